Context: an optimization exercise on an open-source flow, tuned for small area, a short achievable clock period and few clock cycles. The choices shown serve that exercise and are no tape-out recipe. RTL that was checked went through simulation tests only; none was proved equivalent to the original. Runs are listed by start time; runs that overlapped did not see each other's results, and the first one shown may already differ from the original design. Some runs may be left out. An edit can pass the tests and still lose a function that they never use. The RTL of runs 2 to 4 was laid out without a check of its function. Power and IR drop assume default switching activity.

[flow/design.v]
`timescale 1ns / 1ps
module ControlUnit (
    input  logic        clk,
    input  logic        reset,
    input  logic [31:0] instrCode,
    output logic        PCEn,
    output logic        regFileWe,
    output logic [ 3:0] aluControl,
    output logic        aluSrcMuxSel,
    output logic        busWe,
    output logic [ 2:0] RFWDSrcMuxSel,
    output logic        branch,
    output logic        jal,
    output logic        jalr,
    output logic        transfer,
    input  logic        ready
);
    wire  [ 6:0] opcode = instrCode[6:0];
    wire  [ 3:0] operator = {instrCode[30], instrCode[14:12]};
    logic [10:0] signals;
    assign {PCEn, regFileWe, aluSrcMuxSel, busWe, RFWDSrcMuxSel, branch, jal, jalr, transfer} = signals;
    typedef enum {
        FETCH,
        DECODE,
        R_EXE,
        I_EXE,
        B_EXE,
        LU_EXE,
        AU_EXE,
        J_EXE,
        JL_EXE,
        S_EXE,
        S_MEM,
        L_EXE,
        L_MEM,
        L_WB
    } state_e;
    state_e state, next_state;
    always_ff @(posedge clk, posedge reset) begin
        if (reset) begin
            state <= FETCH;
        end else begin
            state <= next_state;
        end
    end
    always_comb begin
        next_state = state;
        case (state)
            FETCH:  next_state = DECODE;
            DECODE: begin
                case (opcode)
                    7'b0110011:  next_state = R_EXE;
                    7'b0010011:  next_state = I_EXE;
                    7'b1100011:  next_state = B_EXE;
                    7'b0110111: next_state = LU_EXE;
                    7'b0010111: next_state = AU_EXE;
                    7'b1101111:  next_state = J_EXE;
                    7'b1100111: next_state = JL_EXE;
                    7'b0100011:  next_state = S_EXE;
                    7'b0000011:  next_state = L_EXE;
                endcase
            end
            R_EXE:  next_state = FETCH;
            I_EXE:  next_state = FETCH;
            B_EXE:  next_state = FETCH;
            LU_EXE: next_state = FETCH;
            AU_EXE: next_state = FETCH;
            J_EXE:  next_state = FETCH;
            JL_EXE: next_state = FETCH;
            S_EXE:  next_state = S_MEM;
            S_MEM:  if (ready) next_state = FETCH;
            L_EXE:  next_state = L_MEM;
            L_MEM:  if (ready) next_state = L_WB;
            L_WB:   next_state = FETCH;
        endcase
    end
    always_comb begin
        signals = 11'b0;
        aluControl = 4'b0000;
        case (state)
            FETCH:  signals = 11'b1_0_0_0_000_0_0_0_0;
            DECODE: signals = 11'b0_0_0_0_000_0_0_0_0;
            R_EXE: begin
                signals = 11'b0_1_0_0_000_0_0_0_0;
                aluControl = operator;
            end
            I_EXE: begin
                signals = 11'b0_1_1_0_000_0_0_0_0;
                if (operator == 4'b1101) aluControl = operator;
                else aluControl = {1'b0, operator[2:0]};
            end
            B_EXE: begin
                signals = 11'b0_0_0_0_000_1_0_0_0;
                aluControl = operator;
            end
            LU_EXE: signals = 11'b0_1_0_0_010_0_0_0_0;
            AU_EXE: signals = 11'b0_1_0_0_011_0_0_0_0;
            J_EXE:  signals = 11'b0_1_0_0_100_0_1_0_0;
            JL_EXE: signals = 11'b0_1_0_0_100_0_1_1_0;
            S_EXE:  signals = 11'b0_0_1_0_000_0_0_0_0;
            S_MEM:  signals = 11'b0_0_1_1_000_0_0_0_1;
            L_EXE:  signals = 11'b0_0_1_0_001_0_0_0_0;
            L_MEM:  signals = 11'b0_0_1_0_001_0_0_0_1;
            L_WB:   signals = 11'b0_1_1_0_001_0_0_0_0;
        endcase
    end
endmodule
`timescale 1ns / 1ps
module DataPath (
    input  logic        clk,
    input  logic        reset,
    input  logic [31:0] instrCode,
    output logic [31:0] instrMemAddr,
    input  logic        PCEn,
    input  logic        regFileWe,
    input  logic [ 3:0] aluControl,
    input  logic        aluSrcMuxSel,
    input  logic [ 2:0] RFWDSrcMuxSel,
    input  logic        branch,
    input  logic        jal,
    input  logic        jalr,
    output logic [31:0] busAddr,
    output logic [31:0] busWData,
    input  logic [31:0] busRData
);
    logic [31:0] aluResult, ExeReg_aluResult;
    logic [31:0] RFData1, RFData2, DecReg_RFData1, DecReg_RFData2, ExeReg_RFData2;
    logic [31:0] PCSrcData, PCOutData, PC_Imm_AdderSrcMuxOut;
    logic [31:0] aluSrcMuxOut, immExt, DecReg_immExt, RFWDSrcMuxOut;
    logic [31:0] PC_4_AdderResult, PC_Imm_AdderResult, PCSrcMuxOut, ExeReg_PCSrcMuxOut;
    logic [31:0] MemAccReg_busRData;
    logic PCSrcMuxSel;
    logic btaken;
    assign instrMemAddr = PCOutData;
    assign busAddr = ExeReg_aluResult;
    assign busWData = ExeReg_RFData2;
    RegisterFile U_RegFile (
        .clk(clk),
        .we (regFileWe),
        .RA1(instrCode[19:15]),
        .RA2(instrCode[24:20]),
        .WA (instrCode[11:7]),
        .WD (RFWDSrcMuxOut),
        .RD1(RFData1),
        .RD2(RFData2)
    );
    register U_DecReg_RFRD1 (
        .clk  (clk),
        .reset(reset),
        .d    (RFData1),
        .q    (DecReg_RFData1)
    );
    register U_DecReg_RFRD2 (
        .clk  (clk),
        .reset(reset),
        .d    (RFData2),
        .q    (DecReg_RFData2)
    );
    register U_ExeReg_RFRD2 (
        .clk  (clk),
        .reset(reset),
        .d    (DecReg_RFData2),
        .q    (ExeReg_RFData2)
    );
    mux_2x1 U_AluSrcMux (
        .sel(aluSrcMuxSel),
        .x0 (DecReg_RFData2),
        .x1 (DecReg_immExt),
        .y  (aluSrcMuxOut)
    );
    register U_MemAccReg_ReadData (
        .clk  (clk),
        .reset(reset),
        .d    (busRData),
        .q    (MemAccReg_busRData)
    );
    mux_5x1 U_RFWDSrcMux (
        .sel(RFWDSrcMuxSel),
        .x0 (aluResult),
        .x1 (MemAccReg_busRData),
        .x2 (DecReg_immExt),
        .x3 (PC_Imm_AdderResult),
        .x4 (PC_4_AdderResult),
        .y  (RFWDSrcMuxOut)
    );
    alu U_ALU (
        .aluControl(aluControl),
        .a         (DecReg_RFData1),
        .b         (aluSrcMuxOut),
        .result    (aluResult),
        .btaken    (btaken)
    );
    register U_ExeReg_ALU (
        .clk  (clk),
        .reset(reset),
        .d    (aluResult),
        .q    (ExeReg_aluResult)
    );
    immExtend U_ImmExtend (
        .instrCode(instrCode),
        .immExt   (immExt)
    );
    register U_DecReg_ImmExtend (
        .clk  (clk),
        .reset(reset),
        .d    (immExt),
        .q    (DecReg_immExt)
    );
    mux_2x1 U_PC_Imm_AdderSrcMux (
        .sel(jalr),
        .x0 (PCOutData),
        .x1 (DecReg_RFData1),
        .y  (PC_Imm_AdderSrcMuxOut)
    );
    adder U_PC_Imm_Adder (
        .a(DecReg_immExt),
        .b(PC_Imm_AdderSrcMuxOut),
        .y(PC_Imm_AdderResult)
    );
    adder U_PC_4_Adder (
        .a(32'd4),
        .b(PCOutData),
        .y(PC_4_AdderResult)
    );
    assign PCSrcMuxSel = jal | (btaken & branch);
    mux_2x1 U_PCSrcMux (
        .sel(PCSrcMuxSel),
        .x0 (PC_4_AdderResult),
        .x1 (PC_Imm_AdderResult),
        .y  (PCSrcMuxOut)
    );
    register U_ExeReg_PCSrcMux (
        .clk  (clk),
        .reset(reset),
        .d    (PCSrcMuxOut),
        .q    (ExeReg_PCSrcMuxOut)
    );
    registerEn U_PC (
        .clk  (clk),
        .reset(reset),
        .en   (PCEn),
        .d    (ExeReg_PCSrcMuxOut),
        .q    (PCOutData)
    );
endmodule
module alu (
    input  logic [ 3:0] aluControl,
    input  logic [31:0] a,
    input  logic [31:0] b,
    output logic [31:0] result,
    output logic        btaken
);
    always_comb begin
        result = 32'bx;
        case (aluControl)
            4'b0000:  result = a + b;
            4'b1000:  result = a - b;
            4'b0001:  result = a << b[4:0];
            4'b0101:  result = a >> b[4:0];
            4'b1101:  result = $signed(a) >>> b[4:0];
            4'b0010:  result = ($signed(a) < $signed(b)) ? 1 : 0;
            4'b0011: result = (a < b) ? 1 : 0;
            4'b0100:  result = a ^ b;
            4'b0110:   result = a | b;
            4'b0111:  result = a & b;
        endcase
    end
    always_comb begin : branch
        btaken = 1'b0;
        case (aluControl[2:0])
            3'b000:  btaken = (a == b);
            3'b001:  btaken = (a != b);
            3'b100:  btaken = ($signed(a) < $signed(b));
            3'b101:  btaken = ($signed(a) >= $signed(b));
            3'b110: btaken = (a < b);
            3'b111: btaken = (a >= b);
        endcase
    end
endmodule
module RegisterFile (
    input  logic        clk,
    input  logic        we,
    input  logic [ 4:0] RA1,
    input  logic [ 4:0] RA2,
    input  logic [ 4:0] WA,
    input  logic [31:0] WD,
    output logic [31:0] RD1,
    output logic [31:0] RD2
);
    logic [31:0] mem[0:2**5-1];
    always_ff @(posedge clk) begin
        if (we) mem[WA] <= WD;
    end
    assign RD1 = (RA1 != 0) ? mem[RA1] : 32'b0;
    assign RD2 = (RA2 != 0) ? mem[RA2] : 32'b0;
endmodule
module registerEn (
    input  logic        clk,
    input  logic        reset,
    input  logic        en,
    input  logic [31:0] d,
    output logic [31:0] q
);
    always_ff @(posedge clk, posedge reset) begin
        if (reset) begin
            q <= 0;
        end else begin
            if (en) q <= d;
        end
    end
endmodule
module register (
    input  logic        clk,
    input  logic        reset,
    input  logic [31:0] d,
    output logic [31:0] q
);
    always_ff @(posedge clk, posedge reset) begin
        if (reset) begin
            q <= 0;
        end else begin
            q <= d;
        end
    end
endmodule
module adder (
    input  logic [31:0] a,
    input  logic [31:0] b,
    output logic [31:0] y
);
    assign y = a + b;
endmodule
module mux_2x1 (
    input  logic        sel,
    input  logic [31:0] x0,
    input  logic [31:0] x1,
    output logic [31:0] y
);
    always_comb begin
        y = 32'bx;
        case (sel)
            1'b0: y = x0;
            1'b1: y = x1;
        endcase
    end
endmodule
module mux_5x1 (
    input  logic [ 2:0] sel,
    input  logic [31:0] x0,
    input  logic [31:0] x1,
    input  logic [31:0] x2,
    input  logic [31:0] x3,
    input  logic [31:0] x4,
    output logic [31:0] y
);
    always_comb begin
        y = 32'bx;
        case (sel)
            3'b000: y = x0;
            3'b001: y = x1;
            3'b010: y = x2;
            3'b011: y = x3;
            3'b100: y = x4;
        endcase
    end
endmodule
module immExtend (
    input  logic [31:0] instrCode,
    output logic [31:0] immExt
);
    wire [6:0] opcode = instrCode[6:0];
    wire [2:0] func3 = instrCode[14:12];
    always_comb begin
        immExt = 32'bx;
        case (opcode)
            7'b0110011: immExt = 32'bx;   
            7'b0000011: immExt = {{20{instrCode[31]}}, instrCode[31:20]};
            7'b0100011:
            immExt = {
                {20{instrCode[31]}}, instrCode[31:25], instrCode[11:7]
            };   
            7'b0010011: begin
                case (func3)
                    3'b001:  immExt = {27'b0, instrCode[24:20]};   
                    3'b101:  immExt = {27'b0, instrCode[24:20]};   
                    3'b011:  immExt = {{20{instrCode[31]}}, instrCode[31:20]};   
                    default: immExt = {{20{instrCode[31]}}, instrCode[31:20]};
                endcase
            end
            7'b1100011:
            immExt = {
                {20{instrCode[31]}},
                instrCode[7],
                instrCode[30:25],
                instrCode[11:8],
                1'b0
            };
            7'b0110111: immExt = {instrCode[31:12], 12'b0};
            7'b0010111: immExt = {instrCode[31:12], 12'b0};
            7'b1101111:
            immExt = {
                {12{instrCode[31]}},
                instrCode[19:12],
                instrCode[20],
                instrCode[30:21],
                1'b0
            };
            7'b1100111: immExt = {{20{instrCode[31]}}, instrCode[31:20]};
        endcase
    end
endmodule
`timescale 1ns / 1ps
module CPU_RV32I (
    input  logic        clk,
    input  logic        reset,
    input  logic [31:0] instrCode,
    output logic [31:0] instrMemAddr,
    output logic        busWe,
    output logic [31:0] busAddr,
    output logic [31:0] busWData,
    input  logic [31:0] busRData,
    output logic        transfer,
    input  logic        ready
);
    logic       PCEn;
    logic       regFileWe;
    logic [3:0] aluControl;
    logic       aluSrcMuxSel;
    logic [2:0] RFWDSrcMuxSel;
    logic       branch;
    logic       jal;
    logic       jalr;
    ControlUnit U_ControlUnit (.*);
    DataPath U_DataPath (.*);
endmodule
[flow/run.sh]
#!/bin/bash
# synth_recipe.tcl (not shown) runs the flow's synth.tcl, then flattens the netlist and writes it again
# the make line also repeats each setting of config.mk as NAME=value (left out here)
make -C /OpenROAD-flow-scripts/flow DESIGN_CONFIG=/design/flow/config.mk WORK_HOME=/design/flow/orfs CLKGATE_MAP_FILE= SYNTH_SCRIPT=/design/flow/synth_recipe.tcl finish
[flow/config.mk]
export PLATFORM = sky130hd
export DESIGN_NAME = CPU_RV32I
export DESIGN_NICKNAME = CPU_RV32I
export VERILOG_FILES = /design/flow/design.v
export SDC_FILE = /design/flow/constraint.sdc
export NUM_CORES = 4
export LEC_CHECK = 0
export CAP_MARGIN = 20
export CORE_MARGIN = 2
export CORE_UTILIZATION = 45
export PLACE_DENSITY = 0.6
export SLEW_MARGIN = 20
[flow/constraint.sdc]
create_clock -name core_clock -period 10.0 [get_ports {clk}]
set_input_delay 2.0000 -clock core_clock [delete_from_list [all_inputs] [get_ports {clk}]]
set_output_delay 2.0000 -clock core_clock [all_outputs]
set_load 0.01 [all_outputs]
==> impl_metrics.yaml, run 1 <==
status:
  status: "no timing/DRC/antenna violations"
clock_tree:
  cts-buffers-inserted: 140
  cts.sinks: 1284
  post_cts_buffers: 0
  clk_pin_slew_ns: 0.06
  ctsHoldBuffers: 0
  ctsRootBufferMaster: "clkbuf_16"
  ctsHtreeMaxLevel: 4
  clock_path_buffers: 3
  cts-resized-gates: 0
  clk_latency_ns: 0.80
  cts_tree: "built"
sta:
  min_period_over_period: 0.792
  setup_viol: 0
  slew_headroom: 0.243
  worstMarginPinSlew_ns: 1.12
  clock_skew_ns: 0.0438
  fin_crit_ns: 7.92
  rsz0062_at_grt: "no"
  fin_setup_tns_ns: 0
  slew_violations: 0
  holdWs_ns: 0.416
  worst_slack_ns: 2.08
  finalHoldViolCount: 0
  fmax_ghz: 0.126
logic_synthesis:
  synth_cell_type_count: 98
  synth-simple-area-share: 0.0567
  synth_ff_type: "edfxtp_1"
  synthArstFlopShare: 0.202
  synthMuxAreaShare: 0.245
  synthCells: 4557
  synth_top_area_frac: 0.451
  synth_area_leaders: "edfxtp_1 (45%), mux4_2 (21%), dfrtp_1 (9.6%)"
  synth_nets: 4748
  synth_top_family_by_area: "multiplexers"
  synth.avg_cell_area_um2: 14.9
  ys_warn_count: 8
  synth_seq_cells: 1284
  synth_compound_area_frac: 0.0926
  ys_seq_area_frac: 0.547
  yosys.area_share.adder: 0.0230
  syn_area_um2: 68100
  synth_top_area_cell: "edfxtp_1"
  synth_xor_area_frac: 0.00900
  synth_edf_count: 1024
power_and_ir_drop:
  p_total_mw: 21.1
  peakVddDrop_uv: 167
  p_per_area_nw_per_um2: 273
  power_leakage_nw: 26.4
route:
  drt_iter0_drc: 5949
  viasPerCell: 6.87
  firstDrtPassIters: 6
  wl_per_cell_um: 38.6
  antenna_left: 0
  wirelength_mm: 263
  vias: 46800
  drc: 0
floorplanning:
  die-area_um2: 154000
  start_util: 0.454
  boundaryPins: 165
  die_w_um: 393
  row_count: 142
  die_h_um: 393
  core_area_um2: 150000
worst_hold_path:
  whs_path_depth: 0
  worst_hold_path_type: "flop to flop"
worst_setup_path:
  critPathArrivalTime_ns: 8.28
  setup.worst_path.end_class: "flop"
  critPathRequiredTime_ns: 10.36
  worstRegToRegCells: 16
  cp_max_fo: 32
  startpoint_type: "flop"
  criticalPathCategory: "flop to flop"
place:
  gp_congestion: 1.06
  io_buffers: 164
  dpl.hpwl_mm: 172
  dp_slack_ns: 2.39
global_route:
  overflow: 0
  grt_pass1_vias: 45700
  grt_max_degree: 128
  antenna_found_initial: 30
  grtUsageTotal: 0.341
  grt_pass1_wl_mm: 364
flow_run:
  drv_cap: 0
layout:
  nets: 4855
  syn2layout_area_growth_pct: 13.5
  final_layout_size_suffix_gt1_frac: 0.253
  post-route-util: 0.515
==> layout make-up <==
class                      count  area, um^2
antenna                       12        30.0
clock buffer                 183        3790
clock inverter                78         925
fill                       12400       72900
inverter                     126         480
multi-input combinational   2814       29500
sequential                  1284       37300
tap                         2016        2520
timing repair buffer         298        2800
==> synthesized netlist by cell type (28+ instances only) <==
| cell type | number |
|---|---|
| nor3_1 | 60 |
| xor2_1 | 31 |
| o21ai_0 | 187 |
| inv_1 | 119 |
| a221oi_1 | 35 |
| nor2_1 | 318 |
| dfrtp_1 | 260 |
| mux4_2 | 640 |
| nand3_1 | 92 |
| a21o_1 | 60 |
| xnor2_1 | 39 |
| ha_1 | 122 |
| edfxtp_1 | 1024 |
| o21a_1 | 38 |
| o211ai_1 | 62 |
| a21oi_1 | 224 |
| buf_2 | 38 |
| mux2i_1 | 120 |
| clkbuf_1 | 216 |
| a211oi_1 | 33 |
| a31oi_1 | 28 |
| mux2_2 | 95 |
| buf_1 | 75 |
| nand2_1 | 175 |
==> per-stage QoR <==
| step | instance area [um^2] | instances |
|---|---|---|
| after floorplan | 68100 | 4557 |
| after global placement | 72400 | 6534 |
| after detailed placement | 72500 | 6536 |
| after CTS | 77200 | 6797 |
| after global routing | 77200 | 6799 |
| final | 77300 | 6811 |
==> registers in the layout, summed over array words and instances, names as in the netlist <==
register,cells
U_DataPath.U_ExeReg_PCSrcMux.q,32
U_DataPath.U_ExeReg_RFRD2.q,32
U_DataPath.U_ExeReg_ALU.q,32
U_DataPath.U_PC.q,32
U_DataPath.U_MemAccReg_ReadData.q,32
U_DataPath.U_DecReg_RFRD1.q,32
U_DataPath.U_RegFile.mem,1024
U_DataPath.U_DecReg_ImmExtend.q,32
U_DataPath.U_DecReg_RFRD2.q,32
U_ControlUnit.state,4
==> final timing paths <==
kind                                                 start                               end  slack (ns)
max in group asynchronous                            reset     U_DataPath.U_ExeReg_ALU.q[14]        6.92
setup / recovery                    U_ControlUnit.state[1]  U_DataPath.U_RegFile.mem[24][26]        2.08
min in group asynchronous                            reset    U_DataPath.U_ExeReg_RFRD2.q[0]        1.71
hold reg to reg            U_DataPath.U_DecReg_RFRD2.q[22]   U_DataPath.U_ExeReg_RFRD2.q[22]        0.42
hold / removal             U_DataPath.U_DecReg_RFRD2.q[22]   U_DataPath.U_ExeReg_RFRD2.q[22]        0.42
setup reg to reg                    U_ControlUnit.state[1]  U_DataPath.U_RegFile.mem[24][26]        2.08
==> per-layer routing <==
layer	global-route usage	share of wire	up-vias
met2	0.523	0.46	2769
li1	-	-	18800
met5	0	0.00065	-
met1	0.472	0.40	24700
met4	0.144	0.048	22
met3	0.0766	0.097	556
==> logic make-up after synthesis <==
| kind of cell | Yosys count |
|---|---|
| flip-flops | 1284 |
| AO/OA/AOI/OAI | 933 |
| multiplexers | 857 |
| AND/OR/NAND/NOR | 830 |
| buffers and inverters | 459 |
| adder cells (fa/ha/maj) | 124 |
| XOR/XNOR | 70 |
==> cells in the final DEF (no fill, tap or decap), types with 31 or more instances in the layout <==
cell type / count
mux2_2: 95
clkbuf_1: 33
mux2i_1: 120
dfrtp_1: 260
inv_1: 118
clkdlybuf4s50_1: 154
edfxtp_1: 1024
o21ai_0: 186
nor2_4: 36
mux4_2: 640
a21oi_1: 223
nand2_1: 175
xnor2_1: 39
a21o_1: 60
clkbuf_16: 142
buf_4: 126
a221oi_1: 35
nor3_1: 58
ha_1: 122
xor2_1: 31
nand3_1: 92
nor2_1: 282
a211oi_1: 33
o211ai_1: 62
==> worst max-delay path, stage by stage (launching register included) <==
cell,delay [ns]
dfrtp_1,0.87
nor2_2,0.28
a2111oi_4,0.40
or2_2,0.42
inv_2,0.37
fa_1,0.50
a21o_1,0.19
a21oi_1,0.36
o21ai_0,0.30
a2111oi_0,0.74
buf_4,0.26
o211ai_1,0.20
a221oi_1,0.67
o21ai_0,0.18
o32ai_1,0.47
o2111ai_1,0.61
o21a_1,0.68
==> power breakdown <==
group	internal (mW)	leakage, nW	switching [mW]
Combinational	2.29	11.8	5.44
Sequential	7.60	12.4	0.459
Clock	3.07	2.29	2.26
Testbench counts, summed over its fixed seeds: cycles 80,180.
==> run 2, diff against run 1 <==
==> flow/design.v (replaced) <==
`timescale 1ns / 1ps
module ControlUnit (
    input  logic        clk,
    input  logic [31:0] instrCode,
    input  logic [31:0] pc,
    input  logic        ex_fwdEn,
    input  logic [ 4:0] ex_rd,
    input  logic [31:0] ex_result,
    input  logic        rf_we,
    output logic [31:0] a,
    output logic [31:0] b,
    output logic [31:0] c,
    output logic        cin,
    output logic [ 2:0] op,
    output logic        sra,
    output logic        predTaken,
    output logic        wr,
    output logic        isL,
    output logic        isS,
    output logic        isB,
    output logic        isJALR,
    output logic        link,
    output logic [31:0] nextPc
);
    wire [6:0] opcode = instrCode[6:0];
    wire [2:0] f3     = instrCode[14:12];
    wire [4:0] rs1    = instrCode[19:15];
    wire [4:0] rs2    = instrCode[24:20];
    wire [4:0] rd     = instrCode[11:7];
    wire isR   = (opcode == 7'b0110011);
    wire isI   = (opcode == 7'b0010011);
    wire isLUI = (opcode == 7'b0110111);
    wire isAUI = (opcode == 7'b0010111);
    wire isJAL = (opcode == 7'b1101111);
    assign isL    = (opcode == 7'b0000011);
    assign isS    = (opcode == 7'b0100011);
    assign isB    = (opcode == 7'b1100011);
    assign isJALR = (opcode == 7'b1100111);
    assign link   = isJAL | isJALR;
    assign wr     = (isR | isI | isL | isLUI | isAUI | isJAL | isJALR) & (rd != 5'd0);
    wire [31:0] immI = {{20{instrCode[31]}}, instrCode[31:20]};
    wire [31:0] immS = {{20{instrCode[31]}}, instrCode[31:25], instrCode[11:7]};
    wire [31:0] immB = {{20{instrCode[31]}}, instrCode[7], instrCode[30:25], instrCode[11:8], 1'b0};
    wire [31:0] immU = {instrCode[31:12], 12'b0};
    wire [31:0] immJ = {{12{instrCode[31]}}, instrCode[19:12], instrCode[20], instrCode[30:21], 1'b0};
    wire [31:0] pcImm = pc + (isJAL ? immJ : (isB ? immB : immU));
    wire [31:0] pc4   = pc + 32'd4;
    assign predTaken = isJAL | (isB & instrCode[31]);
    assign nextPc    = predTaken ? pcImm : pc4;
    logic [31:0] rd1, rd2, v1, v2;
    RegisterFile U_RegFile (
        .clk(clk),
        .we (rf_we),
        .RA1(rs1),
        .RA2(rs2),
        .WA (ex_rd),
        .WD (ex_result),
        .RD1(rd1),
        .RD2(rd2)
    );
    assign v1 = (ex_fwdEn && ex_rd == rs1) ? ex_result : rd1;
    assign v2 = (ex_fwdEn && ex_rd == rs2) ? ex_result : rd2;
    wire isSltx = (f3 == 3'b010) | (f3 == 3'b011);
    assign cin = isB | (isR & ((f3 == 3'b000) & instrCode[30] | isSltx)) | (isI & isSltx);
    logic [31:0] bsel;
    always_comb begin
        if (isR | isB) bsel = v2;
        else if (isLUI) bsel = immU;
        else if (isAUI) bsel = pcImm;
        else if (isS) bsel = immS;
        else bsel = immI;
    end
    assign b   = bsel ^ {32{cin}};
    assign a   = (isLUI | isAUI) ? 32'd0 : v1;
    assign c   = isS ? v2 : ((predTaken | isJALR) ? pc4 : pcImm);
    assign op  = (isR | isI) ? f3 : 3'd0;
    assign sra = instrCode[30];
endmodule
`timescale 1ns / 1ps
module DataPath (
    input  logic        valid,
    input  logic [31:0] a,
    input  logic [31:0] b,
    input  logic [31:0] c,
    input  logic        cin,
    input  logic [ 2:0] op,
    input  logic        sra,
    input  logic [ 2:0] f3,
    input  logic        isL,
    input  logic        isB,
    input  logic        isJALR,
    input  logic        link,
    input  logic        predTaken,
    input  logic [31:0] busRData,
    output logic [31:0] sum,
    output logic [31:0] result,
    output logic        redirect,
    output logic [31:0] target
);
    logic        cout;
    assign {cout, sum} = {1'b0, a} + {1'b0, b} + {32'd0, cin};
    wire lt  = (a[31] == b[31]) ? a[31] : sum[31];
    wire ltu = ~cout;
    wire eq  = &(a ^ b);
    logic [31:0] alu, srl, sra_r;
    assign srl   = a >> b[4:0];
    assign sra_r = $signed(a) >>> b[4:0];
    always_comb begin
        case (op)
            3'd0:  alu = sum;
            3'd1:  alu = a << b[4:0];
            3'd2:  alu = {31'd0, lt};
            3'd3: alu = {31'd0, ltu};
            3'd4:  alu = a ^ b;
            3'd5:   alu = sra ? sra_r : srl;
            3'd6:   alu = a | b;
            default: alu = a & b;
        endcase
    end
    assign result = isL ? busRData : (link ? c : alu);
    logic taken;
    always_comb begin
        case (f3)
            3'b000:    taken = eq;
            3'b001:    taken = ~eq;
            3'b100:    taken = lt;
            3'b101:    taken = ~lt;
            3'b110:   taken = ltu;
            3'b111:   taken = ~ltu;
            default: taken = 1'b0;
        endcase
    end
    assign redirect = valid & (isJALR | (isB & (taken != predTaken)));
    assign target   = isJALR ? sum : c;
endmodule
module RegisterFile (
    input  logic        clk,
    input  logic        we,
    input  logic [ 4:0] RA1,
    input  logic [ 4:0] RA2,
    input  logic [ 4:0] WA,
    input  logic [31:0] WD,
    output logic [31:0] RD1,
    output logic [31:0] RD2
);
    logic [31:0] mem[1:31];
    always_ff @(posedge clk) begin
        if (we && WA != 5'd0) mem[WA] <= WD;
    end
    always_comb begin
        RD1 = 32'd0;
        RD2 = 32'd0;
        for (int i = 1; i < 32; i++) begin
            RD1 = RD1 | (mem[i] & {32{RA1 == 5'(i)}});
            RD2 = RD2 | (mem[i] & {32{RA2 == 5'(i)}});
        end
    end
endmodule
`timescale 1ns / 1ps
module CPU_RV32I (
    input  logic        clk,
    input  logic        reset,
    input  logic [31:0] instrCode,
    output logic [31:0] instrMemAddr,
    output logic        busWe,
    output logic [31:0] busAddr,
    output logic [31:0] busWData,
    input  logic [31:0] busRData,
    output logic        transfer,
    input  logic        ready
);
    logic [31:0] pc;
    logic [31:0] id_a, id_b, id_c;
    logic        id_cin, id_predTaken, id_wr, id_isL, id_isS, id_isB, id_isJALR, id_link, id_sra;
    logic [ 2:0] id_op;
    logic [31:0] id_nextPc;
    logic        ex_valid;
    logic [31:0] ex_a, ex_b, ex_c;
    logic        ex_cin, ex_predTaken, ex_wr, ex_isL, ex_isS, ex_isB, ex_isJALR, ex_link, ex_sra;
    logic [ 2:0] ex_op, ex_f3;
    logic [ 4:0] ex_rd;
    logic [31:0] ex_result, ex_sum, ex_target;
    logic        ex_redirect, stall, rf_we;
    ControlUnit U_ControlUnit (
        .instrCode  (instrCode),
        .pc         (pc),
        .ex_fwdEn   (ex_valid & ex_wr),
        .ex_rd      (ex_rd),
        .ex_result  (ex_result),
        .rf_we      (rf_we),
        .clk        (clk),
        .a          (id_a),
        .b          (id_b),
        .c          (id_c),
        .cin        (id_cin),
        .op         (id_op),
        .sra        (id_sra),
        .predTaken  (id_predTaken),
        .wr         (id_wr),
        .isL        (id_isL),
        .isS        (id_isS),
        .isB        (id_isB),
        .isJALR     (id_isJALR),
        .link       (id_link),
        .nextPc     (id_nextPc)
    );
    always_ff @(posedge clk, posedge reset) begin
        if (reset) begin
            pc       <= 32'd0;
            ex_valid <= 1'b0;
        end else if (ex_redirect) begin
            pc       <= ex_target;
            ex_valid <= 1'b0;
        end else if (!stall) begin
            pc       <= id_nextPc;
            ex_valid <= 1'b1;
        end
    end
    always_ff @(posedge clk) begin
        if (!stall) begin
            ex_a         <= id_a;
            ex_b         <= id_b;
            ex_c         <= id_c;
            ex_cin       <= id_cin;
            ex_op        <= id_op;
            ex_f3        <= instrCode[14:12];
            ex_sra       <= id_sra;
            ex_rd        <= instrCode[11:7];
            ex_predTaken <= id_predTaken;
            ex_wr        <= id_wr;
            ex_isL       <= id_isL;
            ex_isS       <= id_isS;
            ex_isB       <= id_isB;
            ex_isJALR    <= id_isJALR;
            ex_link      <= id_link;
        end
    end
    assign instrMemAddr = pc;
    DataPath U_DataPath (
        .valid     (ex_valid),
        .a         (ex_a),
        .b         (ex_b),
        .c         (ex_c),
        .cin       (ex_cin),
        .op        (ex_op),
        .sra       (ex_sra),
        .f3        (ex_f3),
        .isL       (ex_isL),
        .isB       (ex_isB),
        .isJALR    (ex_isJALR),
        .link      (ex_link),
        .predTaken (ex_predTaken),
        .busRData  (busRData),
        .sum       (ex_sum),
        .result    (ex_result),
        .redirect  (ex_redirect),
        .target    (ex_target)
    );
    assign transfer = ex_valid & (ex_isL | ex_isS);
    assign busWe    = ex_isS;
    assign busAddr  = ex_sum;
    assign busWData = ex_c;
    assign stall    = transfer & ~ready;
    assign rf_we    = ex_valid & ex_wr & ~stall;
endmodule
==> run 2 against run 1 <==
Effect of this change: hold slack improved by 0.22 ns; die area fell by 12%; fmax fell by 3.9%; global-route usage rose by 11 points; highest routed layer unchanged; first-iteration DRC count rose by 97%; design area fell by 12%; synthesized cell count rose by 9.8%.
==> impl_metrics.yaml, run 2 <==
logic_synthesis:
  synth_seq_cells: 1141
  ys_seq_area_frac: 0.572
  yosys-top-cells-count: "edfxtp_1 (1108), a22oi_1 (566), nand2_1 (357)"
  synth_cell_type_count: 84
  synth_top_area_frac: 0.558
  synth_area_leaders: "edfxtp_1 (56%), a22oi_1 (7.1%), a22o_1 (2.7%)"
  synth_ff_type: "edfxtp_1"
  synth.avg_cell_area_um2: 11.9
  synthCells: 5002
  synth_top_area_cell: "edfxtp_1"
  ys_warn_count: 4
  synth_nets: 5169
  syn_area_um2: 59600
  synthArstFlopShare: 0.0289
  synth.most_common_cell: "edfxtp_1"
  synth_edf_count: 1108
floorplanning:
  start_util: 0.454
  boundaryPins: 165
  die_w_um: 368
  die-area_um2: 135000
  row_count: 133
  die_h_um: 368
  core_area_um2: 131000
status:
  status: "no timing/DRC/antenna violations"
sta:
  min_period_over_period: 0.824
  setup_viol: 0
  fin_setup_tns_ns: 0
  fmax_ghz: 0.121
  finalHoldViolCount: 0
  rsz0062_at_grt: "no"
  slew_violations: 0
  fin_crit_ns: 8.24
  slew_headroom: 0.135
  worstMarginPinSlew_ns: 1.28
  clock_skew_ns: 0.0667
global_route:
  overflow: 0
  grt_pass1_vias: 50500
  grt_max_degree: 68
  antenna_found_initial: 20
  grtUsageTotal: 0.450
  grt_pass1_wl_mm: 421
route:
  vias: 54900
  viasPerCell: 7.88
  firstDrtPassIters: 13
  wl_per_cell_um: 45.2
  antenna_left: 0
  drc: 0
  wirelength_mm: 315
  drt_iter0_drc: 11700
layout:
  mostFrequentLayoutCell: "edfxtp_1"
  register_area_um2: 34100
  fillers: 11400
  regMostFlops: "U_ControlUnit.U_RegFile.mem"
  nets: 5277
  final_layout_size_suffix_gt1_frac: 0.122
  syn2layout_area_growth_pct: 14.5
  multiInputGateArea_um2: 24500
  mostFrequentLayoutCells: "edfxtp_1 (1108), a22oi_1 (566), nand2_1 (356), nor2_1 (239), buf_4 (208)"
  largest_register_ffs: 992
power_and_ir_drop:
  combinationalPowerShare: 0.320
  peakVddDrop_uv: 164
  p_int_mw: 10.6
  p_per_area_nw_per_um2: 244
  power_switching_mw: 6.10
  swShare: 0.366
  p_total_mw: 16.7
  p_clk_frac: 0.266
  power_frac_seq: 0.414
  power_leakage_nw: 23.2
flow_run:
  drv_cap: 0
clock_tree:
  cts-buffers-inserted: 116
  post_cts_buffers: 0
  ctsHtreeMaxLevel: 3
  ctsHoldBuffers: 0
  clk_latency_ns: 0.78
  ctsRootBufferMaster: "clkbuf_16"
  clk_pin_slew_ns: 0.07
  cts-resized-gates: 0
  cts.sinks: 1141
  clock_path_buffers: 3
  cts_tree: "built"
worst_setup_path:
  critPathArrivalTime_ns: 6.24
  cp_max_fo: 38
  criticalPathCategory: "flop to output port"
  reg2reg_from: "ex_b[1]"
  startpoint_type: "flop"
  critPathRequiredTime_ns: 8.00
  crit_start: "ex_b[1]"
  setup.worst_path.end_class: "output port"
place:
  gp_congestion: 1.03
  dpl.hpwl_mm: 189
  io_buffers: 164
worst_hold_path:
  worstHoldStart: "pc[6]"
  worst_hold_path_type: "flop to flop"
## run 2: changes by cell type in the layout (fill, tap and decap cells not counted), moves of 82 or more
cell,before,now
a221oi_1,35,181
dfrtp_1,260,33
edfxtp_1,1024,1108
mux4_2,640,72
nand4_1,15,97
a22oi_1,27,566
a22o_1,4,187
nand2_1,175,356
buf_4,126,208
## run 2: critical path: stages (launching register included)
cell             delay (ns)
edfxtp_1               0.32
buf_4                  0.46
inv_1                  0.29
ha_1                   0.40
a21o_1                 0.20
a221o_1                0.37
o31ai_1                0.62
a21o_1                 0.36
nor4b_1                0.51
nor2_1                 0.10
a21oi_1                0.24
nor2b_1                0.07
o21ai_0                0.16
nand2b_1               0.09
fa_1                   0.68
clkdlybuf4s50_1        0.61
## run 2: final timing paths
path | end | slack (ns) | depth (start not counted)
max in group asynchronous | pc[1] | 7.88 | 3
worst max-delay path | busAddr[31] | 1.76 | 15
min in group asynchronous | pc[23] | 1.67 | 3
worst max register to register | ex_b[31] | 2.38 | 23
worst min register to register | pc[6] | 0.64 | 2
worst min-delay path | pc[6] | 0.64 | 2
## run 2: cells by family after synthesis
kind of cell,count (synthesis),share of synthesized area
AOI/OAI and AO/OA,1718,0.213
and+or+nand+nor,1254,0.0989
DFF,1141,0.572
buffers and inverters,495,0.0323
muxes,168,0.0438
xor gates and xnor gates,126,0.0185
adders and majority gates,100,0.0215
## run 2: per-layer routing
metal / GRT usage / share of wire
met4: 0.325 / 0.099
met1: 0.543 / 0.32
met2: 0.644 / 0.40
met3: 0.190 / 0.17
met5: 0.00962 / 0.0015
## run 2: power groups by stage
| stage | clock (mW) | sequential, mW | combinational (mW) |
|---|---|---|---|
| final | 4.43 | 6.90 | 5.32 |
| after global routing | 4.59 | 6.90 | 5.50 |
| after CTS | 4.40 | 6.88 | 5.10 |
| after detailed placement | 0 | 6.98 | 5.09 |
| after global placement | 0 | 6.98 | 5.07 |
| after floorplan | 0 | 6.81 | 2.65 |
## run 2: through the flow
stage / util / setup WS [ns] / hold WS (ns) / cell area (um^2) / std cells
finish: 0.519 / 1.76 / 0.639 / 68300 / 6972
floorplan: - / 1.95 / 0.541 / 59600 / 5002
detailed placement: 0.490 / 1.79 / 0.625 / 64500 / 6747
CTS: 0.519 / 1.89 / 0.639 / 68200 / 6963
global route: 0.519 / 1.44 / 0.694 / 68300 / 6964
global placement: 0.490 / 1.91 / 0.613 / 64400 / 6746
## run 2: cell type report
type                            count  area share
Antenna cell                        9    0.000330
Clock buffer                      136      0.0436
Clock inverter                     80      0.0119
Inverter                          110     0.00605
Multi-Input combinational cell   3366       0.359
Sequential cell                  1141       0.499
Tap cell                         1755      0.0322
Timing Repair Buffer              375      0.0479
==> run 3, diff against run 2 <==
--- a/flow/config.mk
+++ b/flow/config.mk
@@ -6,7 +6,9 @@
 export NUM_CORES = 4
 export LEC_CHECK = 0
+export ABC_CLOCK_PERIOD_IN_PS = 5000
 export CAP_MARGIN = 20
 export CORE_MARGIN = 2
 export CORE_UTILIZATION = 45
 export PLACE_DENSITY = 0.6
+export SETUP_SLACK_MARGIN = 5
 export SLEW_MARGIN = 20
==> run 3 against run 2 <==
Effect of this change: fmax rose by 27%; via count rose by 4.3%; non-clock buffer count rose by 291; clock skew rose by 0.0014 ns; largest cell class unchanged.
==> impl_metrics.yaml, run 3 <==
layout:
  final_cells: 7275
  post-route-util: 0.561
  nets: 5575
  syn2layout_area_growth_pct: 23.6
  design_area_um2: 73700
  mostFrequentLayoutCells: "edfxtp_1 (1108), a22oi_1 (565), buf_4 (391), nand2_1 (340), nor2_1 (223)"
  mostFrequentLayoutCell: "edfxtp_1"
  regMostFlops: "U_ControlUnit.U_RegFile.mem"
  final_layout_size_suffix_gt1_frac: 0.225
  largest_register_ffs: 992
place:
  dp_slack_ns: 2.76
  dp_cells: 6749
  gp_congestion: 1.06
  dpl.hpwl_mm: 187
  place_area_um2: 64700
  io_buffers: 164
floorplanning:
  core_area_um2: 131000
  die-area_um2: 135000
  die_h_um: 368
  boundaryPins: 165
  row_count: 133
  start_util: 0.454
  die_w_um: 368
clock_tree:
  cts-buffers-inserted: 117
  cts.sinks: 1141
  clk_latency_ns: 0.81
  ctsRootBufferMaster: "clkbuf_16"
  cts_tree: "built"
  ctsHtreeMaxLevel: 3
  clock_path_buffers: 3
  ctsHoldBuffers: 0
  clk_pin_slew_ns: 0.06
sta:
  finalHoldViolCount: 0
  holdWs_ns: 0.658
  fin_crit_ns: 6.49
  setup_viol: 0
  rsz0062_at_grt: "yes"
  fmax_ghz: 0.154
  worstMarginPinSlew_ns: 1.24
  fin_setup_tns_ns: 0
  clock_skew_ns: 0.0682
  worst_slack_ns: 3.51
  slew_headroom: 0.176
  slew_violations: 0
  min_period_over_period: 0.649
route:
  firstDrtPassIters: 12
  antenna_left: 0
  vias: 57300
  drc: 0
  wirelength_mm: 329
  wl_per_cell_um: 45.2
  drt_iter0_drc: 12000
  viasPerCell: 7.87
logic_synthesis:
  synthMuxAreaShare: 0.0438
  ys_seq_area_frac: 0.572
  synth_top_area_cell: "edfxtp_1"
  synth_ff_type: "edfxtp_1"
  yosys.area_share.adder: 0.0215
  synth.most_common_cell: "edfxtp_1"
  synth_top_family_by_area: "compound AO/OA/AOI/OAI gates"
  synth_top_area_frac: 0.558
  synth_edf_count: 1108
  ys_warn_count: 4
  synth_xor_area_frac: 0.0185
  synth_area_leaders: "edfxtp_1 (56%), a22oi_1 (7.1%), a22o_1 (2.7%)"
  yosys-top-cells-count: "edfxtp_1 (1108), a22oi_1 (566), nand2_1 (357)"
  syn_area_um2: 59600
  synth-simple-area-share: 0.0989
  synth_cell_type_count: 84
  synth_nets: 5169
  synth_seq_cells: 1141
  synth.avg_cell_area_um2: 11.9
  synthArstFlopShare: 0.0289
  synthCells: 5002
  synth_compound_area_frac: 0.213
power_and_ir_drop:
  p_int_mw: 11.4
  peakVddDrop_uv: 162
  power_leakage_nw: 25.6
  p_total_mw: 18.2
  power_frac_seq: 0.380
  combinationalPowerShare: 0.372
  swShare: 0.371
  p_per_area_nw_per_um2: 247
  power_switching_mw: 6.75
  p_clk_frac: 0.248
flow_run:
  drv_cap: 0
worst_setup_path:
  critPathRequiredTime_ns: 8.00
  startpoint_type: "flop"
  criticalPathCategory: "flop to output port"
  crit_start: "ex_cin"
  cp_max_fo: 2
  setup.worst_path.end_class: "output port"
  critPathArrivalTime_ns: 4.49
  reg2reg_from: "ex_cin"
  worstRegToRegCells: 23
global_route:
  overflow: 0
  grt_pass1_wl_mm: 438
  grt_max_degree: 77
  grtUsageTotal: 0.470
  grt_pass1_vias: 52300
  antenna_found_initial: 17
worst_hold_path:
  whs_path_depth: 2
  worstHoldStart: "pc[6]"
  worst_hold_path_type: "flop to flop"
status:
  status: "no timing/DRC/antenna violations"
run 3: logic make-up (layout without fill, tap and decap cells):
| kind of cell | Yosys count | in the layout |
|---|---|---|
| AO/OA/AOI/OAI | 1718 | 1718 |
| XOR/XNOR | 126 | 126 |
| adder cells (fa/ha/maj) | 100 | 100 |
| buffers and inverters | 495 | 996 |
| flip-flops | 1141 | 1141 |
| multiplexers | 168 | 168 |
| other | 0 | 14 |
| AND/OR/NAND/NOR | 1254 | 1257 |
run 3: critical path, cell delays in order (launching register included):
cell and delay [ns]:
edfxtp_1 0.58, fa_2 0.49, a21o_1 0.18, a221o_1 0.37, o31ai_4 0.34, a21o_4 0.21
nor4b_4 0.22, nor2_1 0.08, a21oi_2 0.14, nor2b_1 0.06, o21ai_1 0.11, nand2b_1 0.09
fa_2 0.66, buf_6 0.14
run 3: cell type report:
| class | count | area, um^2 |
|---|---|---|
| Fill cell | 10900 | 57700 |
| Inverter | 110 | 492 |
| Tap cell | 1755 | 2200 |
| Antenna cell | 14 | 35.0 |
| Clock inverter | 74 | 817 |
| Timing Repair inverter | 3 | 26.3 |
| Multi-Input combinational cell | 3369 | 26700 |
| Sequential cell | 1141 | 34100 |
| Clock buffer | 143 | 3050 |
| Timing Repair Buffer | 666 | 6310 |
run 3: power groups by stage:
| stage | Combinational, mW | Clock, mW | Sequential (mW) |
|---|---|---|---|
| finish | 6.76 | 4.52 | 6.90 |
| global route | 6.88 | 4.68 | 6.89 |
| CTS | 6.06 | 4.48 | 6.87 |
| detailed placement | 5.15 | 0 | 7.00 |
| global placement | 5.12 | 0 | 7.00 |
| floorplan | 2.75 | 0 | 6.81 |
run 3: metal layers:
| layer | wire (um) | up-vias | part of all wire | track usage |
|---|---|---|---|---|
| li1 | - | 21100 | - | - |
| met1 | 105000 | 27500 | 0.32 | 0.561 |
| met2 | 131000 | 6613 | 0.40 | 0.657 |
| met3 | 57500 | 2075 | 0.17 | 0.208 |
| met4 | 35200 | 24 | 0.11 | 0.371 |
| met5 | 351 | - | 0.0011 | 0.0125 |
run 3: timing repair:
| item | CTS | global route |
|---|---|---|
| buffers inserted | 199 | 74 |
| pin swaps | 106 | 104 |
| gates resized for setup | 489 | 163 |
| gates cloned | 22 | 0 |
| endpoints found under the setup margin | 252 | 170 |
run 3: final timing paths:
path / endpoint / slack [ns]
max: busAddr[31] / 3.51
min: pc[6] / 0.66
max in group asynchronous: pc[26] / 7.91
min in group asynchronous: pc[14] / 1.65
max reg2reg: ex_b[0] / 4.45
min reg2reg: pc[6] / 0.66
==> run 4, diff against run 3 <==
--- a/flow/design.v
+++ b/flow/design.v
@@ -5,6 +5,10 @@
     input  logic [31:0] pc,
     input  logic        ex_fwdEn,
+    input  logic        ex_isL,
     input  logic [ 4:0] ex_rd,
     input  logic [31:0] ex_result,
+    input  logic        m_fwdEn,
+    input  logic [ 4:0] m_rd,
+    input  logic [31:0] m_wb,
     input  logic        rf_we,
     output logic [31:0] a,
@@ -21,4 +25,5 @@
     output logic        isJALR,
     output logic        link,
+    output logic        hazard,
     output logic [31:0] nextPc
 );
@@ -54,11 +59,18 @@
         .RA1(rs1),
         .RA2(rs2),
-        .WA (ex_rd),
-        .WD (ex_result),
+        .WA (m_rd),
+        .WD (m_wb),
         .RD1(rd1),
         .RD2(rd2)
     );
-    assign v1 = (ex_fwdEn && ex_rd == rs1) ? ex_result : rd1;
-    assign v2 = (ex_fwdEn && ex_rd == rs2) ? ex_result : rd2;
+    wire e1 = ex_fwdEn && ex_rd == rs1;
+    wire e2 = ex_fwdEn && ex_rd == rs2;
+    wire m1 = m_fwdEn && m_rd == rs1;
+    wire m2 = m_fwdEn && m_rd == rs2;
+    assign v1 = e1 ? ex_result : (m1 ? m_wb : rd1);
+    assign v2 = e2 ? ex_result : (m2 ? m_wb : rd2);
+    wire use1 = ~(isLUI | isAUI | isJAL);
+    wire use2 = isR | isS | isB;
+    assign hazard = ex_isL & ((e1 & use1) | (e2 & use2));
     wire isSltx = (f3 == 3'b010) | (f3 == 3'b011);
     assign cin = isB | (isR & ((f3 == 3'b000) & instrCode[30] | isSltx)) | (isI & isSltx);
@@ -87,11 +99,8 @@
     input  logic        sra,
     input  logic [ 2:0] f3,
-    input  logic        isL,
     input  logic        isB,
     input  logic        isJALR,
     input  logic        link,
     input  logic        predTaken,
-    input  logic [31:0] busRData,
-    output logic [31:0] sum,
     output logic [31:0] result,
     output logic        redirect,
@@ -99,4 +108,5 @@
 );
     logic        cout;
+    logic [31:0] sum;
     assign {cout, sum} = {1'b0, a} + {1'b0, b} + {32'd0, cin};
     wire lt  = (a[31] == b[31]) ? a[31] : sum[31];
@@ -118,5 +128,5 @@
         endcase
     end
-    assign result = isL ? busRData : (link ? c : alu);
+    assign result = link ? c : alu;
     logic taken;
     always_comb begin
@@ -175,4 +185,5 @@
     logic [ 2:0] id_op;
     logic [31:0] id_nextPc;
+    logic        id_hazard;
     logic        ex_valid;
     logic [31:0] ex_a, ex_b, ex_c;
@@ -180,14 +191,26 @@
     logic [ 2:0] ex_op, ex_f3;
     logic [ 4:0] ex_rd;
-    logic [31:0] ex_result, ex_sum, ex_target;
-    logic        ex_redirect, stall, rf_we;
+    logic [31:0] ex_result, ex_target;
+    logic        ex_redirect;
+    logic        m_valid, m_transfer, m_wr, m_isL, m_isS;
+    logic [31:0] m_result, m_data;
+    logic [ 4:0] m_rd;
+    logic [31:0] m_wb;
+    logic        stall, rf_we;
+    assign stall = m_transfer & ~ready;
+    assign m_wb  = m_isL ? busRData : m_result;
+    assign rf_we = m_valid & m_wr & ~stall;
     ControlUnit U_ControlUnit (
+        .clk        (clk),
         .instrCode  (instrCode),
         .pc         (pc),
         .ex_fwdEn   (ex_valid & ex_wr),
+        .ex_isL     (ex_isL),
         .ex_rd      (ex_rd),
         .ex_result  (ex_result),
+        .m_fwdEn    (m_valid & m_wr),
+        .m_rd       (m_rd),
+        .m_wb       (m_wb),
         .rf_we      (rf_we),
-        .clk        (clk),
         .a          (id_a),
         .b          (id_b),
@@ -203,16 +226,25 @@
         .isJALR     (id_isJALR),
         .link       (id_link),
+        .hazard     (id_hazard),
         .nextPc     (id_nextPc)
     );
     always_ff @(posedge clk, posedge reset) begin
         if (reset) begin
-            pc       <= 32'd0;
-            ex_valid <= 1'b0;
-        end else if (ex_redirect) begin
-            pc       <= ex_target;
-            ex_valid <= 1'b0;
+            pc         <= 32'd0;
+            ex_valid   <= 1'b0;
+            m_valid    <= 1'b0;
+            m_transfer <= 1'b0;
         end else if (!stall) begin
-            pc       <= id_nextPc;
-            ex_valid <= 1'b1;
+            m_valid    <= ex_valid;
+            m_transfer <= ex_valid & (ex_isL | ex_isS);
+            if (ex_redirect) begin
+                pc       <= ex_target;
+                ex_valid <= 1'b0;
+            end else if (id_hazard) begin
+                ex_valid <= 1'b0;
+            end else begin
+                pc       <= id_nextPc;
+                ex_valid <= 1'b1;
+            end
         end
     end
@@ -234,4 +266,10 @@
             ex_isJALR    <= id_isJALR;
             ex_link      <= id_link;
+            m_result     <= ex_result;
+            m_data       <= ex_c;
+            m_rd         <= ex_rd;
+            m_wr         <= ex_wr;
+            m_isL        <= ex_isL;
+            m_isS        <= ex_isS;
         end
     end
@@ -246,20 +284,15 @@
         .sra       (ex_sra),
         .f3        (ex_f3),
-        .isL       (ex_isL),
         .isB       (ex_isB),
         .isJALR    (ex_isJALR),
         .link      (ex_link),
         .predTaken (ex_predTaken),
-        .busRData  (busRData),
-        .sum       (ex_sum),
         .result    (ex_result),
         .redirect  (ex_redirect),
         .target    (ex_target)
     );
-    assign transfer = ex_valid & (ex_isL | ex_isS);
-    assign busWe    = ex_isS;
-    assign busAddr  = ex_sum;
-    assign busWData = ex_c;
-    assign stall    = transfer & ~ready;
-    assign rf_we    = ex_valid & ex_wr & ~stall;
-endmodule
+    assign transfer = m_transfer;
+    assign busWe    = m_isS;
+    assign busAddr  = m_result;
+    assign busWData = m_data;
+endmodule
--- a/flow/config.mk
+++ b/flow/config.mk
@@ -6,5 +6,4 @@
 export NUM_CORES = 4
 export LEC_CHECK = 0
-export ABC_CLOCK_PERIOD_IN_PS = 5000
 export CAP_MARGIN = 20
 export CORE_MARGIN = 2
==> run 4 against run 3 <==
Effect of this change: sequential share of layout area is 1.7 points higher; synthesized area is 6.3% higher; wire length is 3.8% higher; critical path type is now input pin to flop; largest cell class unchanged.
==> impl_metrics.yaml, run 4 <==
status:
  status: "no timing/DRC/antenna violations"
clock_tree:
  clock_path_buffers: 3
  clk_pin_slew_ns: 0.06
  clk_latency_ns: 0.81
  cts-buffers-inserted: 132
  ctsRootBufferMaster: "clkbuf_16"
  ctsHoldBuffers: 0
  cts.sinks: 1215
  ctsHtreeMaxLevel: 4
  cts_tree: "built"
floorplanning:
  die_h_um: 379
  row_count: 137
  start_util: 0.454
  die_w_um: 379
  boundaryPins: 165
  die-area_um2: 144000
  core_area_um2: 140000
worst_setup_path:
  worstReg2RegEnd: "ex_b[31]"
  reg2reg_from: "ex_b[21]"
  critPathRequiredTime_ns: 10.62
  criticalPathCategory: "input pin to flop"
  cp_max_fo: 24
  critPathArrivalTime_ns: 5.85
  startpoint_type: "input pin"
  reg2reg_slack_ns: 5.10
  worstRegToRegCells: 20
  setup.worst_path.end_class: "flop"
global_route:
  grt_pass1_wl_mm: 452
  antenna_found_initial: 26
  met2_usage: 0.657
  grt_busiest_layer: "met2"
  grt_util_met3: 0.205
  gr-usage-met1: 0.543
  grtUsageTotal: 0.461
  grt_pass1_vias: 54100
  grt_max_degree: 180
  overflow: 0
logic_synthesis:
  synth.avg_cell_area_um2: 12.0
  synth.most_common_cell: "edfxtp_1"
  syn_area_um2: 63400
  synth_area_leaders: "edfxtp_1 (56%), a22oi_1 (7.6%), mux4_2 (2.2%)"
  synth_edf_count: 1180
  synth_ff_type: "edfxtp_1"
  synth_nets: 5458
  synthArstFlopShare: 0.0288
  ys_warn_count: 4
  yosys-top-cells-count: "edfxtp_1 (1180), a22oi_1 (639), nand2_1 (347)"
  synth_seq_cells: 1215
  synth_cell_type_count: 92
  synth_top_area_cell: "edfxtp_1"
  ys_seq_area_frac: 0.573
  synthCells: 5291
  synth_top_area_frac: 0.559
place:
  dpl.hpwl_mm: 201
  io_buffers: 164
  gp_congestion: 1.04
  dp_cells: 7097
  dp_slack_ns: 2.59
  place_area_um2: 67900
sta:
  worst_slack_ns: 4.77
  finalHoldViolCount: 0
  rsz0062_at_grt: "yes"
  min_period_over_period: 0.523
  setup_viol: 0
  fmax_ghz: 0.191
  fin_crit_ns: 5.23
  clock_skew_ns: 0.0358
  fin_setup_tns_ns: 0
  slew_violations: 0
  slew_headroom: 0.142
  worstMarginPinSlew_ns: 1.28
power_and_ir_drop:
  p_per_area_nw_per_um2: 266
  p_total_mw: 20.1
  power_leakage_nw: 25.9
  peakVddDrop_uv: 214
route:
  wl_per_cell_um: 45.1
  viasPerCell: 7.87
  wirelength_mm: 341
  antenna_left: 0
  drc: 0
  drt_iter0_drc: 13000
  firstDrtPassIters: 13
  vias: 59600
worst_hold_path:
  hold_end: "m_data[5]"
  whs_path_depth: 0
  worst_hold_path_type: "flop to flop"
  worstHoldStart: "ex_c[5]"
flow_run:
  drv_cap: 0
layout:
  regMostFlops: "U_ControlUnit.U_RegFile.mem"
  mostFrequentLayoutCell: "edfxtp_1"
  final_cells: 7564
  nets: 5734
  syn2layout_area_growth_pct: 19.4
  fillers: 11700
  mostFrequentLayoutCells: "edfxtp_1 (1180), a22oi_1 (638), nand2_1 (341), buf_4 (332), nor2_1 (253)"
  final_layout_size_suffix_gt1_frac: 0.183
  design_area_um2: 75700
  largest_register_ffs: 992
## run 4: kinds of logic (layout without fill, tap and decap cells)
family                     after synthesis  in the layout  synth area share
xor gates and xnor gates               126            126            0.0174
adders and majority gates              100            100            0.0202
buffers and inverters                  528            908            0.0331
AOI/OAI and AO/OA                     1803           1804             0.210
muxes                                  183            183            0.0459
DFF                                   1215           1215             0.573
and+or+nand+nor                       1336           1338             0.101
other                                    0             14                 0
## run 4: what timing repair did
| item | 4_1_cts | 5_1_grt |
|---|---|---|
| endpoints found under the setup margin | 131 | 113 |
| buffers inserted | 129 | 67 |
| gates resized for setup | 189 | 157 |
| pin swaps | 63 | 70 |
| gates cloned | 9 | 5 |
## run 4: metal layers
metal / routed length [um] / up-vias
met3: 57000 / 2151
met4: 37000 / 27
met2: 138000 / 6686
li1: - / 22000
met5: 368 / -
met1: 109000 / 28600
## run 4: final cells by class
type	count	area [um^2]	area share
flip-flops and latches	1215	36300	0.480
multi-input cells	3551	26800	0.355
repair buffers	554	5110	0.0676
clock buffers	159	3480	0.0460
well taps	1876	2350	0.0310
clock inverters	82	1100	0.0145
inverters	113	439	0.00580
diodes	14	35.0	0.000463
## run 4: metrics by stage
step / hold WS, ns / utilization
3_5_place_dp: 0.440 / 0.486
5_1_grt: 0.471 / 0.541
3_3_place_gp: 0.440 / 0.486
2_1_floorplan: 0.421 / -
6_report: 0.451 / 0.542
4_1_cts: 0.454 / 0.532
## run 4: critical path, cell delays in order
cell and delay (ns):
clkdlybuf4s15_1 0.59, or2_2 0.68, nor2_4 0.51, buf_4 0.74, a221oi_1 0.21, nand3_1 0.13
nor2_1 0.06, nand4_1 0.09, o221ai_1 0.45, a21oi_1 0.32
## run 4: worst max-delay path by stage
| stage | from | end | slack (ns) | cells past startpoint |
|---|---|---|---|---|
| floorplan | instrCode[4] | ex_b[29] | 4.43 | 20 |
| global placement | instrCode[5] | ex_b[30] | 2.69 | 19 |
| detailed placement | instrCode[5] | ex_b[30] | 2.59 | 19 |
| CTS | instrCode[19] | ex_a[0] | 4.90 | 11 |
| global route | instrCode[5] | ex_b[29] | 4.80 | 20 |
| finish | instrCode[16] | ex_a[17] | 4.77 | 10 |
## run 4: where the power goes
group	internal, mW	switching [mW]
combinational	2.40	4.87
sequential	6.93	0.643
clock	3.02	2.23
==> run 5, diff against run 4 <==
--- a/flow/design.v
+++ b/flow/design.v
@@ -7,5 +7,4 @@
     input  logic        ex_isL,
     input  logic [ 4:0] ex_rd,
-    input  logic [31:0] ex_result,
     input  logic        m_fwdEn,
     input  logic [ 4:0] m_rd,
@@ -15,4 +14,7 @@
     output logic [31:0] b,
     output logic [31:0] c,
+    output logic        fwdA,
+    output logic        fwdB,
+    output logic        fwdC,
     output logic        cin,
     output logic [ 2:0] op,
@@ -49,5 +51,5 @@
     wire [31:0] immU = {instrCode[31:12], 12'b0};
     wire [31:0] immJ = {{12{instrCode[31]}}, instrCode[19:12], instrCode[20], instrCode[30:21], 1'b0};
-    wire [31:0] pcImm = pc + (isJAL ? immJ : (isB ? immB : immU));
+    wire [31:0] pcImm = pc + (instrCode[3] ? immJ : immB);
     wire [31:0] pc4   = pc + 32'd4;
     assign predTaken = isJAL | (isB & instrCode[31]);
@@ -68,9 +70,12 @@
     wire m1 = m_fwdEn && m_rd == rs1;
     wire m2 = m_fwdEn && m_rd == rs2;
-    assign v1 = e1 ? ex_result : (m1 ? m_wb : rd1);
-    assign v2 = e2 ? ex_result : (m2 ? m_wb : rd2);
+    assign v1 = m1 ? m_wb : rd1;
+    assign v2 = m2 ? m_wb : rd2;
     wire use1 = ~(isLUI | isAUI | isJAL);
     wire use2 = isR | isS | isB;
     assign hazard = ex_isL & ((e1 & use1) | (e2 & use2));
+    assign fwdA   = e1 & use1;
+    assign fwdB   = e2 & (isR | isB);
+    assign fwdC   = e2 & isS;
     wire isSltx = (f3 == 3'b010) | (f3 == 3'b011);
     assign cin = isB | (isR & ((f3 == 3'b000) & instrCode[30] | isSltx)) | (isI & isSltx);
@@ -78,11 +83,10 @@
     always_comb begin
         if (isR | isB) bsel = v2;
-        else if (isLUI) bsel = immU;
-        else if (isAUI) bsel = pcImm;
+        else if (isLUI | isAUI) bsel = immU;
         else if (isS) bsel = immS;
         else bsel = immI;
     end
     assign b   = bsel ^ {32{cin}};
-    assign a   = (isLUI | isAUI) ? 32'd0 : v1;
+    assign a   = isAUI ? pc : (isLUI ? 32'd0 : v1);
     assign c   = isS ? v2 : ((predTaken | isJALR) ? pc4 : pcImm);
     assign op  = (isR | isI) ? f3 : 3'd0;
@@ -92,7 +96,11 @@
 module DataPath (
     input  logic        valid,
-    input  logic [31:0] a,
-    input  logic [31:0] b,
-    input  logic [31:0] c,
+    input  logic [31:0] a_id,
+    input  logic [31:0] b_id,
+    input  logic [31:0] c_id,
+    input  logic        fwdA,
+    input  logic        fwdB,
+    input  logic        fwdC,
+    input  logic [31:0] fwdValue,
     input  logic        cin,
     input  logic [ 2:0] op,
@@ -104,7 +112,13 @@
     input  logic        predTaken,
     output logic [31:0] result,
+    output logic [31:0] data,
     output logic        redirect,
     output logic [31:0] target
 );
+    logic [31:0] a, b, c;
+    assign a    = fwdA ? fwdValue : a_id;
+    assign b    = fwdB ? (fwdValue ^ {32{cin}}) : b_id;
+    assign c    = fwdC ? fwdValue : c_id;
+    assign data = c;
     logic        cout;
     logic [31:0] sum;
@@ -183,4 +197,5 @@
     logic [31:0] id_a, id_b, id_c;
     logic        id_cin, id_predTaken, id_wr, id_isL, id_isS, id_isB, id_isJALR, id_link, id_sra;
+    logic        id_fwdA, id_fwdB, id_fwdC;
     logic [ 2:0] id_op;
     logic [31:0] id_nextPc;
@@ -189,7 +204,8 @@
     logic [31:0] ex_a, ex_b, ex_c;
     logic        ex_cin, ex_predTaken, ex_wr, ex_isL, ex_isS, ex_isB, ex_isJALR, ex_link, ex_sra;
+    logic        ex_fwdA, ex_fwdB, ex_fwdC;
     logic [ 2:0] ex_op, ex_f3;
     logic [ 4:0] ex_rd;
-    logic [31:0] ex_result, ex_target;
+    logic [31:0] ex_result, ex_target, ex_data;
     logic        ex_redirect;
     logic        m_valid, m_transfer, m_wr, m_isL, m_isS;
@@ -208,5 +224,4 @@
         .ex_isL     (ex_isL),
         .ex_rd      (ex_rd),
-        .ex_result  (ex_result),
         .m_fwdEn    (m_valid & m_wr),
         .m_rd       (m_rd),
@@ -216,4 +231,7 @@
         .b          (id_b),
         .c          (id_c),
+        .fwdA       (id_fwdA),
+        .fwdB       (id_fwdB),
+        .fwdC       (id_fwdC),
         .cin        (id_cin),
         .op         (id_op),
@@ -254,4 +272,7 @@
             ex_b         <= id_b;
             ex_c         <= id_c;
+            ex_fwdA      <= id_fwdA;
+            ex_fwdB      <= id_fwdB;
+            ex_fwdC      <= id_fwdC;
             ex_cin       <= id_cin;
             ex_op        <= id_op;
@@ -267,5 +288,5 @@
             ex_link      <= id_link;
             m_result     <= ex_result;
-            m_data       <= ex_c;
+            m_data       <= ex_data;
             m_rd         <= ex_rd;
             m_wr         <= ex_wr;
@@ -277,7 +298,11 @@
     DataPath U_DataPath (
         .valid     (ex_valid),
-        .a         (ex_a),
-        .b         (ex_b),
-        .c         (ex_c),
+        .a_id      (ex_a),
+        .b_id      (ex_b),
+        .c_id      (ex_c),
+        .fwdA      (ex_fwdA),
+        .fwdB      (ex_fwdB),
+        .fwdC      (ex_fwdC),
+        .fwdValue  (m_result),
         .cin       (ex_cin),
         .op        (ex_op),
@@ -289,4 +314,5 @@
         .predTaken (ex_predTaken),
         .result    (ex_result),
+        .data      (ex_data),
         .redirect  (ex_redirect),
         .target    (ex_target)
--- a/flow/config.mk
+++ b/flow/config.mk
@@ -9,4 +9,6 @@
 export CORE_MARGIN = 2
 export CORE_UTILIZATION = 45
+export CTS_CLUSTER_DIAMETER = 150
+export CTS_CLUSTER_SIZE = 20
 export PLACE_DENSITY = 0.6
 export SETUP_SLACK_MARGIN = 5
==> run 5 against run 4 <==
Effect of this change: clock skew is 0.00071 ns lower; first-iteration DRC count is 6.3% lower; combinational power is 33% higher; critical path depth is 15 higher; critical endpoint is now pc[28]; largest cell class unchanged; largest power group is now combinational cells.
==> impl_metrics.yaml, run 5 <==
status:
  status: "no timing/DRC/antenna violations"
logic_synthesis:
  synth.avg_cell_area_um2: 11.9
  synthCells: 5263
  synth_top_area_cell: "edfxtp_1"
  synth_ff_type: "edfxtp_1"
  yosys-top-cells-count: "edfxtp_1 (1183), a22oi_1 (459), nor2_1 (366)"
  ys_seq_area_frac: 0.579
  ys_warn_count: 4
  synth_edf_count: 1183
  synth_cell_type_count: 89
  synth_nets: 5430
  syn_area_um2: 62900
  synth_area_leaders: "edfxtp_1 (57%), a22oi_1 (5.5%), a221oi_1 (3.5%)"
  synthArstFlopShare: 0.0287
  synth_top_area_frac: 0.565
  synth_seq_cells: 1218
  synth.most_common_cell: "edfxtp_1"
layout:
  largest_register_ffs: 992
  syn2layout_area_growth_pct: 15.5
  final_layout_size_suffix_gt1_frac: 0.155
  multiInputGateArea_um2: 26400
  regMostFlops: "U_ControlUnit.U_RegFile.mem"
  mostFrequentLayoutCell: "edfxtp_1"
  nets: 5604
  final_cells: 7340
  register_area_um2: 36400
  mostFrequentLayoutCells: "edfxtp_1 (1183), a22oi_1 (458), buf_4 (285), nand2_1 (279), nor2_1 (260)"
  fillers: 11900
power_and_ir_drop:
  p_clk_frac: 0.152
  peakVddDrop_uv: 205
  power_leakage_nw: 24.3
  swShare: 0.434
  power_switching_mw: 8.84
  p_per_area_nw_per_um2: 281
  p_total_mw: 20.4
  combinationalPowerShare: 0.474
  power_frac_seq: 0.375
  p_int_mw: 11.5
sta:
  finalHoldViolCount: 0
  slew_headroom: 0.215
  setup_viol: 0
  rsz0062_at_grt: "yes"
  min_period_over_period: 0.520
  slew_violations: 0
  fin_setup_tns_ns: 0
  clock_skew_ns: 0.0351
  fin_crit_ns: 5.20
  fmax_ghz: 0.192
  worstMarginPinSlew_ns: 1.18
worst_setup_path:
  critPathRequiredTime_ns: 10.61
  slowest_stage: "edfxtp_1"
  setup.worst_path.end_class: "flop"
  critPathArrivalTime_ns: 5.81
  criticalPathCategory: "flop to flop"
  crit_top_cell: "buf_6"
  startpoint_type: "flop"
  cp_max_fo: 6
  slowest_delay_ns: 0.48
global_route:
  grt_pass1_wl_mm: 440
  grtUsageTotal: 0.453
  antenna_found_initial: 20
  overflow: 0
  grt_pass1_vias: 52500
  grt_max_degree: 77
floorplanning:
  die_w_um: 378
  start_util: 0.452
  boundaryPins: 165
  core_area_um2: 139000
  die_h_um: 378
  die-area_um2: 143000
  row_count: 137
route:
  vias: 56800
  met1_length_mm: 108
  drc: 0
  wl_met2_mm: 136
  antenna_left: 0
  drt_iter0_drc: 12200
  route.met3.wl_mm: 53.1
  firstDrtPassIters: 15
  viasPerCell: 7.74
  wirelength_mm: 332
  routed.top_layer: "met5"
  wl_per_cell_um: 45.3
clock_tree:
  cts-buffers-inserted: 71
  cts_tree: "built"
  clock_path_buffers: 3
  ctsHtreeMaxLevel: 3
  clk_pin_slew_ns: 0.09
  ctsRootBufferMaster: "clkbuf_16"
  clk_latency_ns: 0.73
  cts.sinks: 1218
place:
  dpl.hpwl_mm: 201
  dp_cells: 7087
  gp_congestion: 1.03
  io_buffers: 164
worst_hold_path:
  worst_hold_path_type: "flop to flop"
flow_run:
  drv_cap: 0
[run 5: cell count changes in the layout (fill, tap and decap cells not counted), moves of 48 or more]
cell	change
a211oi_1	+48
a221oi_1	+109
a22o_1	+95
a22oi_1	-180
clkbuf_16	-67
mux2i_1	+107
mux4_2	-61
nand2_1	-62
[run 5: final cells by class]
class,instances,area share
Clock buffer,77,0.0248
Sequential cell,1218,0.501
Antenna cell,15,0.000517
Inverter,115,0.00609
Clock inverter,8,0.00212
Timing Repair Buffer,509,0.0686
Tap cell,1876,0.0323
Multi-Input combinational cell,3522,0.364
[run 5: path summary, 6_finish.rpt]
check	from	to	slack (ns)	cells after the start
max reg2reg	ex_fwdB	pc[28]	4.80	25
min reg2reg	ex_isS	m_isS	0.47	0
min	ex_isS	m_isS	0.47	0
min in group asynchronous	reset	pc[7]	1.69	3
max in group asynchronous	reset	pc[30]	7.93	3
max	ex_fwdB	pc[28]	4.80	25
[run 5: metrics by stage]
step	area, um^2	hold WS [ns]	setup WS, ns	util
after floorplan	63000	0.421	3.57	-
after global placement	67600	0.444	2.89	0.486
after detailed placement	67600	0.445	2.80	0.486
after CTS	71700	0.469	4.91	0.516
after global routing	72500	0.494	4.69	0.522
final	72600	0.474	4.80	0.522
[run 5: power by group through the flow]
stage	logic (mW)	clock network (mW)	registers (mW)
finish	9.66	3.09	7.64
detailed placement	8.22	0	7.77
global route	9.93	3.23	7.63
CTS	9.06	3.06	7.58
floorplan	4.74	0	7.42
global placement	8.24	0	7.77
[run 5: critical path, delay by kind of cell, from the launching register on]
family                   cells  cell delay (ns)
AO/OA/AOI/OAI               12             2.29
adder cells (fa/ha/maj)      2             0.49
buffers and inverters        6             0.83
flip-flops                   1             0.48
multiplexers                 1             0.26
AND/OR/NAND/NOR              4             0.71
[run 5: timing repair]
action                                  in CTS  in global routing
resized for setup                          246                 85
setup buffers                               97                 40
hold buffers                                 0                  0
gates cloned                                13                  2
endpoints found under the setup margin     154                 95
pin swaps                                   45                 28
[run 5: metal layers]
layer  track usage  vias to the layer above
met5        0.0178                        -
met1         0.539                    27300
met2         0.649                     6054
li1              -                    21500
met4         0.348                       22
met3         0.187                     1862
[run 5: cells by family (layout without fill, tap and decap cells)]
| kind of cell | count (synthesis) | count (layout) | share of synthesized area |
|---|---|---|---|
| simple gates | 1188 | 1188 | 0.0891 |
| mux | 253 | 253 | 0.0423 |
| fa+ha+maj | 100 | 100 | 0.0204 |
| compound gates | 1809 | 1809 | 0.213 |
| buf+inv | 523 | 709 | 0.0327 |
| other cells | 0 | 15 | 0 |
| flops | 1218 | 1218 | 0.579 |
| xor+xnor | 172 | 172 | 0.0240 |
Testbench counts for the RTL of run 5, summed over its fixed seeds: cycles 27,384.
==> run 6, diff against run 5 <==
--- a/flow/design.v
+++ b/flow/design.v
@@ -121,21 +121,56 @@
     assign c    = fwdC ? fwdValue : c_id;
     assign data = c;
-    logic        cout;
     logic [31:0] sum;
-    assign {cout, sum} = {1'b0, a} + {1'b0, b} + {32'd0, cin};
-    wire lt  = (a[31] == b[31]) ? a[31] : sum[31];
-    wire ltu = ~cout;
-    wire eq  = &(a ^ b);
-    logic [31:0] alu, srl, sra_r;
-    assign srl   = a >> b[4:0];
-    assign sra_r = $signed(a) >>> b[4:0];
+    assign sum = a + b + {31'd0, cin};
+    logic [31:0] cl, ce;
+    always_comb begin
+        for (int i = 0; i < 32; i++) begin
+            cl[i] = ~a[i] & ~b[i];     
+            ce[i] = a[i] ^ b[i];       
+        end
+    end
+    logic [15:0] l1, e1;
+    logic [7:0]  l2, e2;
+    logic [3:0]  l3, e3;
+    logic [1:0]  l4, e4;
+    always_comb begin
+        for (int i = 0; i < 16; i++) begin
+            l1[i] = cl[2*i+1] | (ce[2*i+1] & cl[2*i]);
+            e1[i] = ce[2*i+1] & ce[2*i];
+        end
+        for (int i = 0; i < 8; i++) begin
+            l2[i] = l1[2*i+1] | (e1[2*i+1] & l1[2*i]);
+            e2[i] = e1[2*i+1] & e1[2*i];
+        end
+        for (int i = 0; i < 4; i++) begin
+            l3[i] = l2[2*i+1] | (e2[2*i+1] & l2[2*i]);
+            e3[i] = e2[2*i+1] & e2[2*i];
+        end
+        for (int i = 0; i < 2; i++) begin
+            l4[i] = l3[2*i+1] | (e3[2*i+1] & l3[2*i]);
+            e4[i] = e3[2*i+1] & e3[2*i];
+        end
+    end
+    wire eq  = e4[1] & e4[0];
+    wire ltu = l4[1] | (e4[1] & l4[0]);
+    wire lt  = ce[31] ? ltu : a[31];
+    logic [31:0] alu, shIn, shOut, shRev;
+    wire         isSll = (op == 3'd1);
+    always_comb begin
+        for (int i = 0; i < 32; i++) shIn[i] = isSll ? a[31-i] : a[i];
+    end
+    wire         fill = sra & a[31] & ~isSll;
+    assign shOut = 32'($signed({fill, shIn}) >>> b[4:0]);
+    always_comb begin
+        for (int i = 0; i < 32; i++) shRev[i] = shOut[31-i];
+    end
     always_comb begin
         case (op)
             3'd0:  alu = sum;
-            3'd1:  alu = a << b[4:0];
+            3'd1:  alu = shRev;
             3'd2:  alu = {31'd0, lt};
             3'd3: alu = {31'd0, ltu};
             3'd4:  alu = a ^ b;
-            3'd5:   alu = sra ? sra_r : srl;
+            3'd5:   alu = shOut;
             3'd6:   alu = a | b;
             default: alu = a & b;
==> run 6 against run 5 <==
Effect of this change: still clean on timing, DRC and antenna; sequential share of layout area rose by 1.9 points; synthesized cell count shrank 2.3%; clock skew increased by 0.00065 ns; final cell count shrank 4.1%; design area fell by 3.7%; wire length shrank 1.9%; first-iteration DRC count down 14%; sequential power fell by 0.8%; combinational power shrank 13%.
==> impl_metrics.yaml, run 6 <==
status:
  status: "no timing/DRC/antenna violations"
logic_synthesis:
  synth_top_area_cell: "edfxtp_1"
  synthCells: 5142
  synth.most_common_cell: "edfxtp_1"
  synth_nets: 5307
  ys_seq_area_frac: 0.584
  yosys-top-cells-count: "edfxtp_1 (1183), a22oi_1 (467), nor2_1 (388)"
  synth_top_area_frac: 0.570
  synth_seq_cells: 1218
  syn_area_um2: 62300
  synth.avg_cell_area_um2: 12.1
  ys_warn_count: 4
  synth_edf_count: 1183
  synth_cell_type_count: 98
  synth_area_leaders: "edfxtp_1 (57%), a22oi_1 (5.6%), a221oi_1 (3.6%)"
  synth_ff_type: "edfxtp_1"
  synthArstFlopShare: 0.0287
sta:
  slew_violations: 0
  fin_crit_ns: 5.19
  fin_setup_tns_ns: 0
  clock_skew_ns: 0.0357
  fmax_ghz: 0.193
  finalHoldViolCount: 0
  slew_headroom: 0.183
  min_period_over_period: 0.519
  setup_viol: 0
  worstMarginPinSlew_ns: 1.22
  rsz0062_at_grt: "yes"
worst_setup_path:
  worstReg2RegEnd: "pc[25]"
  startpoint_type: "input pin"
  crit_buf_inv: 3
  crit_cells: 11
  slowest_stage: "nor2_4"
  critPathTopFamily: "simple AND/OR/NAND/NOR gates"
  reg2reg_from: "ex_fwdB"
  crit_end: "ex_a[10]"
  critPathRequiredTime_ns: 10.48
  crit_start: "instrCode[17]"
  cp_max_fo: 22
  critPathArrivalTime_ns: 5.67
  crit_chain: "clkdlybuf4s50_1 -> buf_8 -> or3_1 -> nor2_4 -> buf_6 -> a22oi_1 -> nand3_1 -> nor2_1 -> nand4_1 -> o22ai_1 -> o21ai_0"
  reg2reg_slack_ns: 5.01
  criticalPathCategory: "input pin to flop"
  setup.worst_path.end_class: "flop"
  slowest_delay_ns: 0.60
  worstRegToRegCells: 16
global_route:
  antenna_found_initial: 22
  grt_pass1_vias: 50900
  grt_max_degree: 87
  grtUsageTotal: 0.450
  overflow: 0
  grt_pass1_wl_mm: 436
clock_tree:
  cts-buffers-inserted: 71
  ctsRootBufferMaster: "clkbuf_16"
  clk_latency_ns: 0.74
  clock_path_buffers: 3
  ctsHtreeMaxLevel: 3
  clk_pin_slew_ns: 0.11
  cts_tree: "built"
  ctsHoldBuffers: 0
  cts.sinks: 1218
route:
  drc: 0
  wl_per_cell_um: 46.3
  viasPerCell: 7.72
  firstDrtPassIters: 11
  vias: 54300
  drt_iter0_drc: 10500
  antenna_left: 0
  wirelength_mm: 326
layout:
  mostFrequentLayoutCells: "edfxtp_1 (1183), a22oi_1 (467), nor2_1 (288), a221oi_1 (256), a21oi_1 (254)"
  nets: 5382
  regMostFlops: "U_ControlUnit.U_RegFile.mem"
  final_layout_size_suffix_gt1_frac: 0.124
  largest_register_ffs: 992
  design_area_um2: 69900
  mostFrequentLayoutCell: "edfxtp_1"
  syn2layout_area_growth_pct: 12.1
floorplanning:
  die_w_um: 376
  row_count: 136
  core_area_um2: 137000
  die_h_um: 376
  start_util: 0.453
  boundaryPins: 165
  die-area_um2: 142000
place:
  io_buffers: 164
  place_area_um2: 66800
  dpl.hpwl_mm: 202
  gp_congestion: 1.03
power_and_ir_drop:
  power_leakage_nw: 23.2
  p_per_area_nw_per_um2: 273
  peakVddDrop_uv: 176
worst_hold_path:
  worst_hold_path_type: "flop to flop"
flow_run:
  drv_cap: 0
==> run 6: stage by stage <==
stage | hold slack, ns | setup slack (ns) | instances | utilization | total power, mW
2_1_floorplan | 0.421 | 5.02 | 5142 | - | 12.0
3_3_place_gp | 0.439 | 2.78 | 6889 | 0.486 | 15.6
3_5_place_dp | 0.437 | 3.02 | 6889 | 0.486 | 15.6
4_1_cts | 0.470 | 4.85 | 7011 | 0.505 | 18.7
5_1_grt | 0.482 | 4.92 | 7028 | 0.508 | 19.5
6_report | 0.462 | 4.81 | 7039 | 0.508 | 19.0
==> run 6: report_power, final <==
part	total (mW)	internal, mW	switching, mW	leakage [nW]
sequential	7.58	6.96	0.620	11.4
combinational	8.37	2.64	5.73	10.9
clock	3.09	1.32	1.77	0.949
total	19.0	10.9	8.12	23.2
==> run 6: cell families (layout without fill, tap and decap cells) <==
logic type / after synthesis / in the layout / share of synthesized area
other: 0 / 13 / 0
and+or+nand+nor: 1185 / 1186 / 0.0915
adders and majority gates: 98 / 98 / 0.0200
buffers and inverters: 510 / 599 / 0.0334
AOI/OAI and AO/OA: 1688 / 1688 / 0.200
muxes: 272 / 272 / 0.0467
DFF: 1218 / 1218 / 0.584
xor gates and xnor gates: 171 / 171 / 0.0241
==> run 6: timing repair <==
action,CTS,global route
gates cloned,2,0
endpoints found under the setup margin,153,107
pin swaps,17,12
gates resized for setup,99,74
hold endpoints to repair,0,0
setup buffers,32,15
==> run 6: worst min-delay path by stage <==
stage | startpoint | to | slack [ns] | cells after the start
final | ex_isS | m_isS | 0.46 | 0
after global routing | ex_isS | m_isS | 0.48 | 0
after CTS | ex_isS | m_isS | 0.47 | 0
after detailed placement | ex_isS | m_isS | 0.44 | 0
after global placement | ex_isS | m_isS | 0.44 | 0
after floorplan | ex_isS | m_isS | 0.42 | 0
==> run 6: final cells by class <==
| class | instances | area [um^2] |
|---|---|---|
| Timing Repair inverter | 1 | 5.00 |
| Clock buffer | 81 | 1840 |
| Fill cell | 12000 | 67600 |
| Tap cell | 1794 | 2240 |
| Antenna cell | 13 | 32.5 |
| Clock inverter | 7 | 116 |
| Multi-Input combinational cell | 3415 | 25200 |
| Sequential cell | 1218 | 36400 |
| Timing Repair Buffer | 394 | 3590 |
| Inverter | 116 | 454 |
==> run 6: layer usage <==
layer	part of all wire	track usage	vias up
met1	0.33	0.536	26400
met4	0.11	0.354	16
met2	0.42	0.665	5463
li1	-	-	20800
met5	0.00032	0.00103	-
met3	0.14	0.155	1748
Testbench counts for the RTL of run 6, summed over its fixed seeds: cycles 27,384.
==> run 7, diff against run 6 <==
==> flow/flow/run.sh (new file) <==
#!/bin/bash
set -euo pipefail
bash standard.sh SETUP_SLACK_MARGIN=5.5 finish > flow_make.log 2>&1
==> flow/standard.sh (new file) <==
#!/bin/bash
# synth_recipe.tcl (not shown) runs the flow's synth.tcl, then flattens the netlist and writes it again
# the make line also repeats each setting of config.mk as NAME=value (left out here)
make -C /OpenROAD-flow-scripts/flow DESIGN_CONFIG=/design/flow/config.mk WORK_HOME=/design/flow/orfs CLKGATE_MAP_FILE= SYNTH_SCRIPT=/design/flow/synth_recipe.tcl "${@:-finish}"
--- a/flow/config.mk
+++ b/flow/config.mk
@@ -12,4 +12,3 @@
 export CTS_CLUSTER_SIZE = 20
 export PLACE_DENSITY = 0.6
-export SETUP_SLACK_MARGIN = 5
 export SLEW_MARGIN = 20
removed: flow/run.sh
==> run 7 against run 6 <==
Effect of this change: still clean; global-route usage rose by 0.32 points; via count rose by 2.9%; clock-buffer cell count did not move; utilization rose by 2.2 points; flip-flop and latch count did not move; clock power rose by 2%; sequential power barely moved; combinational power rose by 9.6%; hold slack got worse by 0.0082 ns; non-clock buffer count rose by 141; clock skew rose by 0.023 ns; critical endpoint is now ex_a[18].
==> impl_metrics.yaml, run 7 <==
status:
  status: "no timing/DRC/antenna violations"
logic_synthesis:
  synth.avg_cell_area_um2: 12.1
  synth_top_area_frac: 0.570
  synth_nets: 5307
  synth_seq_cells: 1218
  synth_top_area_cell: "edfxtp_1"
  synthCells: 5142
  ys_seq_area_frac: 0.584
  synth_ff_type: "edfxtp_1"
  yosys-top-cells-count: "edfxtp_1 (1183), a22oi_1 (467), nor2_1 (388)"
  synthArstFlopShare: 0.0287
  synth_area_leaders: "edfxtp_1 (57%), a22oi_1 (5.6%), a221oi_1 (3.6%)"
  synth_edf_count: 1183
  synth.most_common_cell: "edfxtp_1"
  synth_cell_type_count: 98
  syn_area_um2: 62300
  ys_warn_count: 4
sta:
  fin_setup_tns_ns: 0
  worst_slack_ns: 5.26
  fmax_ghz: 0.211
  slew_violations: 0
  slew_headroom: 0.211
  setup_viol: 0
  finalHoldViolCount: 0
  min_period_over_period: 0.474
  worstMarginPinSlew_ns: 1.18
  rsz0062_at_grt: "yes"
  clock_skew_ns: 0.0585
  fin_crit_ns: 4.74
floorplanning:
  die_w_um: 376
  boundaryPins: 165
  start_util: 0.453
  core_area_um2: 137000
  row_count: 136
  die_h_um: 376
  die-area_um2: 142000
layout:
  largest_register_ffs: 992
  final_layout_size_suffix_gt1_frac: 0.176
  mostFrequentLayoutCell: "edfxtp_1"
  nets: 5526
  syn2layout_area_growth_pct: 17.0
  mostFrequentLayoutCells: "edfxtp_1 (1183), a22oi_1 (467), nor2_1 (285), buf_4 (285), a221oi_1 (252)"
  fillers: 11700
  regMostFlops: "U_ControlUnit.U_RegFile.mem"
route:
  drt_iter0_drc: 10900
  drc: 0
  wl_per_cell_um: 46.4
  wirelength_mm: 333
  vias: 55900
  wl_met2_mm: 137
  antenna_left: 0
  routed.top_layer: "met5"
  viasPerCell: 7.79
  met1_length_mm: 108
  route.met3.wl_mm: 50.1
  firstDrtPassIters: 12
global_route:
  grt_max_degree: 130
  overflow: 0
  antenna_found_initial: 15
  grt_pass1_vias: 51700
  grt_pass1_wl_mm: 440
  grtUsageTotal: 0.453
place:
  dpl.hpwl_mm: 201
  dp_slack_ns: 2.90
  io_buffers: 164
  gp_congestion: 1.05
clock_tree:
  clk_latency_ns: 0.76
  clk_pin_slew_ns: 0.10
  ctsRootBufferMaster: "clkbuf_16"
  cts_tree: "built"
  cts-buffers-inserted: 71
  ctsHtreeMaxLevel: 3
  cts.sinks: 1218
  clock_path_buffers: 3
worst_setup_path:
  reg2reg_slack_ns: 5.45
  setup.worst_path.end_class: "flop"
  crit_start: "instrCode[17]"
  worstReg2RegEnd: "m_result[25]"
  critPathRequiredTime_ns: 10.41
  cp_max_fo: 37
  startpoint_type: "input pin"
  worstRegToRegCells: 9
  reg2reg_from: "ex_op[1]"
  crit_end: "ex_a[18]"
  critPathArrivalTime_ns: 5.15
  criticalPathCategory: "input pin to flop"
power_and_ir_drop:
  p_per_area_nw_per_um2: 273
  peakVddDrop_uv: 154
  power_leakage_nw: 24.4
worst_hold_path:
  worst_hold_path_type: "flop to flop"
flow_run:
  drv_cap: 0
run 7: changes by cell type in the layout (fill, tap and decap cells not counted), moves of 9 or more:
cell	change
clkbuf_16	+9
a21oi_1	-23
clkdlybuf4s50_1	-17
mux2i_4	+13
o22ai_1	-12
ha_4	+23
mux2i_1	-11
buf_12	+26
ha_1	-38
a21oi_2	+17
ha_2	+15
buf_4	+84
buf_6	+16
nor3_4	+10
run 7: how the worst min path moves through the flow:
| stage | from | to | slack (ns) | cells after the start |
|---|---|---|---|---|
| after detailed placement | ex_isS | m_isS | 0.44 | 0 |
| final | ex_isS | m_isS | 0.45 | 0 |
| after floorplan | ex_isS | m_isS | 0.42 | 0 |
| after global placement | ex_isS | m_isS | 0.45 | 0 |
| after global routing | ex_isS | m_isS | 0.48 | 0 |
| after CTS | ex_isS | m_isS | 0.46 | 0 |
run 7: worst max-delay path, cell delays in order:
cell       delay, ns
buf_2           0.26
bufbuf_16       0.32
buf_4           0.20
xnor2_1         0.09
nand4_1         0.10
or3_4           0.55
buf_6           0.53
nand4_1         0.28
o22ai_2         0.54
o21ai_0         0.18
run 7: stage by stage:
stage	utilization	cells	hold slack, ns	cell area, um^2	power [mW]
after floorplan	-	5142	0.421	62600	12.0
after global placement	0.485	6869	0.445	66700	15.5
after detailed placement	0.485	6870	0.436	66700	15.5
after CTS	0.518	7094	0.456	71200	19.0
after global routing	0.530	7169	0.485	72900	20.3
final	0.531	7183	0.453	72900	19.9
run 7: routing by layer:
metal  track usage  vias to the layer above
met5       0.00137                        -
met1         0.530                    27100
met3         0.177                     2003
li1              -                    21100
met2         0.659                     5758
met4         0.372                       16
run 7: logic make-up (layout without fill, tap and decap cells):
logic type	after synthesis	after routing	synth area share
AND/OR/NAND/NOR	1185	1189	0.0915
XOR/XNOR	171	171	0.0241
AO/OA/AOI/OAI	1688	1688	0.200
flip-flops	1218	1218	0.584
adder cells (fa/ha/maj)	98	98	0.0200
multiplexers	272	272	0.0467
other	0	14	0
buffers and inverters	510	739	0.0334
run 7: power breakdown:
| part | switching, mW | internal [mW] | total [mW] | leakage (nW) |
|---|---|---|---|---|
| clock network | 1.78 | 1.35 | 3.14 | 0.967 |
| logic | 6.02 | 3.15 | 9.17 | 12.1 |
| registers | 0.628 | 6.96 | 7.59 | 11.4 |
run 7: final cells by class:
class | count | area [um^2] | share of cell area
antenna | 14 | 35.0 | 0.000480
clock buffer | 81 | 1880 | 0.0257
clock inverter | 6 | 108 | 0.00148
inverter | 116 | 513 | 0.00703
multi-input combinational | 3418 | 26400 | 0.363
sequential | 1218 | 36400 | 0.499
tap | 1794 | 2240 | 0.0308
timing repair buffer | 535 | 5310 | 0.0728
timing repair inverter | 1 | 5.00 | 0.0000686
run 7: repair_timing:
action | 4_1_cts | 5_1_grt
gates cloned | 11 | 7
gates resized for setup | 314 | 209
pin swaps | 65 | 54
setup endpoints to repair | 159 | 186
buffers inserted | 126 | 68
hold buffers | 0 | 0
hold endpoints to repair | 0 | 0
==> run 8, diff against run 7 <==
--- a/flow/config.mk
+++ b/flow/config.mk
@@ -11,4 +11,4 @@
 export CTS_CLUSTER_DIAMETER = 150
 export CTS_CLUSTER_SIZE = 20
-export PLACE_DENSITY = 0.6
+export PLACE_DENSITY = 0.7
 export SLEW_MARGIN = 20
==> run 8 against run 7 <==
Effect of this change: wire length grew 0.36%; via count up 3.4%; utilization is 0.34 points lower; flip-flop and latch count stayed put; register-to-register slack lost 0.03 ns; synthesized cell count did not move; clock power about the same; first-iteration DRC count is 22% higher; clock skew decreased by 0.017 ns; design area decreased by 0.65%; non-clock buffer count is 37 lower; highest routed layer unchanged.
==> impl_metrics.yaml, run 8 <==
floorplanning:
  row_count: 136
  start_util: 0.453
  die_w_um: 376
  core_area_um2: 137000
  die-area_um2: 142000
  die_h_um: 376
  boundaryPins: 165
worst_setup_path:
  cp_max_fo: 24
  startpoint_type: "input pin"
  crit_chain: "dlygate4sd2_1 -> buf_12 -> buf_12 -> nor2_1 -> nand2_4 -> nor2_4 -> buf_6 -> a22oi_1 -> nand3_1 -> nor3_4 -> a21oi_4 -> a221oi_4 -> xnor2_1"
  slowest_stage: "nor2_4"
  criticalPathCategory: "input pin to flop"
  setup.worst_path.end_class: "flop"
  crit_top_cell: "buf_12"
  slowest_delay_ns: 0.46
  critPathArrivalTime_ns: 5.18
  critPathRequiredTime_ns: 10.46
sta:
  setup_viol: 0
  holdWs_ns: 0.472
  fmax_ghz: 0.212
  worstMarginPinSlew_ns: 1.29
  clock_skew_ns: 0.0418
  slew_violations: 0
  fin_setup_tns_ns: 0
  slew_headroom: 0.139
  min_period_over_period: 0.472
  rsz0062_at_grt: "yes"
  fin_crit_ns: 4.72
  finalHoldViolCount: 0
global_route:
  grt_pass1_vias: 52600
  grtUsageTotal: 0.457
  antenna_found_initial: 34
  overflow: 0
  grt_pass1_wl_mm: 444
  grt_max_degree: 81
layout:
  mostFrequentLayoutCell: "edfxtp_1"
  regMostFlops: "U_ControlUnit.U_RegFile.mem"
  final_layout_size_suffix_gt1_frac: 0.169
  mostFrequentLayoutCells: "edfxtp_1 (1183), a22oi_1 (467), nor2_1 (281), buf_4 (252), a221oi_1 (247)"
  largest_register_ffs: 992
  design_area_um2: 72500
  nets: 5489
  syn2layout_area_growth_pct: 16.3
clock_tree:
  cts.sinks: 1218
  clk_pin_slew_ns: 0.09
  ctsHoldBuffers: 0
  ctsRootBufferMaster: "clkbuf_16"
  ctsHtreeMaxLevel: 3
  clk_latency_ns: 0.78
  cts-buffers-inserted: 71
  cts_tree: "built"
  clock_path_buffers: 3
flow_run:
  drv_cap: 0
logic_synthesis:
  synth_top_area_cell: "edfxtp_1"
  synth.avg_cell_area_um2: 12.1
  synth_top_area_frac: 0.570
  synth_edf_count: 1183
  synth.most_common_cell: "edfxtp_1"
  yosys-top-cells-count: "edfxtp_1 (1183), a22oi_1 (467), nor2_1 (388)"
  synth_top_family_by_area: "compound AO/OA/AOI/OAI gates"
  synthArstFlopShare: 0.0287
  syn_area_um2: 62300
  synth_ff_type: "edfxtp_1"
  synth-simple-area-share: 0.0915
  synth_compound_area_frac: 0.200
  synthCells: 5142
  synth_nets: 5307
  ys_seq_area_frac: 0.584
  yosys.area_share.adder: 0.0200
  synthMuxAreaShare: 0.0467
  synth_cell_type_count: 98
  ys_warn_count: 4
  synth_seq_cells: 1218
  synth_xor_area_frac: 0.0241
  synth_area_leaders: "edfxtp_1 (57%), a22oi_1 (5.6%), a221oi_1 (3.6%)"
power_and_ir_drop:
  p_clk_frac: 0.159
  power_frac_seq: 0.392
  combinationalPowerShare: 0.450
  p_per_area_nw_per_um2: 271
  power_switching_mw: 8.38
  power_leakage_nw: 24.1
  p_int_mw: 11.3
  peakVddDrop_uv: 147
  swShare: 0.427
route:
  drc: 0
  vias: 57900
  firstDrtPassIters: 14
  wl_per_cell_um: 46.7
  drt_iter0_drc: 13400
  wirelength_mm: 335
  antenna_left: 0
  viasPerCell: 8.07
status:
  status: "no timing/DRC/antenna violations"
place:
  place_area_um2: 66700
  gp_congestion: 1.09
  dpl.hpwl_mm: 196
  io_buffers: 164
worst_hold_path:
  worst_hold_path_type: "flop to flop"
==> run 8: cell counts after synthesis <==
No cell type changed its count.
==> run 8: cell type report <==
class	instances	area [um^2]
Fill cell	11600	65000
Sequential cell	1218	36400
Multi-Input combinational cell	3418	26300
Timing Repair Buffer	498	4990
Tap cell	1794	2240
Clock buffer	80	1810
Inverter	116	472
Clock inverter	10	160
Antenna cell	30	75.1
Timing Repair inverter	1	5.00
==> run 8: critical path, delay by kind of cell <==
family	cells	cell delay (ns)
xor gates and xnor gates	1	0.22
AOI/OAI and AO/OA	3	0.76
and+or+nand+nor	5	1.05
buffers and inverters	4	1.06
==> run 8: kinds of logic after synthesis <==
kind of cell    Yosys count
compound gates         1688
xor+xnor                171
fa+ha+maj                98
buf+inv                 510
flops                  1218
mux                     272
simple gates           1185
==> run 8: final timing paths <==
path,start,to,slack [ns],cells after the start
setup / recovery,instrCode[22],ex_b[18],5.28,13
hold / removal,ex_isS,m_isS,0.47,0
setup reg to reg,ex_op[0],m_result[19],5.42,11
hold reg to reg,ex_isS,m_isS,0.47,0
max in group asynchronous,reset,pc[7],7.92,3
min in group asynchronous,reset,pc[29],1.69,3
==> run 8: per-stage QoR <==
step / util / std cells / power, mW / setup slack (ns)
finish: 0.527 / 7165 / 19.6 / 5.28
global route: 0.527 / 7136 / 20.0 / 5.43
CTS: 0.518 / 7098 / 18.8 / 5.35
detailed placement: 0.485 / 6865 / 15.4 / 2.94
global placement: 0.485 / 6864 / 15.4 / 2.99
floorplan: - / 5142 / 12.0 / 5.29
==> run 8: power groups by stage <==
stage | Sequential (mW) | Clock [mW] | Combinational, mW
after global placement | 7.73 | 0 | 7.67
after detailed placement | 7.73 | 0 | 7.70
after CTS | 7.62 | 3.06 | 8.13
after floorplan | 7.41 | 0 | 4.58
final | 7.69 | 3.12 | 8.83
after global routing | 7.68 | 3.24 | 9.10
==> run 8: metal layers <==
metal,part of all wire,global-route usage,routed length [um],vias to the layer above
li1,-,-,-,21000
met1,0.31,0.522,103000,27300
met2,0.39,0.632,132000,7027
met3,0.18,0.224,58600,2479
met4,0.12,0.398,41100,36
met5,0.0015,0.0209,501,-
==> run 8: what timing repair did <==
action,CTS,global route
setup endpoints to repair,283,153
buffers inserted,133,35
pin swaps,77,43
gates cloned,10,2
resized for setup,310,182
==> run 9, diff against run 8 <==
==> flow/flow/run.sh (replaced) <==
#!/bin/bash
set -euo pipefail
bash standard.sh SETUP_SLACK_MARGIN=5.5 "BUFFER_PORTS_ARGS=-buffer_cell sky130_fd_sc_hd__buf_2" finish > flow_make.log 2>&1
==> run 9 against run 8 <==
Effect of this change: synthesized cell count unchanged; flip-flop and latch count stayed put; sequential share of layout area grew 2.0 points; final cell count is 1.8% lower; critical path type unchanged; global-route usage decreased by 2.1 points; sequential power down 1%; worst setup slack worse by 0.051 ns; largest power group unchanged; combinational power is 3.2% lower; critical endpoint is now ex_a[16]; fmax fell by 1.1%.
==> impl_metrics.yaml, run 9 <==
route:
  firstDrtPassIters: 17
  drc: 0
  drt_iter0_drc: 14100
  wirelength_mm: 319
  antenna_left: 0
  vias: 56200
  wl_per_cell_um: 45.3
  viasPerCell: 7.98
sta:
  holdWs_ns: 0.486
  fin_crit_ns: 4.77
  fmax_ghz: 0.210
  clock_skew_ns: 0.0559
  worstMarginPinSlew_ns: 1.17
  fin_setup_tns_ns: 0
  slew_headroom: 0.222
  rsz0062_at_grt: "yes"
  worst_slack_ns: 5.23
  min_period_over_period: 0.477
  setup_viol: 0
  slew_violations: 0
  finalHoldViolCount: 0
logic_synthesis:
  synth_edf_count: 1183
  synth.avg_cell_area_um2: 12.1
  synth-simple-area-share: 0.0915
  synth_top_area_frac: 0.570
  syn_area_um2: 62300
  ys_seq_area_frac: 0.584
  synthCells: 5142
  synthMuxAreaShare: 0.0467
  synth_ff_type: "edfxtp_1"
  synth_area_leaders: "edfxtp_1 (57%), a22oi_1 (5.6%), a221oi_1 (3.6%)"
  synth_top_family_by_area: "compound AO/OA/AOI/OAI gates"
  yosys-top-cells-count: "edfxtp_1 (1183), a22oi_1 (467), nor2_1 (388)"
  synth.most_common_cell: "edfxtp_1"
  synth_seq_cells: 1218
  synth_compound_area_frac: 0.200
  synthArstFlopShare: 0.0287
  synth_cell_type_count: 98
  synth_xor_area_frac: 0.0241
  ys_warn_count: 4
  synth_nets: 5307
  synth_top_area_cell: "edfxtp_1"
  yosys.area_share.adder: 0.0200
status:
  status: "no timing/DRC/antenna violations"
layout:
  final_layout_size_suffix_gt1_frac: 0.168
  nets: 5372
  syn2layout_area_growth_pct: 11.7
  multiInputGateArea_um2: 25700
  regMostFlops: "U_ControlUnit.U_RegFile.mem"
  register_area_um2: 36400
  largest_register_ffs: 992
  mostFrequentLayoutCells: "edfxtp_1 (1183), a22oi_1 (467), nor2_1 (287), a221oi_1 (251), a21oi_1 (241)"
  fillers: 11800
  design_area_um2: 69600
  mostFrequentLayoutCell: "edfxtp_1"
clock_tree:
  clk_pin_slew_ns: 0.11
  cts-buffers-inserted: 71
  cts_tree: "built"
  clock_path_buffers: 3
  clk_latency_ns: 0.75
  cts.sinks: 1218
  ctsHtreeMaxLevel: 3
  ctsRootBufferMaster: "clkbuf_16"
power_and_ir_drop:
  peakVddDrop_uv: 155
  power_frac_seq: 0.395
  p_clk_frac: 0.161
  p_total_mw: 19.3
  swShare: 0.431
  p_int_mw: 10.9
  combinationalPowerShare: 0.444
  p_per_area_nw_per_um2: 277
  power_switching_mw: 8.31
  power_leakage_nw: 23.2
floorplanning:
  start_util: 0.453
  boundaryPins: 165
  row_count: 136
  die_w_um: 376
  die-area_um2: 142000
  die_h_um: 376
  core_area_um2: 137000
worst_hold_path:
  worst_hold_path_type: "flop to flop"
worst_setup_path:
  cp_max_fo: 18
  critPathArrivalTime_ns: 5.31
  reg2reg_slack_ns: 5.47
  setup.worst_path.end_class: "flop"
  criticalPathCategory: "input pin to flop"
  startpoint_type: "input pin"
  critPathRequiredTime_ns: 10.54
place:
  place_area_um2: 65800
  gp_congestion: 1.08
  dpl.hpwl_mm: 194
  io_buffers: 164
  dp_slack_ns: 3.76
global_route:
  grt_pass1_wl_mm: 425
  grt_max_degree: 81
  overflow: 0
  grtUsageTotal: 0.436
  antenna_found_initial: 28
  grt_pass1_vias: 51400
flow_run:
  drv_cap: 0
## run 9: cell count changes in the layout (fill, tap and decap cells not counted), moves of 11 or more
| cell | change |
|---|---|
| buf_2 | +145 |
| clkdlybuf4s50_1 | -144 |
| buf_4 | -60 |
| buf_12 | -29 |
| a21oi_1 | +15 |
| a21oi_2 | -11 |
| nor3_1 | +11 |
## run 9: final timing paths
check,start,endpoint,cells past startpoint
max,instrCode[17],ex_a[16],11
min,ex_isL,m_isL,0
max reg2reg,ex_op[0],m_result[14],12
min reg2reg,ex_isL,m_isL,0
max in group asynchronous,reset,pc[11],3
min in group asynchronous,reset,pc[24],3
## run 9: final cells by class
cell class	instances	area share
antenna	20	0.000719
clock buffer	80	0.0266
clock inverter	7	0.00165
inverter	116	0.00686
multi-input combinational	3418	0.369
sequential	1218	0.523
tap	1794	0.0322
timing repair buffer	382	0.0399
## run 9: power groups by stage
stage	clock, mW	combinational [mW]	sequential (mW)
finish	3.10	8.55	7.60
global route	3.21	8.83	7.61
CTS	3.04	7.98	7.56
detailed placement	0	7.71	7.67
global placement	0	7.67	7.67
floorplan	0	4.58	7.41
## run 9: cell families after synthesis
logic type               Yosys count
multiplexers                     272
buffers and inverters            510
AO/OA/AOI/OAI                   1688
AND/OR/NAND/NOR                 1185
flip-flops                      1218
adder cells (fa/ha/maj)           98
XOR/XNOR                         171
## run 9: what timing repair did
| item | CTS | global route |
|---|---|---|
| gates cloned | 4 | 1 |
| gates resized for setup | 141 | 122 |
| setup endpoints to repair | 154 | 106 |
| hold buffers | 0 | 0 |
| pin swaps | 28 | 17 |
| buffers inserted | 40 | 18 |
| endpoints found under the hold margin | 0 | 0 |
## run 9: critical path, cell delays in order
cell and delay [ns]:
buf_8 0.23, or3b_2 0.61, nor2_4 0.72, buf_4 0.63, a22o_1 0.26, a221oi_1 0.06, nand3_1 0.12, nor2_1 0.05
nand4_1 0.13, o22ai_2 0.19, o21ai_0 0.28
## run 9: metrics by stage
stage | std cells | utilization
after floorplan | 5142 | -
after global placement | 6863 | 0.479
after detailed placement | 6864 | 0.479
after CTS | 6995 | 0.501
after global routing | 7019 | 0.506
final | 7035 | 0.506
## run 9: metal layers
| metal | vias to the layer above | global-route usage | share of wire |
|---|---|---|---|
| met1 | 26600 | 0.509 | 0.31 |
| met2 | 6505 | 0.604 | 0.40 |
| li1 | 20800 | - | - |
| met4 | 26 | 0.355 | 0.12 |
| met5 | - | 0.00823 | 0.0021 |
| met3 | 2307 | 0.213 | 0.17 |
==> run 10, diff against run 9 <==
--- a/flow/config.mk
+++ b/flow/config.mk
@@ -11,4 +11,4 @@
 export CTS_CLUSTER_DIAMETER = 150
 export CTS_CLUSTER_SIZE = 20
-export PLACE_DENSITY = 0.7
+export PLACE_DENSITY = 0.6
 export SLEW_MARGIN = 20
==> run 10 against run 9 <==
Effect of this change: still clean on timing, DRC and antenna; design area rose by 1.0%; first-iteration DRC count fell by 10%; global-route usage rose by 1.5 points; flip-flop and latch count unchanged; sequential power barely moved; critical path depth increased by 1; clock power barely moved; critical path type unchanged; critical endpoint is now ex_b[19]; largest cell class unchanged.
==> impl_metrics.yaml, run 10 <==
status:
  status: "no timing/DRC/antenna violations"
logic_synthesis:
  syn_area_um2: 62300
  synth_top_area_frac: 0.570
  synth_edf_count: 1183
  ys_seq_area_frac: 0.584
  synthArstFlopShare: 0.0287
  synth_ff_type: "edfxtp_1"
  synth_top_area_cell: "edfxtp_1"
  yosys-top-cells-count: "edfxtp_1 (1183), a22oi_1 (467), nor2_1 (388)"
  synth_seq_cells: 1218
  synth_area_leaders: "edfxtp_1 (57%), a22oi_1 (5.6%), a221oi_1 (3.6%)"
  synth_nets: 5307
  synthCells: 5142
  ys_warn_count: 4
  synth.most_common_cell: "edfxtp_1"
  synth.avg_cell_area_um2: 12.1
  synth_cell_type_count: 98
sta:
  slew_headroom: 0.126
  setup_viol: 0
  fmax_ghz: 0.210
  min_period_over_period: 0.477
  rsz0062_at_grt: "yes"
  fin_setup_tns_ns: 0
  finalHoldViolCount: 0
  worstMarginPinSlew_ns: 1.31
  clock_skew_ns: 0.0519
  fin_crit_ns: 4.77
  slew_violations: 0
layout:
  final_layout_size_suffix_gt1_frac: 0.180
  mostFrequentLayoutCells: "edfxtp_1 (1183), a22oi_1 (467), nor2_1 (287), a221oi_1 (252), nand2_1 (231)"
  fillers: 11900
  regMostFlops: "U_ControlUnit.U_RegFile.mem"
  largest_register_ffs: 992
  mostFrequentLayoutCell: "edfxtp_1"
  nets: 5423
  final_cells: 7083
  syn2layout_area_growth_pct: 12.9
worst_hold_path:
  whs_path_depth: 0
  hold_end: "m_isL"
  worst_hold_path_type: "flop to flop"
  worstHoldStart: "ex_isL"
global_route:
  met2_usage: 0.633
  overflow: 0
  gr-usage-met1: 0.537
  grt_pass1_wl_mm: 436
  grt_max_degree: 79
  grt_busiest_layer: "met2"
  grt_util_met3: 0.188
  grtUsageTotal: 0.451
  antenna_found_initial: 20
  grt_pass1_vias: 51200
worst_setup_path:
  critPathArrivalTime_ns: 5.24
  slowest_stage: "nor2_4"
  criticalPathCategory: "input pin to flop"
  worstReg2RegEnd: "pc[12]"
  cp_max_fo: 23
  critPathRequiredTime_ns: 10.47
  crit_buf_inv: 3
  worstRegToRegCells: 15
  slowest_delay_ns: 0.48
  reg2reg_from: "m_result[28]"
  reg2reg_slack_ns: 5.45
  crit_chain: "buf_6 -> nand3b_1 -> buf_12 -> nor2_4 -> buf_8 -> a22o_1 -> a221oi_1 -> nand3_1 -> nor3_4 -> a21oi_2 -> a221oi_4 -> xnor2_1"
  setup.worst_path.end_class: "flop"
  startpoint_type: "input pin"
  critPathTopFamily: "compound AO/OA/AOI/OAI gates"
power_and_ir_drop:
  p_per_area_nw_per_um2: 275
  p_total_mw: 19.4
  peakVddDrop_uv: 160
  power_leakage_nw: 23.5
route:
  wl_per_cell_um: 46.6
  viasPerCell: 7.86
  wirelength_mm: 330
  drt_iter0_drc: 12600
  firstDrtPassIters: 20
  antenna_left: 0
  vias: 55700
  drc: 0
clock_tree:
  ctsHtreeMaxLevel: 3
  ctsHoldBuffers: 0
  ctsRootBufferMaster: "clkbuf_16"
  clk_latency_ns: 0.73
  clock_path_buffers: 3
  cts.sinks: 1218
  cts-buffers-inserted: 71
  clk_pin_slew_ns: 0.10
  cts_tree: "built"
floorplanning:
  start_util: 0.453
  die-area_um2: 142000
  boundaryPins: 165
  row_count: 136
  die_h_um: 376
  core_area_um2: 137000
  die_w_um: 376
flow_run:
  drv_cap: 0
place:
  dpl.hpwl_mm: 197
  io_buffers: 164
  dp_cells: 6858
  gp_congestion: 1.06
## run 10: cell counts after synthesis
No cell type changed its count.
## run 10: worst max path at each step
stage / from / to / slack [ns] / depth (start not counted)
floorplan: instrCode[3] / ex_c[30] / 5.29 / 15
global placement: instrCode[22] / ex_b[18] / 3.48 / 10
detailed placement: instrCode[22] / ex_b[18] / 3.48 / 10
CTS: instrCode[19] / ex_a[17] / 5.40 / 11
global route: m_result[28] / pc[31] / 5.45 / 15
finish: instrCode[23] / ex_b[19] / 5.23 / 12
## run 10: cells by family (layout without fill, tap and decap cells)
group	count (synthesis)	after routing	synth area share
other	0	13	0
multiplexers	272	272	0.0467
AO/OA/AOI/OAI	1688	1688	0.200
buffers and inverters	510	642	0.0334
XOR/XNOR	171	171	0.0241
flip-flops	1218	1218	0.584
adder cells (fa/ha/maj)	98	98	0.0200
AND/OR/NAND/NOR	1185	1187	0.0915
## run 10: power breakdown
| part | internal, mW | switching (mW) | total [mW] |
|---|---|---|---|
| logic | 2.75 | 5.87 | 8.62 |
| clock network | 1.34 | 1.79 | 3.13 |
| registers | 6.96 | 0.667 | 7.63 |
| total | 11.1 | 8.33 | 19.4 |
## run 10: through the flow
stage / hold slack, ns / setup slack (ns) / instance area (um^2) / utilization
detailed placement: 0.469 / 3.48 / 65800 / 0.478
CTS: 0.488 / 5.40 / 69000 / 0.502
floorplan: 0.421 / 5.29 / 62600 / -
global route: 0.501 / 5.45 / 70300 / 0.511
finish: 0.499 / 5.23 / 70400 / 0.512
global placement: 0.455 / 3.48 / 65800 / 0.478
## run 10: area by class of cell
| type | instances | area (um^2) | share of cell area |
|---|---|---|---|
| well taps | 1794 | 2240 | 0.0319 |
| flip-flops and latches | 1218 | 36400 | 0.517 |
| repair inverters | 1 | 5.00 | 0.0000711 |
| diodes | 13 | 32.5 | 0.000462 |
| clock inverters | 7 | 106 | 0.00151 |
| clock buffers | 84 | 1870 | 0.0266 |
| multi-input cells | 3416 | 25900 | 0.368 |
| repair buffers | 434 | 3320 | 0.0472 |
| inverters | 116 | 467 | 0.00663 |
## run 10: layer usage
metal	vias up	wire, um
met5	-	227
met4	22	36600
met3	1980	54000
met2	6095	132000
met1	26700	107000
li1	20900	-
## run 10: repair_timing
item                                    4_1_cts  5_1_grt
pin swaps                                    25       40
setup buffers                                57       54
gates cloned                                  5        5
endpoints found under the hold margin         0        0
gates resized for setup                     139      174
endpoints found under the setup margin      155      117

-- static timing again, ports no longer ideal --
No port has a modelled driver above. Below, the same layouts with a new extraction and two added sets of constraints.
Step 1 sets driving cells, clkbuf_16 on the clock port and buf_2 on the other inputs (assumed; they add their load-dependent delay and slew).
Step 2 moves the port delays by t, midway between the first and last clock arrival at a register: inputs arrive t later, outputs are due t later. That takes back most of the time a late clock gives input paths.
Three values: no drivers, after step 1, after step 2; two values: the first two.
| run | t (ns) | setup slack, ns | worst register clock-pin slew, ns |
|---|---|---|---|
| run 1 | 0.857 | 2.080 / 2.080 / 2.080 | 0.07 / 0.07 |
| run 2 | 0.833 | 1.762 / 1.679 / 1.604 | 0.07 / 0.07 |
| run 3 | 0.852 | 3.509 / 3.432 / 3.911 | 0.07 / 0.07 |
| run 4 | 0.872 | 4.768 / 4.812 / 3.940 | 0.08 / 0.08 |
| run 5 | 0.792 | 4.804 / 4.804 / 4.131 | 0.11 / 0.11 |
| run 6 | 0.800 | 4.807 / 4.858 / 4.058 | 0.11 / 0.11 |
| run 7 | 0.809 | 5.261 / 5.327 / 4.517 | 0.10 / 0.10 |
| run 8 | 0.843 | 5.282 / 5.349 / 4.506 | 0.10 / 0.10 |
| run 9 | 0.800 | 5.232 / 5.254 / 4.454 | 0.11 / 0.11 |
| run 10 | 0.787 | 5.232 / 5.217 / 4.430 | 0.11 / 0.11 |
After both steps setup and hold are still met in every run listed. For run 4, which loses most, drivers alone change the setup slack by +0.044 ns; drivers and shift together by -0.828 ns.
